This design comes from an exercise in tuning for small area on the open sky130 flow, not from production work.
Where RTL was checked, it was by simulation tests only, not by an equivalence proof against the original.
Runs are listed by start time; runs that overlapped did not see each other's results, and the first one shown may already differ from the original design.
Some runs may be left out. An edit can pass the tests and still lose a function that they never use.
No functional check of the RTL was part of runs 1, 2 and 4.

==> run.sh <==
#!/bin/bash
# synth_recipe.tcl (not shown) runs the flow's synth.tcl, then flattens the netlist and writes it again
# the make line also repeats each setting of config.mk as NAME=value (left out here)
make -C /OpenROAD-flow-scripts/flow DESIGN_CONFIG=/design/flow/config.mk WORK_HOME=/design/flow/orfs CLKGATE_MAP_FILE= SYNTH_SCRIPT=/design/flow/synth_recipe.tcl finish
==> config.mk <==
export PLATFORM = sky130hd
export DESIGN_NAME = fifo_priority
export DESIGN_NICKNAME = fifo_priority
export VERILOG_FILES = /design/flow/design.v
export SDC_FILE = /design/flow/constraint.sdc
export NUM_CORES = 4
export LEC_CHECK = 0
export CAP_MARGIN = 20
export CORE_MARGIN = 2
export CORE_UTILIZATION = 40
export SLEW_MARGIN = 20
==> constraint.sdc <==
create_clock -name core_clock -period 5.0 [get_ports {clk}]
set_input_delay 1.0000 -clock core_clock [delete_from_list [all_inputs] [get_ports {clk}]]
set_output_delay 1.0000 -clock core_clock [all_outputs]
set_load 0.01 [all_outputs]
==> design.v <==
module fifo
#(
  parameter int N = 4,  
  parameter int M = 16  
)(
  input  logic         clk,
  input  logic         rst,
  input  logic [M-1:0] din,
  input  logic         write,
  output logic         full,
  output logic [M-1:0] dout,
  output logic         empty,
  input  logic         read
);
localparam W = $clog2(N);
logic[N-1:0][M-1:0] mem;
logic[W-1:0]        head, tail;
logic[W:0]          items;
logic[W-1:0]        head_nxt, tail_nxt;
assign head_nxt = (head == W'(N-1)) ? 'd0 : head + 'd1;
assign tail_nxt = (tail == W'(N-1)) ? 'd0 : tail + 'd1;
logic[1:0] cmd;
assign cmd = {write, read}; 
always_ff @(posedge clk) begin
  if (rst) begin
    head  <= 'd0;
    tail  <= 'd0;
    items <= 'd0;
    mem   <= 'd0;
  end else begin
    case (cmd)
      2'b00: begin 
      end
      2'b01: begin
        if (!empty) begin  
          head  <= head_nxt;
          items <= items - 'd1;
        end
      end
      2'b10: begin
        if (!full) begin  
          mem[tail] <= din;
          tail      <= tail_nxt;
          items     <= items + 'd1;
        end
      end
      2'b11: begin  
        if (!full) begin
          mem[tail] <= din;
          tail      <= tail_nxt;
        end
        if (!empty) begin
          head <= head_nxt;
        end
      end
      default: begin
        head  <= 'd0;
        tail  <= 'd0;
        items <= 'd0;
      end
    endcase
  end
end
assign dout = mem[head]; 
assign full = (items == N); 
assign empty = (items == 0);
endmodule
module fifo_priority
#(
  parameter int DW    = 33,
  parameter int DEPTH = 5
)
(
  input  logic                clk,
  input  logic                rst,
  input  logic[DW-1:0]      data_in,
  input  logic              vld_i,
  output logic              rdy_o,
  output logic[DW-1:0]   data_out,
  output logic              vld_o,
  input  logic              rdy_i
);
logic[DW-1:0] hp_data, hp_data_out;
logic[DW-1:0] np_data, np_data_out;
logic hp_full, hp_empty;
logic np_full, np_empty;
logic hp_push, hp_pop;
logic np_push, np_pop;
assign hp_data = data_in;
assign np_data = data_in;
assign hp_push = vld_i & !hp_full & !np_full & data_in[DW-1];
assign np_push = vld_i & !hp_full & !np_full & !data_in[DW-1];
assign hp_pop = rdy_i & !hp_empty;
assign np_pop = rdy_i & !np_empty & hp_empty;
assign data_out = hp_empty ? np_data_out : hp_data_out;
fifo #(
  .N (DEPTH),
  .M (DW)
)
fifo_hp (
  .*,
  .din   (hp_data),
  .write (hp_push),
  .full  (hp_full),
  .dout  (hp_data_out),
  .empty (hp_empty),
  .read  (hp_pop)
);
fifo #(
  .N (DEPTH),
  .M (DW)
)
fifo_np (
  .*,
  .din   (np_data),
  .write (np_push),
  .full  (np_full),
  .dout  (np_data_out),
  .empty (np_empty),
  .read  (np_pop)
);
assign rdy_o = !(hp_full | np_full);
assign vld_o = (!hp_empty) | (!np_empty);
endmodule
==> out/metrics.cfg, run 1 <==
[global_routing]
grt_pass1_vias = 11700
grt_max_degree = 88
grt_pass1_wl_um = 66200
track_usage = 0.221
antenna_found_initial = 1
grt-ovfl-total = 0

[critical_path]
path_max_fanout = 24
ff2ff_setup_slack_ns = 1.71
timing.rr.start = fifo_hp.tail[0]$_SDFFE_PP0P_
required_ns = 4.00
cp.arrival_ns = 3.15
end_kind = output pin
worst_setup_path_start_kind = flip-flop
critPathKind = flip-flop to output pin
reg2reg_depth = 8
reg2reg_to = fifo_hp.mem[140]$_SDFFE_PP0P_

[timing]
skew_ns = 0.0135
worst_pin_slew_ns = 1.16
fin_setup_tns_ns = 0
max_freq_ghz = 0.241
fin_crit_sh = 0.830
period_minus_slack_ns = 4.15
relSlewSlack = 0.230
whs_ns = 0.449
rsz0062_at_grt = false
drv_slew = 0
setup_viol = 0
hold_violations = 0

[final_layout]
area_growth_pct = 17.6
layout-drive-gt1-share = 0.109
fin_area_um2 = 16900
antenna_cells = 0
nNetsFinal = 1699

[detailed_routing]
avgRoutedWirePerCell_um = 19.7
wirelength_um = 41800
ant_nets = 0
first_pass_iters = 6
drc = 0
drt-initial-drc-count = 848
via_count = 12000
via_per_inst = 5.63

[cts]
cts-htree-levels = 2
cts_made_buffers = 38
clock_path_buffers = 3
clk_latency_ns = 0.52
cts_num_sinks = 350
cts.repair.resized = 0
clk_pin_slew_worst_paths_ns = 0.06
cts_tree = done
ctsRootBufferMaster = clkbuf_16
postCtsHoldBufs = 0
cts_setup_buffers = 0

[logic_synthesis]
synth_simple_gate_area_frac = 0.170
syn_inst = 1618
ys.flop_type = dfxtp_1
synth.distinct_cells = 46
synthXorXnorAreaFrac = 0.00244
synth_top_family_by_area = compound AO/OA/AOI/OAI gates
synth.cell_area_um2 = 14300
synth_compound_area_frac = 0.178
ys_seq_elements = 350
muxShareOfSynthArea = 0.106
synth_edf_count = 0
synthArstFlopShare = 0
ys_seq_area_frac = 0.488
synth.avg_cell_area_um2 = 8.87
synth_fa_ha_area_frac = 0.0180
yosys_warnings = 1

[status]
status = complete, no violations

[placement]
gp_congestion = 0.742
dp_hpwl_um = 25100
placed_cell_area_um2 = 15600
port_buffers = 71

[die]
die_y_um = 193
rows = 69
core_um2 = 35500
dieArea_um2 = 37400
fp.dieW_um = 193
pin_count = 72
start_util = 0.404

[worst_hold_path]
min-delay-start = fifo_np.mem[1]$_SDFFE_PP0P_
hold_end = fifo_np.mem[1]$_SDFFE_PP0P_
hp-class = flip-flop to flip-flop
hold_path_depth = 2

[flow_run]
maxCapViolCount = 0

## cell usage after synthesis (all sizes together), types with 2 or more instances
library cell / n / area share
a21oi: 182 / 0.063
a221oi: 33 / 0.020
a22oi: 33 / 0.017
a31oi: 2 / 0.00087
and2: 5 / 0.0022
and3: 4 / 0.0017
and3b: 2 / 0.0012
buf: 26 / 0.0086
clkbuf: 100 / 0.026
clkinv: 2 / 0.00052
dfxtp: 350 / 0.49
ha: 19 / 0.017
inv: 8 / 0.0021
mux2i: 3 / 0.0021
mux4: 66 / 0.10
nand2: 462 / 0.12
nand2b: 33 / 0.014
nand3: 10 / 0.0035
nand3b: 6 / 0.0031
nor2: 26 / 0.0068
nor3: 12 / 0.0045
nor3b: 3 / 0.0016
nor4: 4 / 0.0043
nor4b: 2 / 0.0012
nor4bb: 2 / 0.0014
o21a: 2 / 0.0010
o21ai: 202 / 0.070
or3: 3 / 0.0013
xnor2: 3 / 0.0018
## state kept, by name (all words and copies together) (netlist names)
signal and count:
fifo_np.head 3, fifo_np.tail 3, fifo_hp.items 4, fifo_hp.head 3, fifo_np.mem 165, fifo_np.items 4, fifo_hp.mem 165, fifo_hp.tail 3
## per-layer routing
layer | share of wire | up-vias | track usage | routed length [µm]
met5 | 0.00031 | - | 0 | 13
met3 | 0.057 | 77 | 0.0319 | 2390
li1 | - | 5687 | - | -
met1 | 0.44 | 5844 | 0.296 | 18500
met4 | 0.022 | 2 | 0.0642 | 908
met2 | 0.48 | 358 | 0.370 | 19900
## worst max-delay path by stage
stage	start	endpoint	slack, ns	cells past startpoint
after floorplan	fifo_hp.head[1]$_SDFFE_PP0P_	data_out[10]	2.10	5
after global routing	fifo_hp.head[0]$_SDFFE_PP0P_	data_out[1]	0.68	5
final	fifo_hp.head[0]$_SDFFE_PP0P_	data_out[1]	0.85	5
after global placement	fifo_hp.items[1]$_SDFFE_PP0P_	data_out[0]	1.22	5
after CTS	fifo_hp.head[0]$_SDFFE_PP0P_	data_out[24]	0.83	5
after detailed placement	vld_i	fifo_hp.mem[141]$_SDFFE_PP0P_	1.36	7
## worst max-delay path: stages (launching register included)
cell and delay [ns]:
dfxtp_2 0.45, nor3_2 0.66, buf_4 0.48, a221oi_1 0.15, a21oi_1 0.29, clkdlybuf4s50_1 0.60
## placed cells by master, fill, tap and decap left out, drive strengths merged, types with 2 or more instances in the layout
| master | instances |
|---|---|
| clkinv | 6 |
| a221oi | 33 |
| nor3b | 3 |
| a31oi | 2 |
| nand2 | 462 |
| and2 | 5 |
| or3 | 3 |
| nor4b | 2 |
| and3 | 4 |
| nand2b | 33 |
| buf | 40 |
| and3b | 2 |
| inv | 8 |
| nor4bb | 2 |
| clkinvlp | 2 |
| nor2 | 26 |
| bufinv | 5 |
| clkbuf | 51 |
| nand3b | 6 |
| nand3 | 10 |
| a22oi | 33 |
| nor3 | 12 |
| o21ai | 202 |
| mux4 | 66 |
| clkdlybuf4s50 | 70 |
| xnor2 | 3 |
| mux2i | 3 |
| a21oi | 182 |
| nor4 | 4 |
| ha | 19 |
| dfxtp | 350 |
| o21a | 2 |
## metrics by stage
stage                     instances  worst slack, ns   util
after floorplan                1618             2.10      -
after global placement         2058             1.22  0.437
after detailed placement       2062             1.36  0.439
after CTS                      2124            0.833  0.475
after global routing           2125            0.685  0.476
final                          2125            0.848  0.476
## logic make-up after synthesis
kind of cell | count (synthesis)
mux | 69
xor+xnor | 4
fa+ha+maj | 20
simple gates | 578
compound gates | 461
flops | 350
buf+inv | 136
## cell type report
cell class	instances	area, µm²
clock inverter	11	196
multi-input combinational	1132	6910
clock buffer	51	1060
tap	461	577
fill	3354	18600
inverter	10	37.5
sequential	350	7010
timing repair buffer	110	1080
Power of run 1 is not shown: the default activity estimate is doubtful for this run.
==> run 2: changes to the inputs <==
==> design.v (replaced) <==
module fifo_sel3
#(
  parameter int W = 32
)(
  input  logic         ld,
  input  logic         sh,
  input  logic         hd,
  input  logic [W-1:0] a,
  input  logic [W-1:0] b,
  input  logic [W-1:0] c,
  output logic [W-1:0] y
);
assign y = ({W{ld}} & a) | ({W{sh}} & b) | ({W{hd}} & c);
endmodule
module fifo_priority
#(
  parameter int DW    = 33,
  parameter int DEPTH = 5
)
(
  input  logic                clk,
  input  logic                rst,
  input  logic[DW-1:0]      data_in,
  input  logic              vld_i,
  output logic              rdy_o,
  output logic[DW-1:0]   data_out,
  output logic              vld_o,
  input  logic              rdy_i
);
localparam int W  = DW - 1;           
localparam int NS = 2 * DEPTH - 1;    
localparam int MID = DEPTH - 1;       
localparam int CW = $clog2(DEPTH + 1);
logic [CW-1:0] h_cnt, l_cnt;
logic [W-1:0]  slot [NS];
logic h_ne, l_ne, h_full, l_full;
logic push, push_h, push_n, pop_h, pop_n;
assign h_ne   = (h_cnt != '0);
assign l_ne   = (l_cnt != '0);
assign h_full = (h_cnt == CW'(DEPTH));
assign l_full = (l_cnt == CW'(DEPTH));
assign rdy_o = !(h_full | l_full);
assign vld_o = h_ne | l_ne;
assign push   = vld_i & rdy_o;
assign push_h = push & data_in[DW-1];
assign push_n = push & !data_in[DW-1];
assign pop_h  = rdy_i & h_ne;
assign pop_n  = rdy_i & !h_ne & l_ne;
always_ff @(posedge clk) begin
  if (rst) begin
    h_cnt <= '0;
    l_cnt <= '0;
  end else begin
    if (push_h & !pop_h) h_cnt <= h_cnt + 1'b1;
    else if (!push_h & pop_h) h_cnt <= h_cnt - 1'b1;
    if (push_n & !pop_n) l_cnt <= l_cnt + 1'b1;
    else if (!push_n & pop_n) l_cnt <= l_cnt - 1'b1;
  end
end
logic [NS-1:0] ld, sh, hd;
always_comb begin
  for (int i = 0; i < MID; i++) begin
    ld[i] = push_h & (pop_h ? (h_cnt == CW'(i + 1)) : (h_cnt == CW'(i)));
    sh[i] = !ld[i] & rdy_i;
    ld[NS-1-i] = push_n & (pop_n ? (l_cnt == CW'(i + 1)) : (l_cnt == CW'(i)));
    sh[NS-1-i] = !ld[NS-1-i] & rdy_i & !h_ne;
  end
  ld[MID] = (push_h & !pop_h & (h_cnt == CW'(MID))) |
            (push_n & !pop_n & (l_cnt == CW'(MID)));
  sh[MID] = 1'b0;
  hd = ~(ld | sh);
end
logic [W-1:0] slot_nxt [NS];
for (genvar i = 0; i < NS; i++) begin : g_slot
  if (i == MID) begin : g_mid
    fifo_sel3 #(.W(W)) u_sel (
      .ld(ld[i]), .sh(1'b0), .hd(hd[i]),
      .a(data_in[W-1:0]), .b(slot[i]), .c(slot[i]), .y(slot_nxt[i])
    );
  end else begin : g_end
    fifo_sel3 #(.W(W)) u_sel (
      .ld(ld[i]), .sh(sh[i]), .hd(hd[i]),
      .a(data_in[W-1:0]), .b(slot[i < MID ? i + 1 : i - 1]), .c(slot[i]),
      .y(slot_nxt[i])
    );
  end
end
always_ff @(posedge clk) begin
  for (int i = 0; i < NS; i++) slot[i] <= slot_nxt[i];
end
assign data_out = {h_ne, h_ne ? slot[0] : slot[NS-1]};
endmodule
--- a/config.mk
+++ b/config.mk
@@ -9,3 +9,5 @@
 export CORE_MARGIN = 2
 export CORE_UTILIZATION = 40
 export SLEW_MARGIN = 20
+export SYNTH_HIERARCHICAL = 1
+export SYNTH_MINIMUM_KEEP_SIZE = 0
==> out/metrics.cfg, run 2 <==
[final_layout]
final_cell_mix = inv_1 (299), dfxtp_1 (294), a222oi_1 (288), nand2_1 (100), clkdlybuf4s50_1 (71)
final.fill_count = 2725  ; -19%
fin_area_um2 = 13600  ; -19%
antenna_cells = 0  ; unchanged
max_flop_register = slot
multi_input_area_um2 = 4120  ; -40%
seq_area_um2 = 5890  ; -16%
stdcell_count = 1623  ; -24%
layout-drive-gt1-share = 0.0856  ; -0.0232
largest_reg_flops = 288
area_growth_pct = 16.7
largestRegisters = slot x288, h_cnt x3, l_cnt x3
final_common_cell = inv_1
nNetsFinal = 1269  ; -25%

[logic_synthesis]
syn_inst = 1172  ; -28%
synth_compound_area_frac = 0.266  ; +0.0885
synth_top_family_by_area = compound AO/OA/AOI/OAI gates
synth.avg_cell_area_um2 = 9.95  ; +12%
synth_common_cells = inv_1 (299), dfxtp_1 (294), a222oi_1 (288)
yosys_warnings = 10  ; +9
synth.top_cell.area_share = 0.505  ; +0.0161
muxShareOfSynthArea = 0.00708  ; -0.0986
ys.flop_type = dfxtp_1
ys_seq_elements = 294  ; -16%
synth_most_common_cell = inv_1
synth.cell_area_um2 = 11700  ; -19%
synth_fa_ha_area_frac = 0.0161  ; -0.00188
synth_area_leaders = dfxtp_1 (50%), a222oi_1 (25%), inv_1 (9.6%)
synth_area_leader_cell = dfxtp_1
synth_simple_gate_area_frac = 0.0506  ; -0.120
ys_seq_area_frac = 0.505  ; +0.0161
synthXorXnorAreaFrac = 0.00225  ; -0.000190
synthArstFlopShare = 0  ; unchanged
synth_edf_count = 0  ; unchanged
synth.distinct_cells = 36  ; -22%

[timing]
rsz0062_at_grt = false
hold_violations = 0  ; unchanged
max_freq_ghz = 0.244  ; +1.4%
worst_slack_ns = 0.905  ; +0.0573 ns
worst_pin_slew_ns = 1.15  ; -0.00232 ns
setup_viol = 0  ; unchanged
relSlewSlack = 0.230  ; about the same
period_minus_slack_ns = 4.09  ; -0.0573 ns
skew_ns = 0.00812  ; -0.00536 ns
fin_crit_sh = 0.819  ; -0.0115
fin_setup_tns_ns = 0  ; unchanged
drv_slew = 0  ; unchanged

[detailed_routing]
avgRoutedWirePerCell_um = 21.1  ; +7.2%
first_pass_iters = 10  ; +4
ant_nets = 0  ; unchanged
drc = 0  ; unchanged
wirelength_um = 34200  ; -18%
via_per_inst = 5.90  ; +4.7%
drt-initial-drc-count = 2162  ; +150%
via_count = 9568  ; -20%

[critical_path]
critPathKind = flip-flop to output pin
crit_slowest_cell = nor2b_4
end_kind = output pin
slowest_delay_ns = 0.58  ; -0.08 ns
ff2ff_setup_slack_ns = 1.63  ; -0.08 ns
timing.rr.start = h_cnt[0]$_SDFFE_PP0P_
required_ns = 4.00  ; about the same
path_max_fanout = 37  ; +54%
worst_setup_path_start_kind = flip-flop
cp.arrival_ns = 3.09  ; -0.06 ns
crit_path_cell_trace = inv_1 > ha_1 > nor2b_4 > inv_4 > nand2_1 > nand2_1 > clkdlybuf4s50_1
reg2reg_to = slot[4][13]$_DFF_P_
reg2reg_depth = 12  ; +4
cp_common_cell = nand2_1

[cts]
clk_pin_slew_worst_paths_ns = 0.06  ; about the same
cts_num_sinks = 294  ; -16%
cts.repair.resized = 0  ; unchanged
clk_latency_ns = 0.55  ; +0.03 ns
cts-htree-levels = 1  ; -1
postCtsHoldBufs = 0  ; unchanged
ctsRootBufferMaster = clkbuf_16
cts_setup_buffers = 0  ; unchanged
clock_path_buffers = 3  ; unchanged
cts_tree = done
cts_made_buffers = 30  ; -21%

[worst_hold_path]
min-delay-start = slot[0][23]$_DFF_P_
hold_path_depth = 2  ; unchanged
hp-class = flip-flop to flip-flop
hold_end = slot[0][23]$_DFF_P_

[status]
status = complete, no violations

[placement]
post-place-ws_ns = 1.20  ; -0.162 ns
port_buffers = 71  ; unchanged
gp_congestion = 0.780  ; +5.1%
place_inst = 1569  ; -24%
dp_hpwl_um = 20200  ; -20%
placed_cell_area_um2 = 12600  ; -19%

[die]
dieArea_um2 = 30500  ; -18%
core_um2 = 28700  ; -19%
die_y_um = 175  ; -9.6%
pin_count = 72  ; unchanged
fp.dieW_um = 175  ; -9.6%
start_util = 0.406  ; +0.00213
rows = 62  ; -10%

[flow_run]
maxCapViolCount = 0  ; unchanged

[global_routing]
grt_max_degree = 38  ; -57%
grt-ovfl-total = 0  ; unchanged
track_usage = 0.218  ; -0.00235
grt_pass1_vias = 9374  ; -20%
antenna_found_initial = 0  ; -1
grt_pass1_wl_um = 53600  ; -19%

run 2: metrics by stage:
stage               hold WS, ns   util
detailed placement        0.448  0.439
global route              0.477  0.474
finish                    0.459  0.474
CTS                       0.463  0.474
floorplan                 0.433      -
global placement          0.443  0.437
run 2: cell families after synthesis:
family / Yosys count
adders and majority gates: 15
muxes: 8
and+or+nand+nor: 136
other: 1
DFF: 294
xor gates and xnor gates: 3
buffers and inverters: 394
AOI/OAI and AO/OA: 321
run 2: worst max path at each step:
stage | slack [ns] | end | from | cells past startpoint
CTS | 0.81 | data_out[12] | h_cnt[0]$_SDFFE_PP0P_ | 7
global placement | 1.08 | slot[4][30]$_DFF_P_ | data_in[32] | 9
global route | 0.71 | data_out[12] | h_cnt[0]$_SDFFE_PP0P_ | 7
finish | 0.91 | data_out[12] | h_cnt[0]$_SDFFE_PP0P_ | 7
floorplan | 2.42 | slot[4][0]$_DFF_P_ | rdy_i | 9
detailed placement | 1.20 | slot[4][30]$_DFF_P_ | rdy_i | 11
run 2: area by class of cell:
cell class	instances	share of cell area
sequential	294	0.432
multi-input combinational	488	0.302
inverter	300	0.0829
timing repair buffer	103	0.0728
clock buffer	49	0.0686
tap	384	0.0353
clock inverter	5	0.00552
run 2: metal layers:
metal  GRT usage  part of all wire  up-vias  routed length (µm)
li1            -                 -     4490                   -
met1       0.300              0.44     4647               14900
met2       0.367              0.47      393               16000
met3      0.0283             0.082       38                2810
met4      0.0479             0.015        0                 523
met5           0                 0        -                   0
run 2: worst max-delay path: cells and delay by family, from the launching register on:
| kind | cells | cell delay (ns) |
|---|---|---|
| buffers and inverters | 3 | 0.95 |
| AND/OR/NAND/NOR | 3 | 0.89 |
| flip-flops | 1 | 0.34 |
| adder cells (fa/ha/maj) | 1 | 0.32 |
Power of run 2 is not shown: the default activity estimate is doubtful for this run.
==> run 3: changes to the inputs <==
==> design.v (replaced) <==
module fifo_sel3
#(
  parameter int W = 32
)(
  input  logic         ld,
  input  logic         sh,
  input  logic         hd,
  input  logic [W-1:0] a,
  input  logic [W-1:0] b,
  input  logic [W-1:0] c,
  output logic [W-1:0] y
);
assign y = ({W{ld}} & a) | ({W{sh}} & b) | ({W{hd}} & c);
endmodule
module fifo_sel2
#(
  parameter int W = 32
)(
  input  logic         sa,
  input  logic         sb,
  input  logic [W-1:0] a,
  input  logic [W-1:0] b,
  output logic [W-1:0] y
);
assign y = ({W{sa}} & a) | ({W{sb}} & b);
endmodule
module fifo_priority
#(
  parameter int DW    = 33,
  parameter int DEPTH = 5
)
(
  input  logic                clk,
  input  logic                rst,
  input  logic[DW-1:0]      data_in,
  input  logic              vld_i,
  output logic              rdy_o,
  output logic[DW-1:0]   data_out,
  output logic              vld_o,
  input  logic              rdy_i
);
localparam int W   = DW - 1;          
localparam int NS  = 2 * DEPTH - 1;   
localparam int MID = DEPTH - 1;       
logic [DEPTH-1:0] h_occ, l_occ;
logic [W-1:0]     slot [NS];
logic h_ne, l_ne;
logic push, push_h, push_n, pop_h, pop_n;
assign h_ne = h_occ[0];
assign l_ne = l_occ[0];
assign rdy_o = !(h_occ[DEPTH-1] | l_occ[DEPTH-1]);
assign vld_o = h_ne | l_ne;
assign push   = vld_i & rdy_o;
assign push_h = push & data_in[DW-1];
assign push_n = push & !data_in[DW-1];
assign pop_h  = rdy_i & h_ne;
assign pop_n  = rdy_i & !h_ne & l_ne;
always_ff @(posedge clk) begin
  if (rst) begin
    h_occ <= '0;
    l_occ <= '0;
  end else begin
    if (push_h & !pop_h) h_occ <= {h_occ[DEPTH-2:0], 1'b1};
    else if (!push_h & pop_h) h_occ <= {1'b0, h_occ[DEPTH-1:1]};
    if (push_n & !pop_n) l_occ <= {l_occ[DEPTH-2:0], 1'b1};
    else if (!push_n & pop_n) l_occ <= {1'b0, l_occ[DEPTH-1:1]};
  end
end
function automatic logic is_cnt(input logic [DEPTH-1:0] occ, input int k);
  logic gt_km1, gt_k;
  gt_km1 = (k == 0) ? 1'b1 : occ[k-1];
  gt_k   = (k >= DEPTH) ? 1'b0 : occ[k];
  is_cnt = gt_km1 & !gt_k;
endfunction
logic [NS-1:0] ld, sh, hd;
always_comb begin
  for (int i = 0; i < MID; i++) begin
    ld[i] = push_h & (pop_h ? is_cnt(h_occ, i + 1) : is_cnt(h_occ, i));
    sh[i] = !ld[i] & rdy_i;
    ld[NS-1-i] = push_n & (pop_n ? is_cnt(l_occ, i + 1) : is_cnt(l_occ, i));
    sh[NS-1-i] = !ld[NS-1-i] & rdy_i & !h_ne;
  end
  ld[MID] = (push_h & !pop_h & is_cnt(h_occ, MID)) |
            (push_n & !pop_n & is_cnt(l_occ, MID));
  sh[MID] = 1'b0;
  hd = ~(ld | sh);
end
logic [W-1:0] slot_nxt [NS];
for (genvar i = 0; i < NS; i++) begin : g_slot
  if (i == MID) begin : g_mid
    fifo_sel2 #(.W(W)) u_sel (
      .sa(ld[i]), .sb(hd[i]),
      .a(data_in[W-1:0]), .b(slot[i]), .y(slot_nxt[i])
    );
  end else begin : g_end
    fifo_sel3 #(.W(W)) u_sel (
      .ld(ld[i]), .sh(sh[i]), .hd(hd[i]),
      .a(data_in[W-1:0]), .b(slot[i < MID ? i + 1 : i - 1]), .c(slot[i]),
      .y(slot_nxt[i])
    );
  end
end
always_ff @(posedge clk) begin
  for (int i = 0; i < NS; i++) slot[i] <= slot_nxt[i];
end
logic [W-1:0] front;
fifo_sel2 #(.W(W)) u_out (
  .sa(h_ne), .sb(!h_ne), .a(slot[0]), .b(slot[NS-1]), .y(front)
);
assign data_out = {h_ne, front};
endmodule
==> flow/run.sh (new file) <==
#!/bin/bash
# The standard layout, with two changes: the port buffers are the smallest
# buffer cell, and clock tree synthesis uses small clock buffers and adds no
# dummy loads.
set -euo pipefail
cd "$(dirname "$0")/.."
bash standard.sh \
  "BUFFER_PORTS_ARGS=-buffer_cell sky130_fd_sc_hd__buf_1" \
  "CTS_ARGS=-sink_clustering_enable -repair_clock_nets -dont_use_dummy_load -buf_list {sky130_fd_sc_hd__clkbuf_8} -sink_clustering_size 20 -sink_clustering_max_diameter 50" \
  finish > flow.log 2>&1
==> standard.sh (new file) <==
#!/bin/bash
# synth_recipe.tcl (not shown) runs the flow's synth.tcl, then flattens the netlist and writes it again
# the make line also repeats each setting of config.mk as NAME=value (left out here)
make -C /OpenROAD-flow-scripts/flow DESIGN_CONFIG=/design/flow/config.mk WORK_HOME=/design/flow/orfs CLKGATE_MAP_FILE= SYNTH_SCRIPT=/design/flow/synth_recipe.tcl "${@:-finish}"
removed: run.sh
==> out/metrics.cfg, run 3 <==
[worst_hold_path]
hp-class = flip-flop to flip-flop
min-delay-start = slot[2][19]$_DFF_P_

[critical_path]
cp.arrival_ns = 1.97  ; -1.12 ns
ff2ff_setup_slack_ns = 2.52  ; +0.89 ns
worst_setup_path_start_kind = flip-flop
crit_path_cell_trace = clkinv_1 > buf_4 > a22o_1 > buf_1
startpoint = h_occ[0]$_SDFFE_PP0P_
crit_buf_inv = 3  ; unchanged
critPathKind = flip-flop to output pin
path_max_fanout = 29  ; -22%
required_ns = 4.00  ; about the same
cp_top_family = buffers and inverters
crit_slowest_cell = buf_4
timing.rr.start = h_occ[0]$_SDFFE_PP0P_
end_kind = output pin
slowest_delay_ns = 0.38  ; -0.20 ns

[global_routing]
grt_pass1_vias = 8768  ; -6.5%
use_met3 = 0.0255  ; -0.00278
grt_pass1_wl_um = 50400  ; -6.0%
antenna_found_initial = 0  ; unchanged
track_usage = 0.207  ; -0.0109
use_met2 = 0.355  ; -0.0117
groute.layer.met1.usage = 0.273  ; -0.0266
grt-ovfl-total = 0  ; unchanged
grt_max_degree = 43  ; +13%
top_usage_layer = met2

[detailed_routing]
first_pass_iters = 8  ; -2
drc = 0  ; unchanged
ant_nets = 0  ; unchanged
via_per_inst = 6.03  ; +2.2%
avgRoutedWirePerCell_um = 22.0  ; +4.7%
via_count = 8861  ; -7.4%
drt-initial-drc-count = 1693  ; -22%
wirelength_um = 32400  ; -5.2%

[final_layout]
largestRegisters = slot x288, h_occ x5, l_occ x5
nNetsFinal = 1133  ; -11%
max_flop_register = slot
area_growth_pct = 7.00
antenna_cells = 0  ; unchanged
largest_reg_flops = 288  ; unchanged
final_common_cell = dfxtp_1
layout-drive-gt1-share = 0.0833  ; -0.00222
final_cell_mix = dfxtp_1 (297), inv_1 (258), a222oi_1 (256), buf_1 (71), a22o_1 (60)

[cts]
cts_tree = done
cts_made_buffers = 28  ; -6.7%
postCtsHoldBufs = 0  ; unchanged
cts_num_sinks = 298  ; +1.4%
cts.repair.resized = 0  ; unchanged
cts_setup_buffers = 0  ; unchanged
ctsRootBufferMaster = clkbuf_8
cts-htree-levels = 1  ; unchanged
clk_pin_slew_worst_paths_ns = 0.10  ; +0.04 ns
clock_path_buffers = 3  ; unchanged
clk_latency_ns = 0.58  ; +0.03 ns

[timing]
relSlewSlack = 0.255  ; +0.0254
hold_violations = 0  ; unchanged
setup_viol = 0  ; unchanged
max_freq_ghz = 0.337  ; +38%
drv_slew = 0  ; unchanged
rsz0062_at_grt = false
skew_ns = 0.0564  ; +0.0483 ns
fin_crit_sh = 0.593  ; -0.226
fin_setup_tns_ns = 0  ; unchanged
worst_pin_slew_ns = 1.12  ; -0.0355 ns
period_minus_slack_ns = 2.97  ; -1.13 ns

[placement]
gp_congestion = 0.760  ; -2.5%
port_buffers = 71  ; unchanged
dp_hpwl_um = 17600  ; -13%

[logic_synthesis]
synthArstFlopShare = 0  ; unchanged
ys_seq_elements = 298  ; +1.4%
synth.top_cell.area_share = 0.525  ; +0.0200
synth_area_leader_cell = dfxtp_1
synth_area_leaders = dfxtp_1 (52%), a222oi_1 (23%), inv_1 (8.5%)
syn_inst = 1061  ; -9.5%
synth.avg_cell_area_um2 = 10.7  ; +7.7%
synth_common_cells = dfxtp_1 (298), inv_1 (258), a222oi_1 (256)
synth.cell_area_um2 = 11400  ; -2.5%
ys_seq_area_frac = 0.525  ; +0.0200
ys.flop_type = dfxtp_1
synth_most_common_cell = dfxtp_1
synth.distinct_cells = 35  ; -2.8%
synth_edf_count = 0  ; unchanged
yosys_warnings = 10  ; unchanged

[die]
die_y_um = 173  ; -1.2%
rows = 61  ; -1.6%
pin_count = 72  ; unchanged
dieArea_um2 = 29800  ; -2.4%
start_util = 0.408  ; +0.00186
fp.dieW_um = 173  ; -1.2%
core_um2 = 27900  ; -2.9%

[flow_run]
maxCapViolCount = 0  ; unchanged

[status]
status = complete, no violations

==> run 3: cell type report <==
class	instances	area (µm²)
clock buffers	28	385
flip-flops and latches	298	5970
multi-input cells	410	3870
repair buffers	95	487
well taps	378	473
fillers	2675	15700
inverters	261	985
==> run 3: cells by family (layout without fill, tap and decap cells) <==
kind of cell,after synthesis,count (layout),share of synthesized area
adder cells (fa/ha/maj),2,2,0.00220
multiplexers,16,16,0.0149
buffers and inverters,353,384,0.148
AND/OR/NAND/NOR,45,45,0.0207
flip-flops,298,298,0.525
AO/OA/AOI/OAI,347,347,0.290
==> run 3: tightest hold or removal path: stages (launching register included) <==
cell and delay [ns]:
dfxtp_1 0.33, a222oi_1 0.08, inv_1 0.05
==> run 3: metal layers <==
layer | vias up | wire length (µm)
met5 | - | 0
met4 | 0 | 596
met1 | 4329 | 14200
li1 | 4144 | -
met2 | 342 | 15600
met3 | 46 | 2070
==> run 3: per-stage QoR <==
step / utilization / instances / setup slack (ns) / cell area [µm²] / hold slack [ns]
after global routing: 0.437 / 1470 / 1.83 / 12200 / 0.485
after CTS: 0.435 / 1468 / 1.96 / 12100 / 0.457
after detailed placement: 0.421 / 1440 / 1.48 / 11700 / 0.449
final: 0.437 / 1470 / 2.03 / 12200 / 0.458
after global placement: 0.421 / 1440 / 1.55 / 11700 / 0.444
after floorplan: - / 1061 / 2.30 / 11400 / 0.433
==> run 3: final timing paths <==
path,to,cells past startpoint
setup / recovery,data_out[16],4
hold / removal,slot[1][19]$_DFF_P_,2
hold reg to reg,slot[1][19]$_DFF_P_,2
setup reg to reg,slot[7][9]$_DFF_P_,5
Power of run 3 is not shown: the default activity estimate is doubtful for this run.
==> run 4: changes to the inputs <==
--- a/design.v
+++ b/design.v
@@ -44,16 +44,21 @@
 localparam int MID = DEPTH - 1;       
 logic [DEPTH-1:0] h_occ, l_occ;
 logic [W-1:0]     slot [NS];
-logic h_ne, l_ne;
+logic h_ne, l_ne, h_full, l_full;
 logic push, push_h, push_n, pop_h, pop_n;
-assign h_ne = h_occ[0];
-assign l_ne = l_occ[0];
-assign rdy_o = !(h_occ[DEPTH-1] | l_occ[DEPTH-1]);
+logic wr_h, wr_n;
+assign h_ne   = h_occ[0];
+assign l_ne   = l_occ[0];
+assign h_full = h_occ[DEPTH-1];
+assign l_full = l_occ[DEPTH-1];
+assign rdy_o = !(h_full | l_full);
 assign vld_o = h_ne | l_ne;
 assign push   = vld_i & rdy_o;
 assign push_h = push & data_in[DW-1];
 assign push_n = push & !data_in[DW-1];
 assign pop_h  = rdy_i & h_ne;
+assign wr_h   = push_h & !rst;
+assign wr_n   = push_n & !rst;
 assign pop_n  = rdy_i & !h_ne & l_ne;
 always_ff @(posedge clk) begin
   if (rst) begin
@@ -75,15 +80,18 @@
 logic [NS-1:0] ld, sh, hd;
 always_comb begin
   for (int i = 0; i < MID; i++) begin
-    ld[i] = push_h & (pop_h ? is_cnt(h_occ, i + 1) : is_cnt(h_occ, i));
-    sh[i] = !ld[i] & rdy_i;
-    ld[NS-1-i] = push_n & (pop_n ? is_cnt(l_occ, i + 1) : is_cnt(l_occ, i));
-    sh[NS-1-i] = !ld[NS-1-i] & rdy_i & !h_ne;
+    ld[i] = wr_h & (pop_h ? is_cnt(h_occ, i + 1) : is_cnt(h_occ, i));
+    sh[i] = !rst & rdy_i;
+    hd[i] = !rst & !rdy_i;
+    ld[NS-1-i] = wr_n & (pop_n ? is_cnt(l_occ, i + 1) : is_cnt(l_occ, i));
+    sh[NS-1-i] = !rst & rdy_i & !h_ne;
+    hd[NS-1-i] = !rst & !(rdy_i & !h_ne);
   end
-  ld[MID] = (push_h & !pop_h & is_cnt(h_occ, MID)) |
-            (push_n & !pop_n & is_cnt(l_occ, MID));
+  sh[MID-1] = !rst & rdy_i & !l_full;
+  ld[MID] = (wr_h & !pop_h & is_cnt(h_occ, MID)) |
+            (wr_n & !pop_n & is_cnt(l_occ, MID));
   sh[MID] = 1'b0;
-  hd = ~(ld | sh);
+  hd[MID] = !rst & !(rdy_i & (h_full | (l_full & !h_ne)));
 end
 logic [W-1:0] slot_nxt [NS];
 for (genvar i = 0; i < NS; i++) begin : g_slot
==> out/metrics.cfg, run 4 <==
[die]
dieArea_um2 = 29500  ; -1.0%
die_y_um = 172  ; -0.50%
core_um2 = 27800  ; -0.27%
start_util = 0.405  ; -0.00307
pin_count = 72  ; unchanged
fp.dieW_um = 172  ; -0.50%
rows = 61  ; unchanged

[final_layout]
max_flop_register = slot
final_cell_mix = dfxtp_1 (297), inv_1 (257), a222oi_1 (256), buf_1 (71), a22o_1 (60)
stdcell_count = 1454  ; -1.1%
nNetsFinal = 1116  ; -1.5%
largestRegisters = slot x288, h_occ x5, l_occ x5
final_common_cell = dfxtp_1
final.fill_count = 2749  ; +2.8%
largest_reg_flops = 288  ; unchanged
area_growth_pct = 7.29
layout-drive-gt1-share = 0.0772  ; -0.00612

[logic_synthesis]
synth_edf_count = 0  ; unchanged
yosys_warnings = 10  ; unchanged
synth.top_cell.area_share = 0.530  ; +0.00542
ys_seq_area_frac = 0.530  ; +0.00542
synth.cell_area_um2 = 11300  ; -1.0%
synth_common_cells = dfxtp_1 (298), inv_1 (257), a222oi_1 (256)
ys.flop_type = dfxtp_1
synth_area_leaders = dfxtp_1 (53%), a222oi_1 (23%), inv_1 (8.6%)
synth.distinct_cells = 32  ; -8.6%
synth_most_common_cell = dfxtp_1
synth.avg_cell_area_um2 = 10.8  ; +0.98%
synth_area_leader_cell = dfxtp_1
syn_inst = 1040  ; -2.0%
synthArstFlopShare = 0  ; unchanged
ys_seq_elements = 298  ; unchanged

[placement]
port_buffers = 71  ; unchanged
place_inst = 1422  ; -1.3%
dp_hpwl_um = 16000  ; -9.4%
post-place-ws_ns = 1.51  ; +0.0276 ns
gp_congestion = 0.716  ; -5.9%

[timing]
drv_slew = 0  ; unchanged
worst_pin_slew_ns = 1.09  ; -0.0322 ns
whs_ns = 0.465  ; +0.00694 ns
hold_violations = 0  ; unchanged
skew_ns = 0.0515  ; -0.00491 ns
rsz0062_at_grt = false
max_freq_ghz = 0.321  ; -4.7%
fin_crit_sh = 0.622  ; +0.0290
setup_viol = 0  ; unchanged
relSlewSlack = 0.275  ; +0.0199
period_minus_slack_ns = 3.11  ; +0.145 ns
fin_setup_tns_ns = 0  ; unchanged
worst_slack_ns = 1.89  ; -0.145 ns

[cts]
clk_latency_ns = 0.60  ; +0.02 ns
cts_tree = done
cts_setup_buffers = 0  ; unchanged
ctsRootBufferMaster = clkbuf_8
cts_num_sinks = 298  ; unchanged
cts.repair.resized = 0  ; unchanged
clock_path_buffers = 3  ; unchanged
cts-htree-levels = 1  ; unchanged
cts_made_buffers = 30  ; +7.1%
clk_pin_slew_worst_paths_ns = 0.07  ; -0.03 ns
postCtsHoldBufs = 0  ; unchanged

[detailed_routing]
drt-initial-drc-count = 1517  ; -10%
avgRoutedWirePerCell_um = 20.4  ; -7.7%
drc = 0  ; unchanged
ant_nets = 0  ; unchanged
first_pass_iters = 12  ; +4
via_count = 8711  ; -1.7%
wirelength_um = 29600  ; -8.7%
via_per_inst = 5.99  ; -0.61%

[critical_path]
worst_setup_path_start_kind = flip-flop
cp.arrival_ns = 2.11  ; +0.14 ns
required_ns = 4.00  ; about the same
timing.rr.start = h_occ[0]$_SDFFE_PP0P_
critPathKind = flip-flop to output pin
startpoint = h_occ[0]$_SDFFE_PP0P_
end_kind = output pin
path_max_fanout = 15  ; -48%

[global_routing]
antenna_found_initial = 1  ; +1
track_usage = 0.195  ; -0.0124
grt-ovfl-total = 0  ; unchanged
grt_pass1_vias = 8117  ; -7.4%
grt_pass1_wl_um = 46100  ; -8.6%
grt_max_degree = 129  ; +200%

[status]
status = complete, no violations

[worst_hold_path]
hp-class = flip-flop to flip-flop
min-delay-start = slot[6][19]$_DFF_P_

[flow_run]
maxCapViolCount = 0  ; unchanged

-- run 4: cell count changes after synthesis, moves of 2 or more --
cell / delta
a31oi_1: -2
nor2_1: -5
mux2i_1: -3
o21a_1: -4
a21oi_1: -4
a211oi_1: -2
nand2b_1: +4
-- run 4: cell families (layout without fill, tap and decap cells) --
family,Yosys count,in the layout,synth area share
and+or+nand+nor,48,48,0.0256
DFF,298,298,0.530
buffers and inverters,346,381,0.145
adders and majority gates,2,2,0.00222
muxes,13,13,0.0127
other,0,1,0
AOI/OAI and AO/OA,333,333,0.284
-- run 4: worst paths after layout --
kind,end,slack (ns),cells after the start
max reg2reg,slot[6][30]$_DFF_P_,1.89,6
max,data_out[15],1.89,5
min reg2reg,slot[6][19]$_DFF_P_,0.46,2
min,slot[6][19]$_DFF_P_,0.46,2
-- run 4: per-stage QoR --
| stage | area (µm²) | util |
|---|---|---|
| after floorplan | 11300 | - |
| after global placement | 11600 | 0.418 |
| after detailed placement | 11600 | 0.419 |
| after CTS | 12100 | 0.434 |
| after global routing | 12100 | 0.435 |
| final | 12100 | 0.435 |
-- run 4: worst max-delay path, stage by stage, from the launching register on --
cell     delay (ns)
dfxtp_2        0.31
inv_1          0.38
buf_16         0.23
buf_4          0.22
a22o_1         0.23
buf_1          0.17
-- run 4: routing by layer --
layer	GRT usage	part of all wire	vias to the layer above
li1	-	-	4077
met1	0.263	0.44	4242
met2	0.327	0.47	344
met3	0.0251	0.066	48
met4	0.0563	0.022	0
met5	0	0	-
-- run 4: cell type report --
type	instances	area (µm²)	area share
Sequential cell	298	5970	0.494
Multi-Input combinational cell	396	3760	0.311
Inverter	257	965	0.0799
Timing Repair Buffer	94	497	0.0411
Tap cell	378	473	0.0392
Clock buffer	30	413	0.0342
Antenna cell	1	2.50	0.000207
Power of run 4 is not shown: the default activity estimate is doubtful for this run.
==> run 5: changes to the inputs <==
==> design.v (replaced) <==
module fifo_sel3
#(
  parameter int W = 32
)(
  input  logic         ld,
  input  logic         sh,
  input  logic         hd,
  input  logic [W-1:0] a,
  input  logic [W-1:0] b,
  input  logic [W-1:0] c,
  output logic [W-1:0] y
);
assign y = ~(({W{ld}} & a) | ({W{sh}} & b) | ({W{hd}} & c));
endmodule
module fifo_sel2
#(
  parameter int W = 32
)(
  input  logic         sa,
  input  logic         sb,
  input  logic [W-1:0] a,
  input  logic [W-1:0] b,
  output logic [W-1:0] y
);
assign y = ~(({W{sa}} & a) | ({W{sb}} & b));
endmodule
module fifo_front
#(
  parameter int W = 32
)(
  input  logic         sa,
  input  logic         sb,
  input  logic         inv,
  input  logic [W-1:0] a,
  input  logic [W-1:0] b,
  output logic [W-1:0] y
);
assign y = (({W{sa}} & a) | ({W{sb}} & b)) ^ {W{inv}};
endmodule
module fifo_priority
#(
  parameter int DW    = 33,
  parameter int DEPTH = 5
)
(
  input  logic                clk,
  input  logic                rst,
  input  logic[DW-1:0]      data_in,
  input  logic              vld_i,
  output logic              rdy_o,
  output logic[DW-1:0]   data_out,
  output logic              vld_o,
  input  logic              rdy_i
);
localparam int W   = DW - 1;          
localparam int NS  = 2 * DEPTH - 1;   
localparam int MID = DEPTH - 1;       
logic [DEPTH-1:0] h_occ, l_occ;
logic             pol;
logic [W-1:0]     din_p;
logic [W-1:0]     slot [NS];
logic h_ne, l_ne;
logic push, push_h, push_n, pop_h, pop_n;
assign h_ne = h_occ[0];
assign l_ne = l_occ[0];
assign rdy_o = !(h_occ[DEPTH-1] | l_occ[DEPTH-1]);
assign vld_o = h_ne | l_ne;
assign push   = vld_i & rdy_o;
assign push_h = push & data_in[DW-1];
assign push_n = push & !data_in[DW-1];
assign pop_h  = rdy_i & h_ne;
assign pop_n  = rdy_i & !h_ne & l_ne;
always_ff @(posedge clk) begin
  if (rst) pol <= 1'b0;
  else     pol <= !pol;
end
assign din_p = data_in[W-1:0] ^ {W{pol}};
always_ff @(posedge clk) begin
  if (rst) begin
    h_occ <= '0;
    l_occ <= '0;
  end else begin
    if (push_h & !pop_h) h_occ <= {h_occ[DEPTH-2:0], 1'b1};
    else if (!push_h & pop_h) h_occ <= {1'b0, h_occ[DEPTH-1:1]};
    if (push_n & !pop_n) l_occ <= {l_occ[DEPTH-2:0], 1'b1};
    else if (!push_n & pop_n) l_occ <= {1'b0, l_occ[DEPTH-1:1]};
  end
end
function automatic logic is_cnt(input logic [DEPTH-1:0] occ, input int k);
  logic gt_km1, gt_k;
  gt_km1 = (k == 0) ? 1'b1 : occ[k-1];
  gt_k   = (k >= DEPTH) ? 1'b0 : occ[k];
  is_cnt = gt_km1 & !gt_k;
endfunction
logic [NS-1:0] ld, sh, hd;
always_comb begin
  for (int i = 0; i < MID; i++) begin
    ld[i] = push_h & (pop_h ? is_cnt(h_occ, i + 1) : is_cnt(h_occ, i));
    sh[i] = !ld[i] & rdy_i;
    ld[NS-1-i] = push_n & (pop_n ? is_cnt(l_occ, i + 1) : is_cnt(l_occ, i));
    sh[NS-1-i] = !ld[NS-1-i] & rdy_i & !h_ne;
  end
  ld[MID] = (push_h & !pop_h & is_cnt(h_occ, MID)) |
            (push_n & !pop_n & is_cnt(l_occ, MID));
  sh[MID] = 1'b0;
  hd = ~(ld | sh);
end
logic [W-1:0] slot_nxt [NS];
for (genvar i = 0; i < NS; i++) begin : g_slot
  if (i == MID) begin : g_mid
    fifo_sel2 #(.W(W)) u_sel (
      .sa(ld[i]), .sb(hd[i]),
      .a(din_p), .b(slot[i]), .y(slot_nxt[i])
    );
  end else begin : g_end
    fifo_sel3 #(.W(W)) u_sel (
      .ld(ld[i]), .sh(sh[i]), .hd(hd[i]),
      .a(din_p), .b(slot[i < MID ? i + 1 : i - 1]), .c(slot[i]),
      .y(slot_nxt[i])
    );
  end
end
always_ff @(posedge clk) begin
  for (int i = 0; i < NS; i++) slot[i] <= slot_nxt[i];
end
logic [W-1:0] front;
fifo_front #(.W(W)) u_out (
  .sa(h_ne), .sb(!h_ne), .inv(pol), .a(slot[0]), .b(slot[NS-1]), .y(front)
);
assign data_out = {h_ne, front};
endmodule
==> out/metrics.cfg, run 5 <==
[critical_path]
path_max_fanout = 19  ; +4
worst_setup_path_start_kind = flip-flop
cp.arrival_ns = 2.32  ; +0.21 ns
required_ns = 4.00  ; about the same
slowest_delay_ns = 0.64  ; +0.26 ns
critPathKind = flip-flop to output pin
crit_slowest_cell = dfxtp_2
end_kind = output pin
crit_path_cell_trace = clkinv_1 > buf_4 > a22oi_1 > xnor2_1 > buf_1

[detailed_routing]
first_pass_iters = 8  ; -4
avgRoutedWirePerCell_um = 25.0  ; +23%
wirelength_um = 31800  ; +7.3%
via_per_inst = 6.81  ; +14%
ant_nets = 0  ; unchanged
drt-initial-drc-count = 1928  ; +27%
drc = 0  ; unchanged
via_count = 8665  ; -0.53%

[die]
die_y_um = 170  ; -0.81%
dieArea_um2 = 29000  ; -1.6%
fp.dieW_um = 170  ; -0.81%
pin_count = 72  ; unchanged
rows = 60  ; -1.6%
start_util = 0.408  ; +0.00330
core_um2 = 27100  ; -2.4%

[logic_synthesis]
ys.flop_type = dfxtp_1
synthArstFlopShare = 0  ; unchanged
yosys_warnings = 10  ; unchanged
synth_most_common_cell = dfxtp_1
synth_area_leaders = dfxtp_1 (54%), a222oi_1 (23%), buf_6 (5.5%)
synth.distinct_cells = 36  ; +13%
synth_area_leader_cell = dfxtp_1
synth.cell_area_um2 = 11100  ; -1.7%
syn_inst = 879  ; -15%
synth.top_cell.area_share = 0.541  ; +0.0107
synth_common_cells = dfxtp_1 (299), a222oi_1 (256), a22oi_1 (65)
synth_edf_count = 0  ; unchanged
ys_seq_area_frac = 0.541  ; +0.0107
ys_seq_elements = 299  ; +0.34%
synth.avg_cell_area_um2 = 12.6  ; +16%

[timing]
max_freq_ghz = 0.301  ; -6.3%
worst_pin_slew_ns = 1.18  ; +0.0969 ns
skew_ns = 0.0629  ; +0.0115 ns
setup_viol = 0  ; unchanged
fin_crit_sh = 0.664  ; +0.0418
fin_setup_tns_ns = 0  ; unchanged
drv_slew = 0  ; unchanged
period_minus_slack_ns = 3.32  ; +0.209 ns
rsz0062_at_grt = false
relSlewSlack = 0.210  ; -0.0647
hold_violations = 0  ; unchanged

[worst_hold_path]
hp-class = flip-flop to flip-flop

[cts]
clk_latency_ns = 0.57  ; -0.03 ns
cts.repair.resized = 0  ; unchanged
clk_pin_slew_worst_paths_ns = 0.11  ; +0.04 ns
cts_made_buffers = 26  ; -13%
clock_path_buffers = 3  ; unchanged
cts_num_sinks = 299  ; +0.34%
ctsRootBufferMaster = clkbuf_8
cts-htree-levels = 1  ; unchanged
cts_setup_buffers = 0  ; unchanged
cts_tree = done
postCtsHoldBufs = 0  ; unchanged

[final_layout]
antenna_cells = 0  ; -1
nNetsFinal = 941  ; -16%
layout-drive-gt1-share = 0.0967  ; +0.0195
max_flop_register = slot
final_cell_mix = dfxtp_1 (297), a222oi_1 (256), buf_1 (71), a22oi_1 (64)
final.fill_count = 2588  ; -5.9%
final_common_cell = dfxtp_1
largestRegisters = slot x288, h_occ x5, l_occ x5
area_growth_pct = 5.40
largest_reg_flops = 288  ; unchanged

[global_routing]
track_usage = 0.212  ; +0.0174
grt_pass1_wl_um = 49000  ; +6.3%
grt_pass1_vias = 8283  ; +2.0%
antenna_found_initial = 0  ; -1
grt-ovfl-total = 0  ; unchanged
grt_max_degree = 49  ; -62%

[placement]
gp_congestion = 0.733  ; +2.4%
dp_hpwl_um = 17900  ; +12%
port_buffers = 71  ; unchanged

[flow_run]
maxCapViolCount = 0  ; unchanged

[status]
status = complete, no violations

## run 5: critical path, delay by kind of cell (launching register included)
family                    cells  cell delay [ns]
DFF                           1             0.64
buffers and inverters         3             0.64
AOI/OAI and AO/OA             1             0.36
xor gates and xnor gates      1             0.16
## run 5: worst paths after layout
| kind | startpoint | end | slack, ns | depth (start not counted) |
|---|---|---|---|---|
| worst min register to register | slot[1][5]$_DFF_P_ | slot[0][5]$_DFF_P_ | 0.43 | 1 |
| worst max-delay path | h_occ[0]$_SDFFE_PP0P_ | data_out[30] | 1.68 | 5 |
| worst min-delay path | slot[1][5]$_DFF_P_ | slot[0][5]$_DFF_P_ | 0.43 | 1 |
| worst max register to register | h_occ[4]$_SDFFE_PP0P_ | slot[1][7]$_DFF_P_ | 2.37 | 7 |
## run 5: routing by layer
metal  global-route usage  vias up  part of all wire
li1                     -     3831                 -
met1                0.298     4369              0.45
met2                0.339      427              0.45
met3               0.0326       38             0.082
met4               0.0602        0             0.016
met5                    0        -                 0
## run 5: layout make-up
class	instances	area, µm²	area share
well taps	372	465	0.0399
flip-flops and latches	299	5990	0.513
repair buffers	95	454	0.0389
multi-input cells	475	4380	0.375
clock buffers	26	358	0.0307
inverters	5	23.8	0.00204
## run 5: cells by family (layout without fill, tap and decap cells)
logic type               count (synthesis)  in the layout  synth area share
AND/OR/NAND/NOR                         46             46            0.0218
flip-flops                             299            299             0.541
buffers and inverters                  105            126            0.0790
AO/OA/AOI/OAI                          347            347             0.290
adder cells (fa/ha/maj)                  2              2           0.00226
XOR/XNOR                                64             64            0.0506
multiplexers                            16             16            0.0153
## run 5: through the flow
stage | util | instance area, µm² | worst slack [ns] | std cells | hold WS, ns
floorplan | - | 11100 | 2.44 | 879 | 0.416
detailed placement | 0.417 | 11300 | 1.50 | 1245 | 0.430
global placement | 0.417 | 11300 | 1.57 | 1245 | 0.426
global route | 0.431 | 11700 | 1.55 | 1272 | 0.450
CTS | 0.430 | 11700 | 1.64 | 1271 | 0.422
finish | 0.431 | 11700 | 1.68 | 1272 | 0.428
Power of run 5 is not shown: the default activity estimate is doubtful for this run.
==> run 6: changes to the inputs <==
--- a/config.mk
+++ b/config.mk
@@ -7,7 +7,7 @@
 export LEC_CHECK = 0
 export CAP_MARGIN = 20
 export CORE_MARGIN = 2
-export CORE_UTILIZATION = 40
+export CORE_UTILIZATION = 65
 export SLEW_MARGIN = 20
 export SYNTH_HIERARCHICAL = 1
 export SYNTH_MINIMUM_KEEP_SIZE = 0
==> out/metrics.cfg, run 6 <==
[detailed_routing]
drc = 0  ; unchanged
wirelength_um = 32500  ; +2.1%
via_count = 9043  ; +4.4%
via_per_inst = 8.06  ; +18%
drt-initial-drc-count = 2288  ; +19%
avgRoutedWirePerCell_um = 28.9  ; +16%
ant_nets = 0  ; unchanged
first_pass_iters = 13  ; +5

[timing]
relSlewSlack = 0.267  ; +0.0563
rsz0062_at_grt = false
skew_ns = 0.0551  ; -0.00784 ns
setup_viol = 0  ; unchanged
drv_slew = 0  ; unchanged
max_freq_ghz = 0.234  ; -22%
worst_pin_slew_ns = 1.10  ; -0.0819 ns
fin_crit_sh = 0.853  ; +0.189
period_minus_slack_ns = 4.27  ; +0.946 ns
fin_setup_tns_ns = 0  ; unchanged
hold_violations = 0  ; unchanged

[status]
status = complete, no violations

[logic_synthesis]
ys_seq_elements = 299  ; unchanged
synth_compound_area_frac = 0.290  ; unchanged
synth_top_family_by_area = compound AO/OA/AOI/OAI gates
synth_fa_ha_area_frac = 0.00226  ; unchanged
synth_area_leaders = dfxtp_1 (54%), a222oi_1 (23%), buf_6 (5.5%)
synth.top_cell.area_share = 0.541  ; unchanged
synthXorXnorAreaFrac = 0.0506  ; unchanged
synth.avg_cell_area_um2 = 12.6  ; unchanged
muxShareOfSynthArea = 0.0153  ; unchanged
synthArstFlopShare = 0  ; unchanged
syn_inst = 879  ; unchanged
ys_seq_area_frac = 0.541  ; unchanged
synth_simple_gate_area_frac = 0.0218  ; unchanged
synth.cell_area_um2 = 11100  ; unchanged
synth.distinct_cells = 36  ; unchanged
synth_common_cells = dfxtp_1 (299), a222oi_1 (256), a22oi_1 (65)
synth_edf_count = 0  ; unchanged
synth_area_leader_cell = dfxtp_1
synth_most_common_cell = dfxtp_1
yosys_warnings = 10  ; unchanged
ys.flop_type = dfxtp_1

[final_layout]
final_common_cell = dfxtp_1
nNetsFinal = 943  ; +0.21%
final_cell_mix = dfxtp_1 (297), a222oi_1 (256), buf_1 (71), a22oi_1 (64)
area_growth_pct = 3.67
layout-drive-gt1-share = 0.0987  ; +0.00200
largestRegisters = slot x288, h_occ x5, l_occ x5
final.fill_count = 1251  ; -52%
antenna_cells = 0  ; unchanged
largest_reg_flops = 288  ; unchanged
max_flop_register = slot

[global_routing]
track_usage = 0.341  ; +0.129
grt-ovfl-total = 0  ; unchanged
grt_pass1_vias = 8867  ; +7.1%
grt_pass1_wl_um = 49300  ; +0.62%
antenna_found_initial = 0  ; unchanged
grt_max_degree = 49  ; unchanged

[cts]
clk_latency_ns = 0.58  ; about the same
cts.repair.resized = 0  ; unchanged
cts_made_buffers = 25  ; -3.8%
cts_num_sinks = 299  ; unchanged
postCtsHoldBufs = 0  ; unchanged
clk_pin_slew_worst_paths_ns = 0.11  ; about the same
ctsRootBufferMaster = clkbuf_8
clock_path_buffers = 3  ; unchanged
cts_tree = done
cts_setup_buffers = 0  ; unchanged
cts-htree-levels = 1  ; unchanged

[die]
dieArea_um2 = 18100  ; -38%
core_um2 = 16600  ; -39%
die_y_um = 135  ; -21%
fp.dieW_um = 135  ; -21%
rows = 47  ; -22%
pin_count = 72  ; unchanged
start_util = 0.665  ; +0.257

[critical_path]
critPathKind = flip-flop to output pin
end_kind = output pin
path_max_fanout = 43  ; +24
crit_slowest_cell = clkinv_1
slowest_delay_ns = 0.75  ; +0.11 ns
reg2reg_depth = 6  ; -1
cp_common_cell = buf_4
worst_setup_path_start_kind = flip-flop
ff2ff_setup_slack_ns = 1.36  ; -1.01 ns
timing.rr.start = h_occ[0]$_SDFFE_PP0P_
crit_path_cell_trace = buf_4 > clkinv_1 > buf_4 > a22oi_1 > xnor2_1 > buf_1
required_ns = 4.00  ; about the same
cp.arrival_ns = 3.27  ; +0.95 ns
reg2reg_to = slot[0][17]$_DFF_P_

[worst_hold_path]
hold_path_depth = 1  ; unchanged
hp-class = flip-flop to flip-flop
hold_end = slot[0][26]$_DFF_P_
min-delay-start = slot[1][26]$_DFF_P_

[placement]
port_buffers = 71  ; unchanged
gp_congestion = 0.826  ; +13%
dp_hpwl_um = 18000  ; +0.34%

[flow_run]
maxCapViolCount = 0  ; unchanged

run 6: cell counts after synthesis:
Identical to the previous run, type by type.
run 6: through the flow:
stage / hold WS (ns) / util / cell area, µm² / setup WS, ns / instances
finish: 0.426 / 0.690 / 11500 / 0.733 / 1122
global route: 0.434 / 0.690 / 11500 / 0.702 / 1122
detailed placement: 0.430 / 0.664 / 11100 / 1.19 / 1094
floorplan: 0.416 / - / 11100 / 2.44 / 879
global placement: 0.426 / 0.664 / 11100 / 1.33 / 1094
CTS: 0.420 / 0.685 / 11400 / 0.844 / 1119
run 6: worst max path at each step:
| stage | start | end | slack, ns |
|---|---|---|---|
| after floorplan | data_in[32] | slot[4][0]$_DFF_P_ | 2.44 |
| after global placement | data_in[32] | slot[4][13]$_DFF_P_ | 1.33 |
| after detailed placement | data_in[32] | slot[4][0]$_DFF_P_ | 1.19 |
| after CTS | h_occ[0]$_SDFFE_PP0P_ | data_out[8] | 0.84 |
| after global routing | h_occ[0]$_SDFFE_PP0P_ | data_out[10] | 0.70 |
| final | h_occ[0]$_SDFFE_PP0P_ | data_out[8] | 0.73 |
run 6: kinds of logic after synthesis:
group | count (synthesis)
adder cells (fa/ha/maj) | 2
XOR/XNOR | 64
buffers and inverters | 105
AND/OR/NAND/NOR | 46
AO/OA/AOI/OAI | 347
flip-flops | 299
multiplexers | 16
run 6: worst max-delay path, delay by kind of cell (launching register included):
kind	cells	cell delay (ns)
buffers and inverters	4	1.88
AO/OA/AOI/OAI	1	0.34
flip-flops	1	0.31
XOR/XNOR	1	0.17
run 6: per-layer routing:
| layer | track usage | vias to the layer above | share of wire |
|---|---|---|---|
| met3 | 0.0619 | 66 | 0.12 |
| met2 | 0.552 | 697 | 0.46 |
| met4 | 0.118 | 0 | 0.025 |
| met1 | 0.464 | 4456 | 0.39 |
| li1 | - | 3824 | - |
| met5 | 0 | - | 0 |
run 6: cell type report:
cell class	instances	area, µm²	share of cell area
sequential	299	5990	0.522
multi-input combinational	475	4330	0.377
timing repair buffer	98	517	0.0450
clock buffer	25	344	0.0300
tap	220	275	0.0240
inverter	5	23.8	0.00207
Power of run 6 is not shown: the default activity estimate is doubtful for this run.
==> run 7: changes to the inputs <==
==> flow/run.sh (replaced) <==
#!/bin/bash
# The standard layout, with two changes: the port buffers are the smallest
# buffer cell, and clock tree synthesis uses small clock buffers and adds no
# dummy loads.
set -euo pipefail
cd "$(dirname "$0")/.."
bash standard.sh \
  "BUFFER_PORTS_ARGS=-buffer_cell sky130_fd_sc_hd__buf_1" \
  "CTS_ARGS=-sink_clustering_enable -repair_clock_nets -dont_use_dummy_load -buf_list {sky130_fd_sc_hd__clkbuf_8} -sink_clustering_size 20 -sink_clustering_max_diameter 90" \
  finish > flow.log 2>&1
--- a/config.mk
+++ b/config.mk
@@ -7,7 +7,7 @@
 export LEC_CHECK = 0
 export CAP_MARGIN = 20
 export CORE_MARGIN = 2
-export CORE_UTILIZATION = 65
+export CORE_UTILIZATION = 40
 export SLEW_MARGIN = 20
 export SYNTH_HIERARCHICAL = 1
 export SYNTH_MINIMUM_KEEP_SIZE = 0
==> out/metrics.cfg, run 7 <==
[status]
status = complete, no violations

[timing]
relSlewSlack = 0.230  ; -0.0371
drv_slew = 0  ; unchanged
whs_ns = 0.446  ; +0.0203 ns
skew_ns = 0.00826  ; -0.0468 ns
max_freq_ghz = 0.296  ; +26%
period_minus_slack_ns = 3.38  ; -0.885 ns
setup_viol = 0  ; unchanged
worst_slack_ns = 1.62  ; +0.885 ns
fin_crit_sh = 0.676  ; -0.177
hold_violations = 0  ; unchanged
fin_setup_tns_ns = 0  ; unchanged
rsz0062_at_grt = false
worst_pin_slew_ns = 1.15  ; +0.0531 ns

[cts]
cts_tree = done
cts_made_buffers = 18  ; -28%
cts-htree-levels = 1  ; unchanged
clock_path_buffers = 3  ; unchanged
cts.repair.resized = 0  ; unchanged
postCtsHoldBufs = 0  ; unchanged
cts_setup_buffers = 0  ; unchanged
cts_num_sinks = 299  ; unchanged
clk_latency_ns = 0.53  ; -0.05 ns
ctsRootBufferMaster = clkbuf_8
clk_pin_slew_worst_paths_ns = 0.12  ; about the same

[detailed_routing]
wirelength_um = 31900  ; -1.8%
ant_nets = 0  ; unchanged
via_per_inst = 6.83  ; -15%
drt-initial-drc-count = 1883  ; -18%
via_count = 8634  ; -4.5%
avgRoutedWirePerCell_um = 25.2  ; -13%
first_pass_iters = 14  ; +1
drc = 0  ; unchanged

[flow_run]
maxCapViolCount = 0  ; unchanged

[global_routing]
grt_pass1_wl_um = 49000  ; -0.61%
grt_max_degree = 49  ; unchanged
track_usage = 0.212  ; -0.129
grt_pass1_vias = 8239  ; -7.1%
antenna_found_initial = 0  ; unchanged
grt-ovfl-total = 0  ; unchanged

[final_layout]
final.fill_count = 2589  ; +110%
max_flop_register = slot
final_common_cell = dfxtp_1
nNetsFinal = 934  ; -0.95%
final_cell_mix = dfxtp_1 (297), a222oi_1 (256), buf_1 (71), a22oi_1 (64)
largest_reg_flops = 288  ; unchanged
area_growth_pct = 4.54
antenna_cells = 0  ; unchanged
layout-drive-gt1-share = 0.0896  ; -0.00908
utilization = 0.427  ; -0.263
largestRegisters = slot x288, h_occ x5, l_occ x5

[die]
rows = 60  ; +28%
start_util = 0.408  ; -0.257
die_y_um = 170  ; +27%
pin_count = 72  ; unchanged
core_um2 = 27100  ; +63%
dieArea_um2 = 29000  ; +60%
fp.dieW_um = 170  ; +27%

[logic_synthesis]
yosys_warnings = 10  ; unchanged
synth_most_common_cell = dfxtp_1
synth.avg_cell_area_um2 = 12.6  ; unchanged
synth_area_leader_cell = dfxtp_1
ys.flop_type = dfxtp_1
synth_area_leaders = dfxtp_1 (54%), a222oi_1 (23%), buf_6 (5.5%)
synth_common_cells = dfxtp_1 (299), a222oi_1 (256), a22oi_1 (65)
synthArstFlopShare = 0  ; unchanged
synth.distinct_cells = 36  ; unchanged
syn_inst = 879  ; unchanged
ys_seq_area_frac = 0.541  ; unchanged
synth.top_cell.area_share = 0.541  ; unchanged
ys_seq_elements = 299  ; unchanged
synth.cell_area_um2 = 11100  ; unchanged
synth_edf_count = 0  ; unchanged

[critical_path]
end_kind = output pin
worst_setup_path_start_kind = flip-flop
critPathKind = flip-flop to output pin
required_ns = 4.00  ; about the same
cp.arrival_ns = 2.38  ; -0.89 ns
path_max_fanout = 19  ; -56%

[placement]
post-place-ws_ns = 1.50  ; +0.309 ns
gp_congestion = 0.733  ; -11%
port_buffers = 71  ; unchanged
dp_hpwl_um = 17900  ; -0.34%

[worst_hold_path]
hp-class = flip-flop to flip-flop

[run 7: layout make-up]
type / instances / area (µm²) / area share
Sequential cell: 299 / 5990 / 0.518
Multi-Input combinational cell: 475 / 4380 / 0.378
Timing Repair Buffer: 96 / 469 / 0.0405
Tap cell: 372 / 465 / 0.0402
Clock buffer: 18 / 248 / 0.0214
Inverter: 5 / 23.8 / 0.00205
[run 7: path summary, 6_finish.rpt]
check,start,to,slack [ns],depth (start not counted)
worst max-delay path,h_occ[0]$_SDFFE_PP0P_,data_out[30],1.62,5
worst min-delay path,slot[0][22]$_DFF_P_,slot[0][22]$_DFF_P_,0.45,1
worst max register to register,h_occ[4]$_SDFFE_PP0P_,slot[1][10]$_DFF_P_,2.33,7
worst min register to register,slot[0][22]$_DFF_P_,slot[0][22]$_DFF_P_,0.45,1
[run 7: kinds of logic after synthesis]
| logic type | Yosys count | synth area share |
|---|---|---|
| AOI/OAI and AO/OA | 347 | 0.290 |
| DFF | 299 | 0.541 |
| buffers and inverters | 105 | 0.0790 |
| xor gates and xnor gates | 64 | 0.0506 |
| and+or+nand+nor | 46 | 0.0218 |
| muxes | 16 | 0.0153 |
| adders and majority gates | 2 | 0.00226 |
[run 7: worst max-delay path: stages (launching register included)]
cell,delay (ns)
dfxtp_2,0.68
clkinv_1,0.17
buf_4,0.26
a22oi_1,0.36
xnor2_1,0.16
buf_1,0.20
[run 7: per-stage QoR]
stage | cell area (µm²) | std cells
global route | 11600 | 1265
CTS | 11500 | 1263
floorplan | 11100 | 879
global placement | 11300 | 1245
detailed placement | 11300 | 1245
finish | 11600 | 1265
[run 7: per-layer routing]
| metal | up-vias | wire (µm) | GRT usage |
|---|---|---|---|
| met5 | - | 0 | 0 |
| met1 | 4361 | 14300 | 0.299 |
| met3 | 34 | 2680 | 0.0351 |
| met2 | 421 | 14500 | 0.340 |
| met4 | 0 | 414 | 0.0524 |
| li1 | 3818 | - | - |
Power of run 7 is not shown: the default activity estimate is doubtful for this run.
==> run 8: changes to the inputs <==
--- a/design.v
+++ b/design.v
@@ -37,6 +37,19 @@
 );
 assign y = (({W{sa}} & a) | ({W{sb}} & b)) ^ {W{inv}};
 endmodule
+module fifo_slot_ctl (
+  input  logic wr,
+  input  logic r,
+  input  logic a,
+  input  logic b,
+  output logic ld,
+  output logic sh,
+  output logic hd
+);
+assign ld = wr & (r ? a : b);
+assign sh = r & !ld;
+assign hd = !r & !ld;
+endmodule
 module fifo_priority
 #(
   parameter int DW    = 33,
@@ -75,15 +88,27 @@
   else     pol <= !pol;
 end
 assign din_p = data_in[W-1:0] ^ {W{pol}};
+logic inc_h, dec_h, inc_n, dec_n;
+logic [DEPTH-1:0] h_occ_nxt, l_occ_nxt;
+assign inc_h = push_h & !pop_h;
+assign dec_h = pop_h & !push_h;
+assign inc_n = push_n & !pop_n;
+assign dec_n = pop_n & !push_n;
+always_comb begin
+  for (int k = 0; k < DEPTH; k++) begin
+    h_occ_nxt[k] = (h_occ[k] & ((k + 1 < DEPTH ? h_occ[k+1] : 1'b0) | !dec_h)) |
+                   (inc_h & (k > 0 ? h_occ[k-1] : 1'b1));
+    l_occ_nxt[k] = (l_occ[k] & ((k + 1 < DEPTH ? l_occ[k+1] : 1'b0) | !dec_n)) |
+                   (inc_n & (k > 0 ? l_occ[k-1] : 1'b1));
+  end
+end
 always_ff @(posedge clk) begin
   if (rst) begin
     h_occ <= '0;
     l_occ <= '0;
   end else begin
-    if (push_h & !pop_h) h_occ <= {h_occ[DEPTH-2:0], 1'b1};
-    else if (!push_h & pop_h) h_occ <= {1'b0, h_occ[DEPTH-1:1]};
-    if (push_n & !pop_n) l_occ <= {l_occ[DEPTH-2:0], 1'b1};
-    else if (!push_n & pop_n) l_occ <= {1'b0, l_occ[DEPTH-1:1]};
+    h_occ <= h_occ_nxt;
+    l_occ <= l_occ_nxt;
   end
 end
 function automatic logic is_cnt(input logic [DEPTH-1:0] occ, input int k);
@@ -93,18 +118,31 @@
   is_cnt = gt_km1 & !gt_k;
 endfunction
 logic [NS-1:0] ld, sh, hd;
+logic r_n;
+logic [MID-1:0] h_at_r, h_at_s, l_at_r, l_at_s;
+assign r_n = rdy_i & !h_ne;
 always_comb begin
   for (int i = 0; i < MID; i++) begin
-    ld[i] = push_h & (pop_h ? is_cnt(h_occ, i + 1) : is_cnt(h_occ, i));
-    sh[i] = !ld[i] & rdy_i;
-    ld[NS-1-i] = push_n & (pop_n ? is_cnt(l_occ, i + 1) : is_cnt(l_occ, i));
-    sh[NS-1-i] = !ld[NS-1-i] & rdy_i & !h_ne;
+    h_at_r[i] = (i == 0) ? !h_occ[1] : is_cnt(h_occ, i + 1);
+    h_at_s[i] = is_cnt(h_occ, i);
+    l_at_r[i] = (i == 0) ? !l_occ[1] : is_cnt(l_occ, i + 1);
+    l_at_s[i] = is_cnt(l_occ, i);
   end
-  ld[MID] = (push_h & !pop_h & is_cnt(h_occ, MID)) |
-            (push_n & !pop_n & is_cnt(l_occ, MID));
-  sh[MID] = 1'b0;
-  hd = ~(ld | sh);
 end
+for (genvar i = 0; i < MID; i++) begin : g_ctl
+  fifo_slot_ctl u_h (
+    .wr(push_h), .r(rdy_i), .a(h_at_r[i]), .b(h_at_s[i]),
+    .ld(ld[i]), .sh(sh[i]), .hd(hd[i])
+  );
+  fifo_slot_ctl u_n (
+    .wr(push_n), .r(r_n), .a(l_at_r[i]), .b(l_at_s[i]),
+    .ld(ld[NS-1-i]), .sh(sh[NS-1-i]), .hd(hd[NS-1-i])
+  );
+end
+assign ld[MID] = (push_h & !rdy_i & is_cnt(h_occ, MID)) |
+                 (push_n & !r_n & is_cnt(l_occ, MID));
+assign sh[MID] = 1'b0;
+assign hd[MID] = !ld[MID];
 logic [W-1:0] slot_nxt [NS];
 for (genvar i = 0; i < NS; i++) begin : g_slot
   if (i == MID) begin : g_mid
--- a/config.mk
+++ b/config.mk
@@ -7,7 +7,7 @@
 export LEC_CHECK = 0
 export CAP_MARGIN = 20
 export CORE_MARGIN = 2
-export CORE_UTILIZATION = 40
+export CORE_UTILIZATION = 65
 export SLEW_MARGIN = 20
 export SYNTH_HIERARCHICAL = 1
 export SYNTH_MINIMUM_KEEP_SIZE = 0
==> out/metrics.cfg, run 8 <==
[critical_path]
reg2reg_depth = 5  ; -2
cp_top_family = buffers and inverters
critPathKind = flip-flop to output pin
path_max_fanout = 24  ; +5
crit_path_cell_trace = inv_1 > buf_4 > a22oi_1 > xnor2_1 > buf_1
worst_setup_path_start_kind = flip-flop
cp.depth = 5  ; unchanged
end_kind = output pin
crit_buf_inv = 3  ; unchanged
crit_slowest_cell = inv_1
required_ns = 4.00  ; about the same
cp.arrival_ns = 2.54  ; +0.16 ns
slowest_delay_ns = 0.74  ; +0.06 ns

[detailed_routing]
ant_nets = 0  ; unchanged
avgRoutedWirePerCell_um = 29.1  ; +15%
drt-initial-drc-count = 2460  ; +31%
first_pass_iters = 14  ; unchanged
via_count = 9044  ; +4.7%
drc = 0  ; unchanged
wirelength_um = 32300  ; +1.4%
via_per_inst = 8.13  ; +19%

[cts]
ctsRootBufferMaster = clkbuf_8
cts_setup_buffers = 0  ; unchanged
clk_pin_slew_worst_paths_ns = 0.11  ; about the same
cts_tree = done
cts.repair.resized = 0  ; unchanged
cts-htree-levels = 1  ; unchanged
cts_num_sinks = 299  ; unchanged
clk_latency_ns = 0.54  ; about the same
cts_made_buffers = 18  ; unchanged
postCtsHoldBufs = 0  ; unchanged
clock_path_buffers = 3  ; unchanged

[timing]
relSlewSlack = 0.310  ; +0.0800
hold_violations = 0  ; unchanged
setup_viol = 0  ; unchanged
max_freq_ghz = 0.283  ; -4.4%
rsz0062_at_grt = false
skew_ns = 0.0221  ; +0.0138 ns
worst_slack_ns = 1.46  ; -0.155 ns
fin_crit_sh = 0.707  ; +0.0309
period_minus_slack_ns = 3.54  ; +0.155 ns
drv_slew = 0  ; unchanged
worst_pin_slew_ns = 1.03  ; -0.119 ns
fin_setup_tns_ns = 0  ; unchanged

[logic_synthesis]
syn_inst = 868  ; -1.3%
synth.top_cell.area_share = 0.544  ; +0.00338
synth_edf_count = 0  ; unchanged
ys.flop_type = dfxtp_1
synth_area_leaders = dfxtp_1 (54%), a222oi_1 (23%), buf_6 (5.6%)
yosys_warnings = 10  ; unchanged
synth_area_leader_cell = dfxtp_1
synth_common_cells = dfxtp_1 (299), a222oi_1 (256), a22oi_1 (64)
synth.distinct_cells = 35  ; -2.8%
synth_most_common_cell = dfxtp_1
synthArstFlopShare = 0  ; unchanged
ys_seq_area_frac = 0.544  ; +0.00338
synth.avg_cell_area_um2 = 12.7  ; +0.64%
synth.cell_area_um2 = 11000  ; -0.62%
ys_seq_elements = 299  ; unchanged

[placement]
post-place-ws_ns = 1.90  ; +0.400 ns
place_inst = 1094  ; -12%
dp_hpwl_um = 17700  ; -1.4%
port_buffers = 71  ; unchanged
gp_congestion = 0.848  ; +16%

[final_layout]
layout-drive-gt1-share = 0.0919  ; +0.00234
area_growth_pct = 2.59
largest_reg_flops = 288  ; unchanged
final_common_cell = dfxtp_1
max_flop_register = slot
seq_area_um2 = 5990  ; unchanged
largestRegisters = slot x288, h_occ x5, l_occ x5
final.fill_count = 1282  ; -50%
multi_input_area_um2 = 4250  ; -2.9%
nNetsFinal = 931  ; -0.32%
utilization = 0.681  ; +0.254
antenna_cells = 0  ; unchanged
final_cell_mix = dfxtp_1 (297), a222oi_1 (256), buf_1 (71), a22oi_1 (64)
stdcell_count = 1112  ; -12%

[die]
core_um2 = 16600  ; -39%
fp.dieW_um = 134  ; -21%
die_y_um = 134  ; -21%
rows = 47  ; -22%
pin_count = 72  ; unchanged
dieArea_um2 = 18000  ; -38%
start_util = 0.663  ; +0.255

[worst_hold_path]
hp-class = flip-flop to flip-flop
hold_path_depth = 1  ; unchanged

[global_routing]
grt_max_degree = 45  ; -8.2%
grt_pass1_vias = 8710  ; +5.7%
track_usage = 0.343  ; +0.131
antenna_found_initial = 0  ; unchanged
grt_pass1_wl_um = 48900  ; -0.13%
grt-ovfl-total = 0  ; unchanged

[flow_run]
maxCapViolCount = 0  ; unchanged

[status]
status = complete, no violations

[run 8: changes by cell type after synthesis, sizes merged, moves of 4 or more]
| cell | before | now |
|---|---|---|
| nor2 | 16 | 10 |
| o21a | 4 | 0 |
| nand2 | 9 | 2 |
| mux2 | 7 | 0 |
| a21boi | 1 | 8 |
[run 8: final cells by class]
type / count / share of cell area
tap: 220 / 0.0244
clock buffer: 18 / 0.0219
inverter: 6 / 0.00200
multi-input combinational: 467 / 0.377
sequential: 299 / 0.531
timing repair buffer: 102 / 0.0442
[run 8: path summary, 6_finish.rpt]
path / startpoint / to / slack (ns)
max: h_occ[0]$_SDFF_PP0_ / data_out[3] / 1.46
min: slot[5][16]$_DFF_P_ / slot[5][16]$_DFF_P_ / 0.45
max reg2reg: h_occ[0]$_SDFF_PP0_ / slot[0][15]$_DFF_P_ / 2.25
min reg2reg: slot[5][16]$_DFF_P_ / slot[5][16]$_DFF_P_ / 0.45
[run 8: through the flow]
step                      instance area, µm²  hold slack (ns)
after CTS                              11300            0.446
final                                  11300            0.449
after global routing                   11300            0.463
after detailed placement               11000            0.430
after floorplan                        11000            0.416
after global placement                 11000            0.426
[run 8: worst reg2reg max path, delay by kind of cell, from the launching register on]
kind                   cells  cell delay (ns)
buffers and inverters      2             1.13
AND/OR/NAND/NOR            1             0.75
flip-flops                 1             0.33
multiplexers               1             0.22
AO/OA/AOI/OAI              1             0.16
[run 8: kinds of logic after synthesis]
kind of cell	share of synthesized area
simple gates	0.0212
flops	0.544
compound gates	0.299
buf+inv	0.0773
mux	0.00728
xor+xnor	0.0509
[run 8: per-module statistics from Yosys, one instance, submodules excluded, excerpt]
module	flops+latches	cell area, µm²
fifo_priority	299	6670
fifo_slot_ctl	0	28.8
[run 8: metal layers]
layer	track usage	part of all wire
met5	0	0
met4	0.133	0.030
met3	0.0559	0.12
met2	0.554	0.46
met1	0.466	0.39
Power of run 8 is not shown: the default activity estimate is doubtful for this run.
==> run 9: changes to the inputs <==
==> flow/run.sh (replaced) <==
#!/bin/bash
# The standard layout, with two changes: the port buffers are the smallest
# buffer cell, and clock tree synthesis uses small clock buffers and adds no
# dummy loads.
set -euo pipefail
cd "$(dirname "$0")/.."
bash standard.sh \
  "BUFFER_PORTS_ARGS=-buffer_cell sky130_fd_sc_hd__buf_1" \
  "CTS_ARGS=-sink_clustering_enable -repair_clock_nets -dont_use_dummy_load -buf_list {sky130_fd_sc_hd__clkbuf_8} -sink_clustering_size 18 -sink_clustering_max_diameter 90" \
  finish > flow.log 2>&1
--- a/config.mk
+++ b/config.mk
@@ -7,7 +7,7 @@
 export LEC_CHECK = 0
 export CAP_MARGIN = 20
 export CORE_MARGIN = 2
-export CORE_UTILIZATION = 65
+export CORE_UTILIZATION = 75
 export SLEW_MARGIN = 20
 export SYNTH_HIERARCHICAL = 1
 export SYNTH_MINIMUM_KEEP_SIZE = 0
==> out/metrics.cfg, run 9 <==
[status]
status = complete, no violations

[timing]
skew_ns = 0.0301  ; +0.00800 ns
setup_viol = 0  ; unchanged
fin_setup_tns_ns = 0  ; unchanged
relSlewSlack = 0.256  ; -0.0537
period_minus_slack_ns = 3.95  ; +0.417 ns
fin_crit_sh = 0.791  ; +0.0834
max_freq_ghz = 0.253  ; -11%
worst_pin_slew_ns = 1.12  ; +0.0817 ns
rsz0062_at_grt = false
drv_slew = 0  ; unchanged
hold_violations = 0  ; unchanged

[cts]
clk_pin_slew_worst_paths_ns = 0.11  ; about the same
postCtsHoldBufs = 0  ; unchanged
cts_made_buffers = 20  ; +2
cts_tree = done
clock_path_buffers = 3  ; unchanged
cts-htree-levels = 1  ; unchanged
cts_setup_buffers = 0  ; unchanged
ctsRootBufferMaster = clkbuf_8
clk_latency_ns = 0.54  ; about the same
cts.repair.resized = 0  ; unchanged
cts_num_sinks = 299  ; unchanged

[global_routing]
grt_pass1_vias = 8938  ; +2.6%
grt-ovfl-total = 0  ; unchanged
antenna_found_initial = 0  ; unchanged
grt_pass1_wl_um = 49200  ; +0.49%
track_usage = 0.389  ; +0.0464
grt_max_degree = 56  ; +24%

[die]
dieArea_um2 = 15700  ; -13%
start_util = 0.763  ; +0.0993
fp.dieW_um = 125  ; -6.7%
pin_count = 72  ; unchanged
rows = 44  ; -6.4%
core_um2 = 14400  ; -13%
die_y_um = 125  ; -6.7%

[final_layout]
final.fill_count = 934  ; -27%
final_common_cell = dfxtp_1
area_growth_pct = 2.57  ; about the same
largestRegisters = slot x288, h_occ x5, l_occ x5
layout-drive-gt1-share = 0.0908  ; -0.00112
seq_area_um2 = 5990  ; about the same
final_cell_mix = dfxtp_1 (298), a222oi_1 (256), buf_1 (71), a22oi_1 (64)
max_flop_register = slot
nNetsFinal = 931  ; unchanged
antenna_cells = 0  ; unchanged
multi_input_area_um2 = 4280  ; +0.65%
largest_reg_flops = 288  ; unchanged
utilization = 0.782  ; +0.102

[logic_synthesis]
synth.top_cell.area_share = 0.544  ; unchanged
synth.distinct_cells = 35  ; unchanged
synth_common_cells = dfxtp_1 (299), a222oi_1 (256), a22oi_1 (64)
synth_area_leader_cell = dfxtp_1
synth_area_leaders = dfxtp_1 (54%), a222oi_1 (23%), buf_6 (5.6%)
ys_seq_area_frac = 0.544  ; unchanged
synth_edf_count = 0  ; unchanged
synth.avg_cell_area_um2 = 12.7  ; unchanged
yosys_warnings = 10  ; unchanged
syn_inst = 868  ; unchanged
ys.flop_type = dfxtp_1
synth_most_common_cell = dfxtp_1
synth.cell_area_um2 = 11000  ; unchanged
synthArstFlopShare = 0  ; unchanged
ys_seq_elements = 299  ; unchanged

[placement]
dp_hpwl_um = 18100  ; +2.3%
port_buffers = 71  ; unchanged
gp_congestion = 0.868  ; +2.4%

[detailed_routing]
drc = 0  ; unchanged
drt-initial-drc-count = 2808  ; +14%
avgRoutedWirePerCell_um = 30.0  ; +3.3%
via_per_inst = 8.58  ; +5.4%
ant_nets = 0  ; unchanged
wirelength_um = 32300  ; about the same
first_pass_iters = 11  ; -3
via_count = 9227  ; +2.0%

[critical_path]
path_max_fanout = 21  ; -13%
end_kind = output pin
worst_setup_path_start_kind = flip-flop
crit_path_cell_trace = inv_1 > buf_4 > a22oi_1 > xnor2_1 > buf_1
ff2ff_setup_slack_ns = 1.66  ; -0.59 ns
required_ns = 4.00  ; about the same
crit_slowest_cell = dfxtp_1
slowest_delay_ns = 0.78  ; +0.04 ns
critPathKind = flip-flop to output pin
cp.arrival_ns = 2.95  ; +0.41 ns

[flow_run]
maxCapViolCount = 0  ; unchanged

[worst_hold_path]
hp-class = flip-flop to flip-flop

run 9: changes by cell type in the layout (fill, tap and decap cells not counted), sizes merged:
cell	delta
buf	-2
clkbuf	+2
run 9: layout make-up:
type,instances,area share
flip-flops and latches,299,0.531
multi-input cells,467,0.379
repair buffers,100,0.0432
clock buffers,20,0.0244
well taps,184,0.0204
inverters,6,0.00200
run 9: Yosys stat by module (local to each module, per instance), excerpt:
| module | area (µm²) | cells inside | times used | flops+latches |
|---|---|---|---|---|
| fifo_priority | 6670 | 396 | 1 | 299 |
| fifo_slot_ctl | 28.8 | 4 | 8 | 0 |
run 9: final timing paths:
path	from	depth (start not counted)	endpoint
hold reg to reg	slot[1][3]$_DFF_P_	1	slot[1][3]$_DFF_P_
setup / recovery	h_occ[0]$_SDFF_PP0_	5	data_out[25]
hold / removal	slot[1][3]$_DFF_P_	1	slot[1][3]$_DFF_P_
setup reg to reg	h_occ[0]$_SDFF_PP0_	6	slot[1][12]$_DFF_P_
run 9: routing by layer:
metal / vias up / global-route usage / wire length, µm
met5: - / 0 / 0
met4: 0 / 0.178 / 1330
met3: 112 / 0.0830 / 4600
met2: 860 / 0.605 / 14500
met1: 4448 / 0.527 / 11800
li1: 3807 / - / -
run 9: cell families (layout without fill, tap and decap cells):
group / Yosys count / count (layout) / synth area share
buf+inv: 102 / 126 / 0.0773
compound gates: 357 / 357 / 0.299
flops: 299 / 299 / 0.544
xor+xnor: 64 / 64 / 0.0509
mux: 8 / 8 / 0.00728
simple gates: 38 / 38 / 0.0212
run 9: per-stage QoR:
stage / hold WS, ns / cell area [µm²] / setup WS, ns / std cells
2_1_floorplan: 0.416 / 11000 / 2.56 / 868
3_3_place_gp: 0.426 / 11000 / 1.53 / 1055
3_5_place_dp: 0.431 / 11000 / 1.44 / 1056
4_1_cts: 0.446 / 11300 / 1.13 / 1076
5_1_grt: 0.458 / 11300 / 0.950 / 1076
6_report: 0.447 / 11300 / 1.05 / 1076
run 9: critical path: cells and delay by family, from the launching register on:
family,cells,cell delay [ns]
xor+xnor,1,0.15
flops,1,0.78
compound gates,1,0.25
buf+inv,3,1.22
Power of run 9 is not shown: the default activity estimate is doubtful for this run.
==> run 10: changes to the inputs <==
--- a/config.mk
+++ b/config.mk
@@ -7,7 +7,7 @@
 export LEC_CHECK = 0
 export CAP_MARGIN = 20
 export CORE_MARGIN = 2
-export CORE_UTILIZATION = 75
+export CORE_UTILIZATION = 65
 export SLEW_MARGIN = 20
 export SYNTH_HIERARCHICAL = 1
 export SYNTH_MINIMUM_KEEP_SIZE = 0
==> out/metrics.cfg, run 10 <==
[timing]
worst_pin_slew_ns = 1.04  ; -0.0718 ns
rsz0062_at_grt = false
drv_slew = 0  ; unchanged
relSlewSlack = 0.303  ; +0.0471
period_minus_slack_ns = 3.55  ; -0.407 ns
fin_setup_tns_ns = 0  ; unchanged
fin_crit_sh = 0.709  ; -0.0813
max_freq_ghz = 0.282  ; +11%
hold_violations = 0  ; unchanged
setup_viol = 0  ; unchanged
skew_ns = 0.0292  ; -0.000913 ns

[cts]
cts.repair.resized = 0  ; unchanged
cts_made_buffers = 20  ; unchanged
clk_latency_ns = 0.54  ; about the same
cts_setup_buffers = 0  ; unchanged
clock_path_buffers = 3  ; unchanged
cts_num_sinks = 299  ; unchanged
postCtsHoldBufs = 0  ; unchanged
clk_pin_slew_worst_paths_ns = 0.11  ; about the same
cts_tree = done
cts-htree-levels = 1  ; unchanged
ctsRootBufferMaster = clkbuf_8

[global_routing]
antenna_found_initial = 0  ; unchanged
grt-ovfl-total = 0  ; unchanged
grt_max_degree = 45  ; -20%
track_usage = 0.344  ; -0.0451
grt_pass1_vias = 8758  ; -2.0%
grt_pass1_wl_um = 49200  ; about the same

[final_layout]
max_flop_register = slot
largestRegisters = slot x288, h_occ x5, l_occ x5
layout-drive-gt1-share = 0.0940  ; +0.00315
area_growth_pct = 2.84
final_cell_mix = dfxtp_1 (297), a222oi_1 (256), buf_1 (71), a22oi_1 (64)
final_common_cell = dfxtp_1
nNetsFinal = 933  ; +0.21%
utilization = 0.682  ; -0.100
final.fill_count = 1275  ; +37%
largest_reg_flops = 288  ; unchanged
stdcell_count = 1114  ; +3.5%
antenna_cells = 0  ; unchanged

[detailed_routing]
via_per_inst = 8.11  ; -5.4%
first_pass_iters = 14  ; +3
ant_nets = 0  ; unchanged
drc = 0  ; unchanged
drt-initial-drc-count = 2502  ; -11%
avgRoutedWirePerCell_um = 29.1  ; -3.1%
via_count = 9036  ; -2.1%
wirelength_um = 32400  ; +0.33%

[flow_run]
maxCapViolCount = 0  ; unchanged

[logic_synthesis]
synth.top_cell.area_share = 0.544  ; unchanged
synth_most_common_cell = dfxtp_1
synthArstFlopShare = 0  ; unchanged
ys_seq_area_frac = 0.544  ; unchanged
yosys_warnings = 10  ; unchanged
synth_common_cells = dfxtp_1 (299), a222oi_1 (256), a22oi_1 (64)
synth_edf_count = 0  ; unchanged
syn_inst = 868  ; unchanged
ys_seq_elements = 299  ; unchanged
synth.distinct_cells = 35  ; unchanged
ys.flop_type = dfxtp_1
synth.cell_area_um2 = 11000  ; unchanged
synth_area_leaders = dfxtp_1 (54%), a222oi_1 (23%), buf_6 (5.6%)
synth.avg_cell_area_um2 = 12.7  ; unchanged
synth_area_leader_cell = dfxtp_1

[die]
fp.dieW_um = 134  ; +7.2%
core_um2 = 16600  ; +15%
pin_count = 72  ; unchanged
start_util = 0.663  ; -0.0993
dieArea_um2 = 18000  ; +15%
die_y_um = 134  ; +7.2%
rows = 47  ; +6.8%

[worst_hold_path]
hold_end = slot[6][10]$_DFF_P_
hp-class = flip-flop to flip-flop
hold_path_depth = 1  ; unchanged
min-delay-start = slot[6][10]$_DFF_P_

[critical_path]
path_max_fanout = 24  ; +14%
startpoint = h_occ[0]$_SDFF_PP0_
timing.rr.start = h_occ[0]$_SDFF_PP0_
ff2ff_setup_slack_ns = 2.21  ; +0.55 ns
critPathKind = flip-flop to output pin
end_kind = output pin
reg2reg_to = slot[0][28]$_DFF_P_
worst_setup_path_start_kind = flip-flop
reg2reg_depth = 5  ; -1
cp.arrival_ns = 2.55  ; -0.40 ns
required_ns = 4.00  ; about the same

[placement]
gp_congestion = 0.848  ; -2.3%
place_inst = 1094  ; +3.6%
dp_hpwl_um = 17700  ; -2.2%
port_buffers = 71  ; unchanged

[status]
status = complete, no violations

==> run 10: critical path, cell delays in order, from the launching register on <==
cell and delay, ns:
dfxtp_2 0.33, inv_1 0.74, buf_4 0.37, a22oi_1 0.17, xnor2_1 0.22, buf_1 0.17
==> run 10: layer usage <==
| metal | up-vias | global-route usage | wire, µm |
|---|---|---|---|
| met1 | 4402 | 0.467 | 12400 |
| met3 | 89 | 0.0608 | 3950 |
| li1 | 3817 | - | - |
| met4 | 0 | 0.122 | 882 |
| met5 | - | 0 | 0 |
| met2 | 728 | 0.560 | 15200 |
==> run 10: kinds of logic (layout without fill, tap and decap cells) <==
group | after synthesis | in the layout | synth area share
flip-flops | 299 | 299 | 0.544
XOR/XNOR | 64 | 64 | 0.0509
AND/OR/NAND/NOR | 38 | 38 | 0.0212
multiplexers | 8 | 8 | 0.00728
buffers and inverters | 102 | 128 | 0.0773
AO/OA/AOI/OAI | 357 | 357 | 0.299
==> run 10: final cells by class <==
class | count | area [µm²] | area share
Multi-Input combinational cell | 467 | 4250 | 0.376
Inverter | 6 | 22.5 | 0.00199
Tap cell | 220 | 275 | 0.0243
Timing Repair Buffer | 102 | 499 | 0.0441
Sequential cell | 299 | 5990 | 0.529
Clock buffer | 20 | 275 | 0.0243
==> run 10: worst max-delay path by stage <==
| stage | end | slack (ns) | cells past startpoint |
|---|---|---|---|
| after floorplan | slot[5][10]$_DFF_P_ | 2.56 | 4 |
| after global placement | slot[0][30]$_DFF_P_ | 1.98 | 6 |
| after detailed placement | slot[0][15]$_DFF_P_ | 1.90 | 6 |
| after CTS | data_out[3] | 1.50 | 5 |
| after global routing | data_out[3] | 1.41 | 5 |
| final | data_out[3] | 1.45 | 5 |
==> run 10: metrics by stage <==
stage | instance area, µm² | setup slack (ns) | hold slack, ns
2_1_floorplan | 11000 | 2.56 | 0.416
4_1_cts | 11300 | 1.50 | 0.442
5_1_grt | 11300 | 1.41 | 0.461
6_report | 11300 | 1.45 | 0.444
3_5_place_dp | 11000 | 1.90 | 0.430
3_3_place_gp | 11000 | 1.98 | 0.426
==> run 10: Yosys stat by module (local to each module, per instance), excerpt <==
module	flip-flops and latches	times used
fifo_priority	299	1
fifo_slot_ctl	0	8
Power of run 10 is not shown: the default activity estimate is doubtful for this run.

## what the ideal ports hide
The results above use ideal ports. As a check the final layouts listed here were re-extracted and re-timed, cells and wires unchanged. Step 1 (the two cells are an assumption about what drives the block):
set clk [get_ports {clk}]
set_driving_cell -lib_cell sky130_fd_sc_hd__clkbuf_16 $clk
set_driving_cell -lib_cell sky130_fd_sc_hd__buf_2 [delete_from_list [all_inputs] $clk]
Step 2, shift: input delay + t, output delay - t, t = (earliest + latest rising clock arrival at the registers) / 2. This alone moves slack from input paths to output paths. Three values: no drivers, after step 1, after step 2; two values: the first two.
run | t (ns) | setup slack, ns | hold WS [ns] | worst setup path after step 2
run 1 | 0.568 | 0.848 / 0.794 / 1.327 | 0.449 / 0.449 / 0.449 | input to register
run 2 | 0.597 | 0.905 / 0.856 / 1.174 | 0.459 / 0.459 / 0.459 | input to register
run 3 | 0.599 | 2.033 / 1.990 / 1.457 | 0.458 / 0.458 / 0.458 | input to register
run 4 | 0.617 | 1.888 / 1.844 / 1.470 | 0.465 / 0.465 / 0.465 | input to register
run 5 | 0.584 | 1.679 / 1.633 / 1.507 | 0.428 / 0.428 / 0.428 | input to register
run 6 | 0.591 | 0.733 / 0.693 / 0.993 | 0.426 / 0.426 / 0.426 | input to register
run 7 | 0.575 | 1.618 / 1.573 / 1.484 | 0.446 / 0.446 / 0.446 | input to register
run 8 | 0.574 | 1.464 / 1.421 / 1.842 | 0.449 / 0.449 / 0.449 | input to register
run 9 | 0.568 | 1.046 / 1.006 / 1.336 | 0.447 / 0.447 / 0.447 | input to register
run 10 | 0.565 | 1.453 / 1.412 / 1.811 | 0.444 / 0.444 / 0.444 | input to register
After both steps every run listed still meets setup and hold. The setup slack of run 3, which loses most, moves by -0.043 ns with the drivers and by -0.576 ns with both steps.
